Source: an optimization exercise on an open RTL-to-GDS flow (aim: small area). Production flows keep margins and buffers that such runs may drop. At most, simulation tests tie the RTL to the original design; equivalence was not proved. Order is by start time. A run may have started before the one above it ended, and the first run may already hold edits. Not every run is shown, and edits may drop behaviour that the tests do not exercise. The RTL of run 3 was laid out without a check of its function. Power is estimated from default activity; no workload was simulated.

==> flow/design.v <==
`timescale 1ns / 1ps
module Counter #(parameter WIDTH = 8, parameter LIMIT = 127)(
    input clk,
    input rst,                       
    input en,                        
    output rdy,                      
    output [WIDTH-1:0] out           
    );
reg [WIDTH:0] counter;
assign rdy = counter[WIDTH];
assign out = counter[WIDTH-1:0];
always @ (posedge clk)
begin
	if(rst) counter <= LIMIT;
	else if(en) begin
		if(!counter[WIDTH]) counter <= counter - 1;
		else counter <= LIMIT;
	end
end
endmodule
`timescale 1ns / 1ps
module Random_Counter #(parameter WIDTH = 8, parameter LIMIT = 255)(
    input clk,
    input rst,                       
    input en,                        
    output [WIDTH:0] out
    );
reg [WIDTH:0] counter;
assign out = counter;
always @ (posedge clk)
begin
	if(rst) counter <= 0;
	else if(en) begin
		if(counter < LIMIT) counter <= counter + 1;
		else counter <= 0;
	end
end
endmodule
`timescale 1ns / 1ps
module Register #(parameter WIDTH = 9)(
    input clk,
    input rst,                       
    input enable,                    
    input [WIDTH:0] in,
    output reg [WIDTH:0] out
    );
always @ (posedge clk)
begin
	if(rst) out <= 0;
	else if(enable) out <= in;
end
endmodule
`timescale 1ns / 1ps
module Timer(
    input clk,
    input rst,
    input en,                        
    output tmr_rdy0,                 
    output tmr_rdy1                  
    );
wire [5:0] timer_out;
Counter #(6, 58) timer (
    .clk(clk),
    .rst(rst),
    .en(en),
    .rdy(tmr_rdy0),
    .out(timer_out)
    );
assign tmr_rdy1 = timer_out == 1;
endmodule
`timescale 1ns / 1ps
module Sync_Generator(
    input clk,
    input rst,
    output [9:0] pixel_out,           
    output [9:0] line_out,            
    output visible,                   
    output hsync,
    output vsync,
    output p_rdy,                     
    output l_rdy                      
    );
Counter #(10, 798) pixel_counter (
    .clk(clk),
    .rst(rst),
    .en(1'b1),
    .rdy(p_rdy),
    .out(pixel_out)
    );
Counter #(10, 523) line_counter (
    .clk(clk),
    .rst(rst),
    .en(p_rdy),
    .rdy(l_rdy),
    .out(line_out)
    );
assign visible = pixel_out < 640 & line_out < 480;
assign hsync = pixel_out >= 687 & pixel_out < 783;
assign vsync = line_out >= 512 & line_out < 514;
endmodule
`timescale 1ns / 1ps
module Random_Rectangle_Generator(
    input clk,
    input rst,
    input p_rdy,                      
    input red_load,                   
    input blue_load,                  
    output [9:0] rw0_out, rw1_out,    
    output [8:0] rh0_out, rh1_out,    
    output [9:0] bw0_out, bw1_out,    
    output [8:0] bh0_out, bh1_out     
    );
wire [9:0] w0_in, w1_in;
wire [8:0] h0_in, h1_in;
Random_Counter #(9, 640) random_width0 (.clk(clk), .rst(rst), .en(1'b1), .out(w0_in));
Register #(9) red_width0(.clk(clk), .rst(rst), .enable(red_load), .in(w0_in), .out(rw0_out));
Register #(9) blue_width0(.clk(clk), .rst(rst), .enable(blue_load), .in(w0_in), .out(bw0_out));
Random_Counter #(9, 640) random_width1 (.clk(clk), .rst(rst), .en(p_rdy), .out(w1_in));
Register #(9) red_width1(.clk(clk), .rst(rst), .enable(red_load), .in(w1_in), .out(rw1_out));
Register #(9) blue_width1(.clk(clk), .rst(rst), .enable(blue_load), .in(w1_in), .out(bw1_out));
Random_Counter #(8, 480) random_height0 (.clk(clk), .rst(rst), .en(1'b1), .out(h0_in));
Register #(8) red_height0(.clk(clk), .rst(rst), .enable(red_load), .in(h0_in), .out(rh0_out));
Register #(8) blue_height0(.clk(clk), .rst(rst), .enable(blue_load), .in(h0_in), .out(bh0_out));
Random_Counter #(8, 480) random_height1 (.clk(clk), .rst(rst), .en(p_rdy), .out(h1_in));
Register #(8) red_height1(.clk(clk), .rst(rst), .enable(red_load), .in(h1_in), .out(rh1_out));
Register #(8) blue_height1(.clk(clk), .rst(rst), .enable(blue_load), .in(h1_in), .out(bh1_out));
endmodule
`timescale 1ns / 1ps
module Rectangle_Display(
    input [9:0] pixel_out,
    input [9:0] line_out,
    input [9:0] rw0_out, rw1_out,
    input [8:0] rh0_out, rh1_out,
    input [9:0] bw0_out, bw1_out,
    input [8:0] bh0_out, bh1_out,
    input visible,
    output [1:0] red,
    output [1:0] green,
    output [1:0] blue
    );
wire red_box = ((rw0_out > pixel_out & rw1_out < pixel_out) | (rw1_out > pixel_out & rw0_out < pixel_out)) & ((rh0_out > line_out & rh1_out < line_out) | (rh1_out > line_out & rh0_out < line_out));
wire blue_box = ((bw0_out > pixel_out & bw1_out < pixel_out) | (bw1_out > pixel_out & bw0_out < pixel_out)) & ((bh0_out > line_out & bh1_out < line_out) | (bh1_out > line_out & bh0_out < line_out));
assign green[0] = ~(red_box | blue_box) & visible;
assign green[1] = green[0];
assign blue[0] = (~red_box & visible);
assign blue[1] = blue[0];
assign red[0] = red_box | green[0];
assign red[1] = red[0];
endmodule
`timescale 1ns / 1ps
module Vga_Driver(
    input clk,
    input rst,
    output vsync,
    output hsync,
    output [1:0] red,
    output [1:0] green,
    output [1:0] blue,
    output sec                        
    );
wire [9:0] pixel_out;
wire [9:0] line_cnt;
wire [8:0] line_out = line_cnt[8:0];  
wire visible, p_rdy, l_rdy;
Sync_Generator sync_generator (
    .clk(clk),
    .rst(rst),
    .pixel_out(pixel_out),
    .line_out(line_cnt),
    .visible(visible),
    .hsync(hsync),
    .vsync(vsync),
    .p_rdy(p_rdy),
    .l_rdy(l_rdy)
    );
wire frame_end = p_rdy & l_rdy;
wire tmr_rdy0, tmr_rdy1;
Timer timer (
    .clk(clk),
    .rst(rst),
    .en(frame_end),
    .tmr_rdy0(tmr_rdy0),
    .tmr_rdy1(tmr_rdy1)
    );
wire red_load = frame_end & tmr_rdy0;
wire blue_load = frame_end & tmr_rdy1;
assign sec = red_load;
wire [9:0] rw0_out, rw1_out;
wire [8:0] rh0_out, rh1_out;
wire [9:0] bw0_out, bw1_out;
wire [8:0] bh0_out, bh1_out;
Random_Rectangle_Generator random_rectangle_generator (
    .clk(clk),
    .rst(rst),
    .p_rdy(p_rdy),
    .red_load(red_load),
    .blue_load(blue_load),
    .rw0_out(rw0_out),
    .rw1_out(rw1_out),
    .rh0_out(rh0_out),
    .rh1_out(rh1_out),
    .bw0_out(bw0_out),
    .bw1_out(bw1_out),
    .bh0_out(bh0_out),
    .bh1_out(bh1_out)
    );
Rectangle_Display rectangle_display (
    .pixel_out(pixel_out),
    .line_out({1'b0, line_out}),
    .rw0_out(rw0_out),
    .rw1_out(rw1_out),
    .rh0_out(rh0_out),
    .rh1_out(rh1_out),
    .bw0_out(bw0_out),
    .bw1_out(bw1_out),
    .bh0_out(bh0_out),
    .bh1_out(bh1_out),
    .visible(visible),
    .red(red),
    .green(green),
    .blue(blue)
    );
endmodule
`timescale 1ns / 1ps
module Random_Frequency_Generator(
    input clk,
    input rst,
    input sec,                        
    output [11:0] frequency
    );
wire [11:0] r_out;
Counter #(12, 3000) rnd_freq (
    .clk(clk),
    .rst(r_out < 300 | rst),
    .en(1'b1),
    .rdy(),
    .out(r_out)
    );
Register #(11) frequency_reg (.clk(clk), .rst(rst), .enable(sec), .in(r_out), .out(frequency));
endmodule
`timescale 1ns / 1ps
module Frequency_To_PWM(
    input clk,
    input rst,
    input [11:0] frequency,
    output reg pwm
    );
reg [23:0] accumulator;
always@(posedge clk)
begin
	if(rst) begin
		accumulator <= 0;
		pwm <= 1'b1;
	end
	else if(accumulator > 12500000)
		begin
			accumulator <= 0;
			pwm <= ~pwm;
		end
	else
		accumulator <= accumulator + frequency;
end
endmodule
`timescale 1ns / 1ps
module Sound_Driver(
    input clk,
    input rst,
    input sec,                        
    output pwm
    );
wire [11:0] frequency;
Random_Frequency_Generator random_frequency_generator (
    .clk(clk),
    .rst(rst),
    .sec(sec),
    .frequency(frequency)
    );
Frequency_To_PWM frequency_to_pwm (
    .clk(clk),
    .rst(rst),
    .frequency(frequency),
    .pwm(pwm)
    );
endmodule
`timescale 1ns / 1ps
module WEBDRIVER_TORSO(
    input clk,                        
    input rstbt,                      
    output [12:4] aio                 
    );
wire sec;
Vga_Driver vga_driver (
    .clk(clk),
    .rst(rstbt),
    .vsync(aio[11]),
    .hsync(aio[12]),
    .red(aio[6:5]),
    .green(aio[8:7]),
    .blue(aio[10:9]),
    .sec(sec)
    );
Sound_Driver sound_driver (
    .clk(clk),
    .rst(rstbt),
    .sec(sec),
    .pwm(aio[4])
    );
endmodule
==> flow/run.sh <==
#!/bin/bash
# synth_recipe.tcl (not shown) runs the flow's synth.tcl, then flattens the netlist and writes it again
# the make line also repeats each setting of config.mk as NAME=value (left out here)
make -C /OpenROAD-flow-scripts/flow DESIGN_CONFIG=/design/flow/config.mk WORK_HOME=/design/flow/orfs CLKGATE_MAP_FILE= SYNTH_SCRIPT=/design/flow/synth_recipe.tcl finish
==> flow/config.mk <==
export PLATFORM = sky130hd
export DESIGN_NAME = WEBDRIVER_TORSO
export DESIGN_NICKNAME = WEBDRIVER_TORSO
export VERILOG_FILES = /design/flow/design.v
export SDC_FILE = /design/flow/constraint.sdc
export NUM_CORES = 4
export LEC_CHECK = 0
export CAP_MARGIN = 20
export CORE_MARGIN = 2
export CORE_UTILIZATION = 40
export SLEW_MARGIN = 20
==> flow/constraint.sdc <==
create_clock -name core_clock -period 40.0 [get_ports {clk}]
set_input_delay 8.0000 -clock core_clock [delete_from_list [all_inputs] [get_ports {clk}]]
set_output_delay 8.0000 -clock core_clock [all_outputs]
set_load 0.01 [all_outputs]
==> reports/metrics.cfg, run 1 <==
[routing]
remaining_drc_errors=0
vias_per_cell=5.20
route.final.wire_length_um=21500
dr.pass1.iters=4
detailroute.via_count=7827
initialDrtViolationCount=389
wl_per_cell_um=14.3
route.antenna.remaining_nets=0

[yosys]
synth_largest_type_area_fraction=0.396
synth_seq_area_share=0.396
synth.distinct_cells=62
yosysWarningCount=10
postSynthCellCount=1184
syn_area_per_cell_sq_um=8.25
syn-num-nets=1285
ys_ff_latch=193
netlist_top_cells_area=sky130_fd_sc_hd__dfxtp_1 (40%), sky130_fd_sc_hd__ha_1 (13%), sky130_fd_sc_hd__nand2_1 (9.3%)
netlist.top_cell.by_area=sky130_fd_sc_hd__dfxtp_1
synth_enable_flop_cells=0
asyncSetResetFlopFracSynth=0
post_synth_instance_area_sq_mm=0.00977
synth-main-ff-cell=sky130_fd_sc_hd__dfxtp_1

[critical_path]
setup.worst_path.class=flop to output port
cp_slowest_cell=sky130_fd_sc_hd__a2111oi_0
crit_fanout=7
worst_path_largest_cell_delay_ns=0.66
critPathTopFamily=compound AO/OA/AOI/OAI gates
setup.worst_path.end_class=output port
worst-endpoint-arrival_ns=3.60
crit_path_cell_chain=inv_1 -> ha_1 -> a211oi_1 -> nor2_1 -> a2111oi_0 -> o311ai_0 -> a22oi_1 -> o2bb2ai_1 -> clkdlybuf4s50_1
critical_path.startpoint_type=flop
worstPathBufferInverterCount=2
worst-endpoint-required_ns=32.00

[global_route]
grt_max_degree=68
grt_remaining_overflow=0
wire_length_of_the_first_global_routing_pass_um=35900
grt_antenna_before_repair=0
grt.total_usage=0.172
number_of_global_route_vias_before_repair=7157

[clock_tree]
source_to_sink_clock_delay_at_the_later_pin_of_the_worst_skew_pair_ns=0.44
cts_tree=built
clock_tree.root_cell=sky130_fd_sc_hd__clkbuf_16
cts.sink_count=193
cts.path.max_buffers=2
ctsHoldBuffers=0
postCtsResizedCells=0
post-cts-setup-buffers=0
htreeDepth=4
clk_pin_slew_ns=0.08
cts_inserted_buffers=17

[cells_and_area]
n_fill_cell=2419
final_cell_mix=sky130_fd_sc_hd__nand2_1 (242), sky130_fd_sc_hd__dfxtp_1 (193), sky130_fd_sc_hd__a21oi_1 (143), sky130_fd_sc_hd__ha_1 (98), sky130_fd_sc_hd__nor2_1 (85)
final_net_count=1269
area_used_by_multi_input_combinational_logic_sq_mm=0.00551
ff_latch_area_sq_mm=0.00386
area.growth.synth_to_final_pct=9.36
layout.cell_area.non_filler_sq_mm=0.0107
final_instance_count_without_filler_cells=1505
layout_commonest_cell=sky130_fd_sc_hd__nand2_1
drive_above_1_share=0.0423
antenna-diode-count=0

[power]
vdd_ir_drop_max_mv=0.0243
share_clk_of_total_power=0.451
powerDensity_mw_per_mm2=34.8
p_switching_uw=92.0
p_int_uw=279
power_frac_seq=0.525
share_comb_of_total_power=0.024
switching_share=0.248
p_leak_nw=4.02

[timing]
clock-skew-final_ns=0.00874
layout_min_cycle_time_ns=11.60
min_period_over_period=0.290
finalSetupViolCount=0
fmax_mhz=86.2
relSlewSlack=0.356
final.setup.worst_slack_ns=28.40
grt_setup_unrepaired=false
slew_at_the_pin_closest_to_its_max_slew_limit_ns=0.965
maxSlewViolCount=0
final_hold_viol_count=0
setup-tns-final_ns=0

[placed_design]
gp_congestion=0.830
dpl_cell_area_sq_mm=0.0101
dp.final_hpwl_um=15000
placed_cells_incl_taps=1472
port_buffers=10
preCtsSetupSlack_ns=28.89

[die]
die_y_um=160
standard_cell_rows=57
fp.dieArea_sq_mm=0.0257
initial_utilization=0.404
io_pins=11
floorplan.die.width_um=160
core_sq_mm=0.0242

[run]
timing.max_cap.violations=0

[run_status]
result_of_the_run=finished clean

[hold_path]
hold_path.class=flop to flop

## tightest hold or removal path, cell delays in order, from the launching register on
cell	delay, ns
sky130_fd_sc_hd__dfxtp_1	0.31
sky130_fd_sc_hd__nand2_1	0.05
sky130_fd_sc_hd__a21oi_1	0.05
## cell type report
type | instances | area share
Clock buffer | 17 | 0.0398
Timing Repair Buffer | 14 | 0.0131
Multi-Input combinational cell | 893 | 0.516
Clock inverter | 15 | 0.0141
Sequential cell | 193 | 0.362
Tap cell | 324 | 0.0379
Inverter | 49 | 0.0172
## synth_stat cells, types with 7 or more instances
| master | number |
|---|---|
| sky130_fd_sc_hd__clkbuf_1 | 40 |
| sky130_fd_sc_hd__a211o_1 | 7 |
| sky130_fd_sc_hd__o21ai_0 | 35 |
| sky130_fd_sc_hd__xnor2_1 | 30 |
| sky130_fd_sc_hd__xor2_1 | 23 |
| sky130_fd_sc_hd__or3_1 | 10 |
| sky130_fd_sc_hd__nor2_1 | 85 |
| sky130_fd_sc_hd__nand4_1 | 27 |
| sky130_fd_sc_hd__inv_1 | 49 |
| sky130_fd_sc_hd__nand2_1 | 243 |
| sky130_fd_sc_hd__dfxtp_1 | 193 |
| sky130_fd_sc_hd__nand3_1 | 29 |
| sky130_fd_sc_hd__a211oi_1 | 13 |
| sky130_fd_sc_hd__and3_1 | 14 |
| sky130_fd_sc_hd__ha_1 | 98 |
| sky130_fd_sc_hd__a21oi_1 | 143 |
| sky130_fd_sc_hd__nor3_1 | 19 |
| sky130_fd_sc_hd__a21o_1 | 13 |
## cell families (layout without fill, tap and decap cells)
logic type / after synthesis / count (layout) / share of synthesized area
compound gates: 268 / 268 / 0.168
xor+xnor: 53 / 53 / 0.0475
fa+ha+maj: 99 / 99 / 0.128
buf+inv: 98 / 95 / 0.0407
flops: 193 / 193 / 0.396
mux: 3 / 3 / 0.00320
other cells: 1 / 1 / 0.000384
simple gates: 469 / 469 / 0.217
## power groups by stage
stage	sequential, mW	combinational [mW]	clock (mW)
floorplan	0.199	0.00723	0
global route	0.195	0.0103	0.179
CTS	0.195	0.00909	0.171
global placement	0.199	0.00885	0
finish	0.195	0.00900	0.167
detailed placement	0.199	0.00895	0
## sequential cells by signal (all words and copies together) (netlist names)
name,cells
sound_driver.frequency_to_pwm.accumulator,24
sound_driver.random_frequency_generator.rnd_freq.counter,13
sound_driver.random_frequency_generator.frequency_reg.out,12
vga_driver.sync_generator.line_counter.counter,11
vga_driver.sync_generator.pixel_counter.counter,11
vga_driver.random_rectangle_generator.blue_width0.out,10
vga_driver.random_rectangle_generator.blue_width1.out,10
vga_driver.random_rectangle_generator.random_width0.counter,10
vga_driver.random_rectangle_generator.random_width1.counter,10
vga_driver.random_rectangle_generator.red_width0.out,10
vga_driver.random_rectangle_generator.red_width1.out,10
vga_driver.random_rectangle_generator.blue_height0.out,9
vga_driver.random_rectangle_generator.blue_height1.out,9
vga_driver.random_rectangle_generator.random_height0.counter,9
vga_driver.random_rectangle_generator.random_height1.counter,9
vga_driver.random_rectangle_generator.red_height0.out,9
vga_driver.random_rectangle_generator.red_height1.out,9
vga_driver.timer.timer.counter,7
sound_driver.frequency_to_pwm.pwm,1
## per-stage QoR
step	power [mW]	hold slack, ns	util
finish	0.371	0.457	0.442
global route	0.385	0.484	0.442
CTS	0.375	0.461	0.441
detailed placement	0.208	0.444	0.417
global placement	0.208	0.443	0.417
floorplan	0.206	0.422	-
## final timing paths
kind | cells past startpoint | slack [ns] | from | endpoint
max | 9 | 28.40 | flop | aio[5]
min | 2 | 0.46 | flop | flop
max reg2reg | 6 | 37.54 | sound_driver.frequency_to_pwm.accumulator[7]$_SDFF_PP0_ | sound_driver.frequency_to_pwm.accumulator[23]$_SDFF_PP0_
min reg2reg | 2 | 0.46 | flop | flop
## routing by layer
| layer | vias up | GRT usage | wire length (um) |
|---|---|---|---|
| met3 | 17 | 0.0306 | 452 |
| li1 | 4095 | - | - |
| met2 | 71 | 0.275 | 9690 |
| met4 | 0 | 0.0455 | 278 |
| met5 | - | 0 | 0 |
| met1 | 3644 | 0.238 | 11100 |
==> run 2, diff against run 1 <==
==> flow/design.v (replaced) <==
`timescale 1ns / 1ps
module WEBDRIVER_TORSO(
    input clk,                        
    input rstbt,                      
    output [12:4] aio                 
    );
wire rst = rstbt;
reg [9:0] px;
reg [9:0] ln;
reg [5:0] tm;
wire p_rdy = &px;
wire frame_end = p_rdy & (&ln);
wire red_load = frame_end & (&tm);
wire blue_load = frame_end & (tm == 6'd1);
always @(posedge clk) begin
	if (rst) px <= 10'd798;
	else if (p_rdy) px <= 10'd798;
	else px <= px - 10'd1;
end
always @(posedge clk) begin
	if (rst) ln <= 10'd523;
	else if (p_rdy) begin
		if (&ln) ln <= 10'd523;
		else ln <= ln - 10'd1;
	end
end
always @(posedge clk) begin
	if (rst) tm <= 6'd58;
	else if (frame_end) begin
		if (&tm) tm <= 6'd58;
		else tm <= tm - 6'd1;
	end
end
reg sb, sr;
always @(posedge clk) begin
	if (rst) begin
		sb <= 1'b0;
		sr <= 1'b0;
	end else if (red_load) begin
		sb <= 1'b0;
		sr <= 1'b1;
	end else if (blue_load) sb <= 1'b1;
end
reg [9:0] bw0, bw1;
reg [8:0] bh0, bh1;
wire [9:0] cw0 = blue_load ? 10'd367 : sb ? 10'd564 : 10'd290;
wire [9:0] cw1 = blue_load ? 10'd91  : sb ? 10'd318 : 10'd409;
wire [8:0] ch0 = blue_load ? 9'd410  : sb ? 9'd245  : 9'd174;
wire [8:0] ch1 = blue_load ? 9'd235  : sb ? 9'd334  : 9'd88;
wire [10:0] sw0 = bw0 + cw0;
wire [10:0] sw1 = bw1 + cw1;
wire [9:0] sh0 = bh0 + ch0;
wire [9:0] sh1 = bh1 + ch1;
wire [9:0] rw0 = (sw0 >= 11'd641) ? sw0 - 11'd641 : sw0;
wire [9:0] rw1 = (sw1 >= 11'd641) ? sw1 - 11'd641 : sw1;
wire [8:0] rh0 = (sh0 >= 10'd481) ? sh0 - 10'd481 : sh0;
wire [8:0] rh1 = (sh1 >= 10'd481) ? sh1 - 10'd481 : sh1;
always @(posedge clk) begin
	if (rst) begin
		bw0 <= 10'd350;
		bw1 <= 10'd231;
		bh0 <= 9'd306;
		bh1 <= 9'd392;
	end else if (blue_load) begin
		bw0 <= rw0;
		bw1 <= rw1;
		bh0 <= rh0;
		bh1 <= rh1;
	end
end
wire [9:0] x = px;
wire [8:0] y9 = ln[8:0];
wire visible = (x < 10'd640) & (ln < 10'd480);
wire hsync = (x >= 10'd687) & (x < 10'd783);
wire vsync = (ln >= 10'd512) & (ln < 10'd514);
wire red_box = sr & ((rw0 > x & rw1 < x) | (rw1 > x & rw0 < x))
                  & ((rh0 > y9 & rh1 < y9) | (rh1 > y9 & rh0 < y9));
wire blue_box = (sb | sr) & ((bw0 > x & bw1 < x) | (bw1 > x & bw0 < x))
                  & ((bh0 > y9 & bh1 < y9) | (bh1 > y9 & bh0 < y9));
wire green = ~(red_box | blue_box) & visible;
wire blue = ~red_box & visible;
wire red = red_box | green;
reg [11:0] freq;
reg [23:0] acc;
reg pwm;
always @(posedge clk) begin
	if (rst) freq <= 12'd299;
	else if (red_load) freq <= (freq >= 12'd1447) ? freq - 12'd1148 : freq + 12'd1554;
end
always @(posedge clk) begin
	if (rst | ~sr) begin
		acc <= 24'd0;
		pwm <= 1'b1;
	end else if (acc > 24'd12500000) begin
		acc <= 24'd0;
		pwm <= ~pwm;
	end else acc <= acc + {12'd0, freq};
end
assign aio[12] = hsync;
assign aio[11] = vsync;
assign aio[10:9] = {2{blue}};
assign aio[8:7] = {2{green}};
assign aio[6:5] = {2{red}};
assign aio[4] = pwm;
endmodule
==> run 2 against run 1 <==
Effect of this change:
- core utilization is 0.82 points lower
- fmax is 31% lower
- sequential power is 48% lower
- setup slack worse by 5.2 ns
- area after synthesis is 5.9% lower
- clock power is 46% lower
- non-clock buffer count stayed put
==> reports/metrics.cfg, run 2 <==
[clock_tree]
post-cts-setup-buffers=0  ; unchanged
postCtsResizedCells=0  ; unchanged
cts.path.max_buffers=2  ; unchanged
clock_tree.root_cell=sky130_fd_sc_hd__clkbuf_16  ; unchanged
ctsHoldBuffers=0  ; unchanged
source_to_sink_clock_delay_at_the_later_pin_of_the_worst_skew_pair_ns=0.36  ; was 0.44 ns
cts_tree=built  ; unchanged
cts.sink_count=102  ; was 193
cts_inserted_buffers=9  ; was 17
htreeDepth=3  ; was 4
clk_pin_slew_ns=0.08  ; about the same

[cells_and_area]
n_fill_cell=2293  ; was 2419
top_regs=acc: 24 flops, freq: 11 flops  ; was sound_driver.frequency_to_pwm.accumulator: 24 flops, sound_driver.random_frequency_generator.rnd_freq.counter: 13 flops, sound_driver.random_frequency_generator.frequency_reg.out: 12 flops
final_cell_mix=sky130_fd_sc_hd__ha_1 (130), sky130_fd_sc_hd__nand2_1 (106), sky130_fd_sc_hd__nor2_1 (105), sky130_fd_sc_hd__dfxtp_1 (102), sky130_fd_sc_hd__inv_1 (74)  ; was sky130_fd_sc_hd__nand2_1 (242), sky130_fd_sc_hd__dfxtp_1 (193), sky130_fd_sc_hd__a21oi_1 (143), sky130_fd_sc_hd__ha_1 (98), sky130_fd_sc_hd__nor2_1 (85)
final_net_count=1286  ; was 1269
ff_latch_area_sq_mm=0.00204  ; was 0.00386 sq mm
drive_above_1_share=0.0399  ; was 0.0423
regMostFlops=acc  ; was sound_driver.frequency_to_pwm.accumulator
area_used_by_multi_input_combinational_logic_sq_mm=0.00669  ; was 0.00551 sq mm
layout_commonest_cell=sky130_fd_sc_hd__ha_1  ; was sky130_fd_sc_hd__nand2_1
final_instance_count_without_filler_cells=1439  ; was 1505
antenna-diode-count=0  ; unchanged
area.growth.synth_to_final_pct=6.48  ; was 9.36%
largest_register_ff_count=24  ; unchanged

[yosys]
syn-num-nets=1298  ; was 1285
yosysWarningCount=1  ; was 10
post_synth_instance_area_sq_mm=0.00919  ; was 0.00977 sq mm
asyncSetResetFlopFracSynth=0  ; unchanged
synth_seq_area_share=0.222  ; was 0.396
synth.distinct_cells=76  ; was 62
postSynthCellCount=1161  ; was 1184
synth_largest_type_area_fraction=0.222  ; was 0.396
netlist_top_cells_area=sky130_fd_sc_hd__dfxtp_1 (22%), sky130_fd_sc_hd__ha_1 (18%), sky130_fd_sc_hd__xnor2_1 (6.7%)  ; was sky130_fd_sc_hd__dfxtp_1 (40%), sky130_fd_sc_hd__ha_1 (13%), sky130_fd_sc_hd__nand2_1 (9.3%)
synth-main-ff-cell=sky130_fd_sc_hd__dfxtp_1  ; unchanged
cell_with_the_most_instances_after_synthesis=sky130_fd_sc_hd__ha_1  ; was sky130_fd_sc_hd__nand2_1
synth.cells.most_frequent=sky130_fd_sc_hd__ha_1 (130), sky130_fd_sc_hd__nand2_1 (106), sky130_fd_sc_hd__nor2_1 (105)  ; was sky130_fd_sc_hd__nand2_1 (243), sky130_fd_sc_hd__dfxtp_1 (193), sky130_fd_sc_hd__a21oi_1 (143)
netlist.top_cell.by_area=sky130_fd_sc_hd__dfxtp_1  ; unchanged
ys_ff_latch=102  ; was 193
synth_enable_flop_cells=0  ; unchanged
syn_area_per_cell_sq_um=7.92  ; was 8.25 sq um

[placed_design]
placed_cells_incl_taps=1423  ; was 1472
dp.final_hpwl_um=18100  ; was 15000 um
port_buffers=10  ; unchanged
gp_congestion=0.955  ; was 0.830
preCtsSetupSlack_ns=23.61  ; was 28.89 ns

[timing]
finalSetupViolCount=0  ; unchanged
relSlewSlack=0.406  ; was 0.356
final_hold_viol_count=0  ; unchanged
clock-skew-final_ns=0.0120  ; was 0.00874 ns
fmax_mhz=59.5  ; was 86.2 MHz
slew_at_the_pin_closest_to_its_max_slew_limit_ns=0.888  ; was 0.965 ns
grt_setup_unrepaired=false  ; unchanged
final.setup.worst_slack_ns=23.19  ; was 28.40 ns
holdWs_ns=0.472  ; was 0.457 ns
setup-tns-final_ns=0  ; unchanged
layout_min_cycle_time_ns=16.81  ; was 11.60 ns
min_period_over_period=0.420  ; was 0.290
maxSlewViolCount=0  ; unchanged

[critical_path]
worst_path_largest_cell_delay_ns=0.79  ; was 0.66 ns
critical_path.startpoint_type=flop  ; unchanged
worst-endpoint-arrival_ns=8.81  ; was 3.60 ns
worstPathBufferInverterCount=3  ; was 2
worst-endpoint-required_ns=32.00  ; about the same
crit_fanout=14  ; was 7
setup.worst_path.class=flop to output port  ; unchanged
cp_slowest_cell=sky130_fd_sc_hd__or4_1  ; was sky130_fd_sc_hd__a2111oi_0
setup.worst_path.end_class=output port  ; unchanged
cp_common_cell=sky130_fd_sc_hd__o21ai_0
critPathTopFamily=compound AO/OA/AOI/OAI gates  ; unchanged

[die]
standard_cell_rows=55  ; was 57
initial_utilization=0.407  ; was 0.404
core_sq_mm=0.0226  ; was 0.0242 sq mm
die_y_um=156  ; was 160 um
io_pins=11  ; unchanged
floorplan.die.width_um=156  ; was 160 um
fp.dieArea_sq_mm=0.0242  ; was 0.0257 sq mm

[routing]
detailroute.via_count=8126  ; was 7827
route.antenna.remaining_nets=0  ; unchanged
vias_per_cell=5.65  ; was 5.20
remaining_drc_errors=0  ; unchanged
dr.pass1.iters=8  ; was 4
initialDrtViolationCount=508  ; was 389
wl_per_cell_um=16.6  ; was 14.3 um
route.final.wire_length_um=23900  ; was 21500 um

[power]
p_switching_uw=50.8  ; was 92.0 uW
p_leak_nw=4.10  ; was 4.02 nW
vdd_ir_drop_max_mv=0.0188  ; was 0.0243 mV
switching_share=0.255  ; was 0.248
share_comb_of_total_power=0.035  ; was 0.024
powerDensity_mw_per_mm2=20.3  ; was 34.8 mW/mm^2
p_int_uw=148  ; was 279 uW
share_clk_of_total_power=0.450  ; was 0.451
power_frac_seq=0.514  ; was 0.525

[global_route]
grt_max_degree=42  ; was 68
number_of_global_route_vias_before_repair=7469  ; was 7157
grt.total_usage=0.204  ; was 0.172
grt_remaining_overflow=0  ; unchanged
wire_length_of_the_first_global_routing_pass_um=39500  ; was 35900 um
grt_antenna_before_repair=0  ; unchanged

[hold_path]
hold_path.class=flop to flop  ; unchanged

[run]
timing.max_cap.violations=0  ; unchanged

[run_status]
result_of_the_run=finished clean  ; unchanged

==> run 2: cell count changes in the layout (fill, tap and decap cells not counted), sizes merged, moves of 9 or more <==
cell	previous run	this run
a21oi	143	69
dfxtp	193	102
ha	98	130
inv	56	78
nand2	243	107
nor2	85	105
nor2b	5	21
nor3	19	31
nor3b	2	11
o211ai	6	16
o21a	6	32
o21ai	36	79
xnor2	30	70
==> run 2: cell type report <==
cell class                 instances  area share
multi-input combinational        947       0.683
sequential                       102       0.209
tap                              285      0.0364
inverter                          75      0.0290
clock buffer                       9      0.0230
timing repair buffer              14      0.0128
clock inverter                     7     0.00690
==> run 2: logic make-up (layout without fill, tap and decap cells) <==
| group | count (synthesis) | in the layout | synth area share |
|---|---|---|---|
| xor gates and xnor gates | 100 | 100 | 0.0953 |
| muxes | 8 | 8 | 0.00885 |
| DFF | 102 | 102 | 0.222 |
| and+or+nand+nor | 414 | 414 | 0.226 |
| buffers and inverters | 112 | 105 | 0.0514 |
| adders and majority gates | 137 | 137 | 0.190 |
| AOI/OAI and AO/OA | 288 | 288 | 0.207 |
==> run 2: tightest hold or removal path: cells and delay by family, from the launching register on <==
family	cells	cell delay, ns
and+or+nand+nor	1	0.07
AOI/OAI and AO/OA	1	0.05
DFF	1	0.33
==> run 2: metrics by stage <==
step	cell area, sq um	util	power [mW]
2_1_floorplan	9190	-	0.110
3_3_place_gp	9490	0.421	0.112
3_5_place_dp	9490	0.421	0.112
4_1_cts	9790	0.434	0.202
5_1_grt	9790	0.434	0.206
6_report	9790	0.434	0.199
==> run 2: power by group through the flow <==
stage / combinational, mW / clock, mW / sequential (mW)
floorplan: 0.00505 / 0 / 0.105
global placement: 0.00690 / 0 / 0.105
detailed placement: 0.00692 / 0 / 0.105
CTS: 0.00699 / 0.0921 / 0.102
global route: 0.00801 / 0.0957 / 0.103
finish: 0.00700 / 0.0897 / 0.102
==> run 2: path summary, 6_finish.rpt <==
check / startpoint / endpoint / slack, ns / cells past startpoint
worst max register to register: px[0]$_SDFF_PP0_ / bw0[8]$_SDFFE_PP1P_ / 33.85 / 19
worst min-delay path: acc[23]$_SDFF_PP0_ / acc[23]$_SDFF_PP0_ / 0.47 / 2
worst min register to register: acc[23]$_SDFF_PP0_ / acc[23]$_SDFF_PP0_ / 0.47 / 2
worst max-delay path: px[0]$_SDFF_PP0_ / aio[6] / 23.19 / 30
==> run 2: layer usage <==
metal | vias up | GRT usage | part of all wire
met1 | 3810 | 0.293 | 0.51
met4 | 0 | 0.0463 | 0.016
li1 | 4142 | - | -
met2 | 144 | 0.315 | 0.43
met3 | 30 | 0.0392 | 0.041
met5 | - | 0 | 0
==> run 3, diff against run 2 <==
==> flow/design.v (replaced) <==
`timescale 1ns / 1ps
module WEBDRIVER_TORSO(
    input clk,                        
    input rstbt,                      
    output [12:4] aio                 
    );
wire rst = rstbt;
reg [9:0] px;
reg [9:0] ln;
reg [5:0] tm;
wire p_rdy = &px;
wire frame_end = p_rdy & (&ln);
wire red_load = frame_end & (&tm);
always @(posedge clk) begin
	if (rst) px <= 10'd798;
	else if (p_rdy) px <= 10'd798;
	else px <= px - 10'd1;
end
always @(posedge clk) begin
	if (rst) ln <= 10'd523;
	else if (p_rdy) begin
		if (&ln) ln <= 10'd523;
		else ln <= ln - 10'd1;
	end
end
always @(posedge clk) begin
	if (rst) tm <= 6'd58;
	else if (frame_end) begin
		if (&tm) tm <= 6'd58;
		else tm <= tm - 6'd1;
	end
end
reg sr;
always @(posedge clk) begin
	if (rst) sr <= 1'b0;
	else if (red_load) sr <= 1'b1;
end
wire [9:0] x = px;
wire [8:0] y9 = ln[8:0];
wire step_line = (ln[9:5] == 5'b01111);
wire step = step_line & (tm == 6'd0);
wire [9:0] hv = step_line ? x : {1'b0, y9};
wire bw0_lt, bw0_eq, rw0_lt, rw0_eq, f0;
wire bw1_lt, bw1_eq, rw1_lt, rw1_eq, f1;
wire bh0_lt, bh0_eq, rh0_lt, rh0_eq, f2;
wire bh1_lt, bh1_eq, rh1_lt, rh1_eq, f3;
Torso_Side #(.N(641), .INIT(350), .DR(290), .DB(77),  .DF(367)) side_w0 (
    .clk(clk), .rst(rst), .v(x), .step(step), .clr(red_load),
    .b_lt(bw0_lt), .b_eq(bw0_eq), .r_lt(rw0_lt), .r_eq(rw0_eq), .stepped(f0));
Torso_Side #(.N(641), .INIT(231), .DR(409), .DB(323), .DF(91)) side_w1 (
    .clk(clk), .rst(rst), .v(x), .step(step), .clr(red_load),
    .b_lt(bw1_lt), .b_eq(bw1_eq), .r_lt(rw1_lt), .r_eq(rw1_eq), .stepped(f1));
Torso_Side #(.N(481), .INIT(306), .DR(174), .DB(236), .DF(410)) side_h0 (
    .clk(clk), .rst(rst), .v(hv), .step(step), .clr(red_load),
    .b_lt(bh0_lt), .b_eq(bh0_eq), .r_lt(rh0_lt), .r_eq(rh0_eq), .stepped(f2));
Torso_Side #(.N(481), .INIT(392), .DR(88),  .DB(147), .DF(235)) side_h1 (
    .clk(clk), .rst(rst), .v(hv), .step(step), .clr(red_load),
    .b_lt(bh1_lt), .b_eq(bh1_eq), .r_lt(rh1_lt), .r_eq(rh1_eq), .stepped(f3));
wire red_box = sr & ~step_line
             & (rw0_lt ^ rw1_lt) & ~rw0_eq & ~rw1_eq
             & (rh0_lt ^ rh1_lt) & ~rh0_eq & ~rh1_eq;
wire blue_box = (sr | f0)
             & (bw0_lt ^ bw1_lt) & ~bw0_eq & ~bw1_eq
             & (bh0_lt ^ bh1_lt) & ~bh0_eq & ~bh1_eq;
wire visible = (x < 10'd640) & (ln < 10'd480);
wire hsync = (x >= 10'd687) & (x < 10'd783);
wire vsync = (ln >= 10'd512) & (ln < 10'd514);
wire green = ~(red_box | blue_box) & visible;
wire blue = ~red_box & visible;
wire red = red_box | green;
reg [11:0] freq;
reg [23:0] acc;
reg pwm;
always @(posedge clk) begin
	if (rst) freq <= 12'd299;
	else if (red_load) freq <= (freq >= 12'd1447) ? freq - 12'd1148 : freq + 12'd1554;
end
always @(posedge clk) begin
	if (rst | ~sr) begin
		acc <= 24'd0;
		pwm <= 1'b1;
	end else if (acc > 24'd12500000) begin
		acc <= 24'd0;
		pwm <= ~pwm;
	end else acc <= acc + {12'd0, freq};
end
assign aio[12] = hsync;
assign aio[11] = vsync;
assign aio[10:9] = {2{blue}};
assign aio[8:7] = {2{green}};
assign aio[6:5] = {2{red}};
assign aio[4] = pwm;
endmodule
module Torso_Side #(parameter N = 641, parameter INIT = 0, parameter DR = 0,
                    parameter DB = 0, parameter DF = 0)(
    input clk,
    input rst,
    input [9:0] v,                   
    input step,                      
    input clr,                       
    output b_lt,                     
    output b_eq,                     
    output r_lt,                     
    output r_eq,                     
    output reg stepped               
    );
reg [9:0] b;
wire signed [11:0] d = $signed({2'b00, v}) - $signed({2'b00, b});
localparam signed [11:0] KA = DR;
localparam signed [11:0] KAW = DR - N;
localparam signed [11:0] KB = N - DB;
localparam signed [11:0] KBW = -DB;
localparam signed [11:0] KF = DF;
localparam signed [11:0] KFW = DF - N;
wire wrap = stepped ? (b >= DB) : (b >= N - DR);
wire signed [11:0] k = stepped ? (wrap ? KBW : KB) : (wrap ? KAW : KA);
assign b_lt = d < 0;
assign b_eq = d == 0;
assign r_lt = d < k;
assign r_eq = d == k;
wire take = step & ~stepped & ((d == KF & v < N) | d == KFW);
always @(posedge clk) begin
	if (rst) begin
		b <= INIT;
		stepped <= 1'b0;
	end else if (take) begin
		b <= v;
		stepped <= 1'b1;
	end else if (clr) stepped <= 1'b0;
end
endmodule
==> flow/flow/run.sh (new file) <==
#!/bin/bash
# Own layout flow: the standard synthesis, then the combinational logic
# is mapped again with an area-oriented ABC script (flip-flops, their names
# and cell types are kept as they are), then the standard layout.
set -euo pipefail
R=orfs/results/${FLOW_PLATFORM}/WEBDRIVER_TORSO/base
LIB=${FLOW_HOME}/platforms/${FLOW_PLATFORM}/lib/sky130_fd_sc_hd__tt_025C_1v80.lib

bash standard.sh synth > flow_synth.log 2>&1
cp $R/1_2_yosys.v std_synth.v

sed -e "s#@LIB@#${LIB}#g" -e "s#@ABC@#${PWD}/flow/area.abc#g" \
    -e "s#@IN@#${PWD}/std_synth.v#g" -e "s#@OUT@#${PWD}/remap.v#g" \
    flow/remap.ys > remap_run.ys
yosys -s remap_run.ys > flow_remap.log 2>&1

cp remap.v $R/1_2_yosys.v
rm -f $R/1_synth.odb $R/1_synth.sdc
touch $R/1_2_yosys.v
bash standard.sh > flow_layout.log 2>&1
==> flow/flow/area.abc (new file) <==
strash
dc2
dc2
strash
&get -n
&dch -f
&nf -R 1000
&put
==> flow/flow/remap.ys (new file) <==
# Map the standard synthesis's combinational cells again for area.
read_liberty -ignore_miss_func @LIB@
setattr -mod -set blackbox 1 sky130_fd_sc_hd__df* sky130_fd_sc_hd__edf* sky130_fd_sc_hd__sdf* sky130_fd_sc_hd__sedf* sky130_fd_sc_hd__dl* sky130_fd_sc_hd__conb_1
read_verilog @IN@
hierarchy -top WEBDRIVER_TORSO
flatten
opt_clean -purge
opt
abc -script @ABC@ -liberty @LIB@ -dont_use sky130_fd_sc_hd__lpflow_* -dont_use sky130_fd_sc_hd__fa* -dont_use sky130_fd_sc_hd__ha_* -dont_use sky130_fd_sc_hd__probe_p_8 -dont_use sky130_fd_sc_hd__probec_p_8
read_liberty -lib -ignore_miss_func @LIB@
opt_clean -purge
hilomap -singleton -hicell sky130_fd_sc_hd__conb_1 HI -locell sky130_fd_sc_hd__conb_1 LO
insbuf -buf sky130_fd_sc_hd__buf_4 A X
splitnets
opt_clean -purge
stat -liberty @LIB@
check -assert -mapped
write_verilog -noattr -nohex -nodec @OUT@
==> flow/standard.sh (new file) <==
#!/bin/bash
# synth_recipe.tcl (not shown) runs the flow's synth.tcl, then flattens the netlist and writes it again
# the make line also repeats each setting of config.mk as NAME=value (left out here)
make -C /OpenROAD-flow-scripts/flow DESIGN_CONFIG=/design/flow/config.mk WORK_HOME=/design/flow/orfs CLKGATE_MAP_FILE= SYNTH_SCRIPT=/design/flow/synth_recipe.tcl "${@:-finish}"
removed: flow/run.sh
==> run 3 against run 2 <==
Effect of this change:
- area after synthesis is 25% lower
- via count is 19% lower
- combinational power is 41% higher
- die area is 24% lower
- critical endpoint unchanged
- critical path type unchanged
- flip-flop and latch count is 5 higher
- still clean on timing, DRC and antenna
- cell count is 18% lower
- synthesized cell count is 20% lower
==> reports/metrics.cfg, run 3 <==
[run_status]
result_of_the_run=finished clean  ; unchanged

[routing]
detailroute.via_count=6622  ; was 8126
wl_per_cell_um=15.1  ; was 16.6 um
dr.pass1.iters=5  ; was 8
route.final.wire_length_um=17800  ; was 23900 um
vias_per_cell=5.59  ; was 5.65
route.antenna.remaining_nets=0  ; unchanged
remaining_drc_errors=0  ; unchanged
initialDrtViolationCount=414  ; was 508

[power]
vdd_ir_drop_max_mv=0.0223  ; was 0.0188 mV
p_leak_nw=2.61  ; was 4.10 nW
total_power_uw=212  ; was 199 uW
powerDensity_mw_per_mm2=27.8  ; was 20.3 mW/mm^2

[timing]
layout_min_cycle_time_ns=14.64  ; was 16.81 ns
final_hold_viol_count=0  ; unchanged
clock-skew-final_ns=0.0123  ; was 0.0120 ns
grt_setup_unrepaired=false  ; unchanged
fmax_mhz=68.3  ; was 59.5 MHz
finalSetupViolCount=0  ; unchanged
setup-tns-final_ns=0  ; unchanged
final.setup.worst_slack_ns=25.36  ; was 23.19 ns
min_period_over_period=0.366  ; was 0.420
relSlewSlack=0.443  ; was 0.406
slew_at_the_pin_closest_to_its_max_slew_limit_ns=0.813  ; was 0.888 ns
maxSlewViolCount=0  ; unchanged

[hold_path]
worst_hold_path.endpoint=acc[23]$_SDFF_PP0_  ; unchanged
hold_path.class=flop to flop  ; unchanged
timing.hold.worst.start=acc[23]$_SDFF_PP0_  ; unchanged
timing.hold.worst_path_depth=2  ; unchanged

[critical_path]
setup.worst_path.class=flop to output port  ; unchanged
worst-endpoint-required_ns=32.00  ; about the same
critical_path.startpoint_type=flop  ; unchanged
rr_startpoint=ln[6]$_SDFFE_PP0P_  ; was px[0]$_SDFF_PP0_
setup.worst_path.end_class=output port  ; unchanged
worst-endpoint-arrival_ns=6.64  ; was 8.81 ns
register_to_register_setup_slack_ns=33.98  ; was 33.85 ns
r2r-end=side_h0.b[4]$_SDFFE_PP1P_  ; was bw0[8]$_SDFFE_PP1P_
crit_fanout=9  ; was 14
r2r_cells=26  ; was 19

[placed_design]
preCtsSetupSlack_ns=25.81  ; was 23.61 ns
dp.final_hpwl_um=13300  ; was 18100 um
gp_congestion=0.926  ; was 0.955
port_buffers=10  ; unchanged
placed_cells_incl_taps=1169  ; was 1423
dpl_cell_area_sq_mm=0.00731  ; was 0.00949 sq mm

[clock_tree]
cts_tree=built  ; unchanged
cts_inserted_buffers=9  ; unchanged
postCtsResizedCells=0  ; unchanged
source_to_sink_clock_delay_at_the_later_pin_of_the_worst_skew_pair_ns=0.36  ; about the same
ctsHoldBuffers=0  ; unchanged
clock_tree.root_cell=sky130_fd_sc_hd__clkbuf_16  ; unchanged
post-cts-setup-buffers=0  ; unchanged
cts.sink_count=107  ; was 102
cts.path.max_buffers=2  ; unchanged
htreeDepth=3  ; unchanged
clk_pin_slew_ns=0.07  ; was 0.08 ns

[die]
floorplan.die.width_um=136  ; was 156 um
io_pins=11  ; unchanged
core_sq_mm=0.0171  ; was 0.0226 sq mm
die_y_um=136  ; was 156 um
fp.dieArea_sq_mm=0.0184  ; was 0.0242 sq mm
standard_cell_rows=48  ; was 55
initial_utilization=0.405  ; was 0.407

[global_route]
grt_antenna_before_repair=0  ; unchanged
grt_max_degree=61  ; was 42
grt.total_usage=0.201  ; was 0.204
grt_remaining_overflow=0  ; unchanged
number_of_global_route_vias_before_repair=5829  ; was 7469
wire_length_of_the_first_global_routing_pass_um=29700  ; was 39500 um

[cells_and_area]
antenna-diode-count=0  ; unchanged
layout_commonest_cell=sky130_fd_sc_hd__nor2_1  ; was sky130_fd_sc_hd__ha_1
largest_register_ff_count=24  ; unchanged
top_regs=acc: 24 flops, freq: 11 flops  ; unchanged
final_cell_mix=sky130_fd_sc_hd__nor2_1 (137), sky130_fd_sc_hd__dfxtp_1 (107), sky130_fd_sc_hd__a21oi_1 (90), sky130_fd_sc_hd__nand2_1 (79), sky130_fd_sc_hd__o21ai_0 (73)  ; was sky130_fd_sc_hd__ha_1 (130), sky130_fd_sc_hd__nand2_1 (106), sky130_fd_sc_hd__nor2_1 (105), sky130_fd_sc_hd__dfxtp_1 (102), sky130_fd_sc_hd__inv_1 (74)
final_net_count=957  ; was 1286
drive_above_1_share=0.0292  ; was 0.0399
n_fill_cell=1702  ; was 2293
final_instance_count_without_filler_cells=1185  ; was 1439
regMostFlops=acc  ; unchanged
layout.cell_area.non_filler_sq_mm=0.00764  ; was 0.00979 sq mm
area.growth.synth_to_final_pct=10.2  ; was 6.48%

[run]
timing.max_cap.violations=0  ; unchanged

[yosys]
post_synth_instance_area_sq_mm=0.00693  ; was 0.00919 sq mm
syn-num-nets=936  ; was 1298
yosysWarningCount=5  ; was 1
postSynthCellCount=934  ; was 1161
syn_area_per_cell_sq_um=7.42  ; was 7.92 sq um

## run 3: critical path, cell delays in order, from the launching register on
cell and delay, ns:
sky130_fd_sc_hd__dfxtp_1 0.42, sky130_fd_sc_hd__nand3_1 0.19, sky130_fd_sc_hd__nor2_1 0.54, sky130_fd_sc_hd__clkinv_1 0.31, sky130_fd_sc_hd__nor2_1 0.14, sky130_fd_sc_hd__a21oi_1 0.14
sky130_fd_sc_hd__nand2_1 0.13, sky130_fd_sc_hd__a21oi_1 0.09, sky130_fd_sc_hd__maj3_1 0.40, sky130_fd_sc_hd__maj3_1 0.40, sky130_fd_sc_hd__maj3_1 0.40, sky130_fd_sc_hd__o21a_1 0.12
sky130_fd_sc_hd__a21oi_1 0.18, sky130_fd_sc_hd__nor2_1 0.06, sky130_fd_sc_hd__a21oi_1 0.19, sky130_fd_sc_hd__nor2_1 0.06, sky130_fd_sc_hd__a21oi_1 0.22, sky130_fd_sc_hd__o21ai_0 0.15
sky130_fd_sc_hd__xnor2_1 0.36, sky130_fd_sc_hd__o22ai_1 0.15, sky130_fd_sc_hd__a211oi_1 0.31, sky130_fd_sc_hd__o211ai_1 0.14, sky130_fd_sc_hd__nand3_1 0.10, sky130_fd_sc_hd__xor2_1 0.08
sky130_fd_sc_hd__nor3_1 0.29, sky130_fd_sc_hd__nand2b_1 0.17, sky130_fd_sc_hd__clkdlybuf4s50_1 0.54
## run 3: through the flow
step,hold WS (ns),utilization
2_1_floorplan,0.410,-
3_3_place_gp,0.448,0.427
3_5_place_dp,0.464,0.427
4_1_cts,0.482,0.446
5_1_grt,0.510,0.446
6_report,0.472,0.446
## run 3: worst max-delay path by stage
stage                        from      to  cells past startpoint
3_5_place_dp   ln[8]$_SDFFE_PP0P_  aio[6]                     26
6_report       ln[6]$_SDFFE_PP0P_  aio[6]                     26
4_1_cts        ln[8]$_SDFFE_PP0P_  aio[6]                     26
3_3_place_gp   ln[7]$_SDFFE_PP0P_  aio[6]                     26
2_1_floorplan  ln[7]$_SDFFE_PP0P_  aio[5]                     26
5_1_grt        ln[8]$_SDFFE_PP0P_  aio[5]                     26
## run 3: per-layer routing
layer / vias up / global-route usage / wire length (um)
met5: - / 0 / 0
met4: 0 / 0.0567 / 286
met3: 19 / 0.0415 / 827
met2: 146 / 0.313 / 7900
met1: 3030 / 0.282 / 8830
li1: 3427 / - / -
## run 3: area by class of cell
class | count | area [sq um] | share of cell area
Clock inverter | 5 | 66.3 | 0.00868
Clock buffer | 11 | 253 | 0.0331
Timing Repair Buffer | 19 | 163 | 0.0213
Sequential cell | 107 | 2140 | 0.280
Tap cell | 225 | 282 | 0.0369
Inverter | 29 | 109 | 0.0143
Multi-Input combinational cell | 789 | 4620 | 0.605
## run 3: power by group
group	internal [mW]	total [mW]	switching, mW
combinational	0.00345	0.00987	0.00642
clock	0.0528	0.0948	0.0421
sequential	0.107	0.107	0.000588
total	0.163	0.212	0.0491
==> run 4, diff against run 3 <==
==> flow/design.v (replaced) <==
`timescale 1ns / 1ps
module WEBDRIVER_TORSO(
    input clk,                        
    input rstbt,                      
    output [12:4] aio                 
    );
wire rst = rstbt;
reg [9:0] px;
reg [9:0] ln;
reg [5:0] tm;
wire p_rdy = &px;
wire l_end = &ln;
wire frame_end = p_rdy & l_end;
wire t_end = &tm;
wire t_one = (tm == 6'd1);
wire red_load = frame_end & t_end;
wire blue_load = frame_end & t_one;
wire [9:0] ln_dec = ln - 10'd1;
wire [9:0] ln_next = l_end ? 10'd523 : ln_dec;
always @(posedge clk) begin
	if (rst) px <= 10'd798;
	else if (p_rdy) px <= 10'd798;
	else px <= px - 10'd1;
end
always @(posedge clk) begin
	if (rst) ln <= 10'd523;
	else if (p_rdy) ln <= ln_next;
end
always @(posedge clk) begin
	if (rst) tm <= 6'd58;
	else if (frame_end) begin
		if (t_end) tm <= 6'd58;
		else tm <= tm - 6'd1;
	end
end
reg sb, sr;
wire sb_next = red_load ? 1'b0 : (blue_load | sb);
always @(posedge clk) begin
	if (rst) begin
		sb <= 1'b0;
		sr <= 1'b0;
	end else begin
		sb <= sb_next;
		sr <= sr | red_load;
	end
end
wire [9:0] x = px;
wire upd_line = l_end & t_one;
wire upd_w = upd_line & (x == 10'd798);
wire upd_h = upd_line & (x == 10'd797);
wire upd = upd_w | upd_h;
wire ysel = p_rdy | upd_h;
wire [9:0] v = ysel ? {1'b0, ln_next[8:0]} : x;
reg [9:0] bw0, bw1;
reg [8:0] bh0, bh1;
wire [9:0] bs0 = ysel ? {1'b0, bh0} : bw0;
wire [9:0] bs1 = ysel ? {1'b0, bh1} : bw1;
wire [9:0] c0 = ysel ? (upd ? 10'd410 : sb_next ? 10'd245 : 10'd174)
                     : (upd ? 10'd367 : sb_next ? 10'd564 : 10'd290);
wire [9:0] c1 = ysel ? (upd ? 10'd235 : sb_next ? 10'd334 : 10'd88)
                     : (upd ? 10'd91  : sb_next ? 10'd318 : 10'd409);
wire [10:0] nm = ysel ? 11'd481 : 11'd641;
wire [10:0] s0 = bs0 + c0;
wire [10:0] s1 = bs1 + c1;
wire [9:0] r0 = (s0 >= nm) ? s0 - nm : s0;
wire [9:0] r1 = (s1 >= nm) ? s1 - nm : s1;
always @(posedge clk) begin
	if (rst) begin
		bw0 <= 10'd350;
		bw1 <= 10'd231;
		bh0 <= 9'd306;
		bh1 <= 9'd392;
	end else begin
		if (upd_w) begin
			bw0 <= r0;
			bw1 <= r1;
		end
		if (upd_h) begin
			bh0 <= r0[8:0];
			bh1 <= r1[8:0];
		end
	end
end
wire red_in = (r0 > v & r1 < v) | (r1 > v & r0 < v);
wire blue_in = (bs0 > v & bs1 < v) | (bs1 > v & bs0 < v);
reg ry, by;
always @(posedge clk) begin
	if (rst) begin
		ry <= 1'b0;
		by <= 1'b0;
	end else if (p_rdy) begin
		ry <= red_in;
		by <= blue_in;
	end
end
wire xv = x < 10'd640;
wire visible = xv & (ln < 10'd480);
wire hsync = (x >= 10'd687) & (x < 10'd783);
wire vsync = (ln[9:1] == 9'd256);
wire red_box = sr & xv & ry & red_in;
wire blue_box = (sb | sr) & by & blue_in;
wire green = ~(red_box | blue_box) & visible;
wire blue = ~red_box & visible;
wire red = red_box | green;
reg [10:0] fq;
wire [11:0] freq = {fq, 1'b1};
reg [23:0] acc;
reg pwm;
always @(posedge clk) begin
	if (rst) fq <= 11'd149;
	else if (red_load) fq <= (fq >= 11'd723) ? fq - 11'd574 : fq + 11'd777;
end
always @(posedge clk) begin
	if (rst | ~sr) begin
		acc <= 24'd0;
		pwm <= 1'b1;
	end else if (acc > 24'd12500000) begin
		acc <= 24'd0;
		pwm <= ~pwm;
	end else acc <= acc + {12'd0, freq};
end
assign aio[12] = hsync;
assign aio[11] = vsync;
assign aio[10:9] = {2{blue}};
assign aio[8:7] = {2{green}};
assign aio[6:5] = {2{red}};
assign aio[4] = pwm;
endmodule
==> run 4 against run 3 <==
Effect of this change:
- still clean
- die area shrank 6.7%
- synthesized cell count decreased by 7.3%
- combinational power fell by 41%
- sequential share of layout area is 1.1 points higher
- flip-flop and latch count decreased by 3
- wire length decreased by 0.97%
- via count shrank 6.9%
- critical path type unchanged
- largest power group unchanged
==> reports/metrics.cfg, run 4 <==
[timing]
fmax_mhz=57.1  ; was 68.3 MHz
layout_min_cycle_time_ns=17.52  ; was 14.64 ns
grt_setup_unrepaired=false  ; unchanged
clock-skew-final_ns=0.0128  ; was 0.0123 ns
min_period_over_period=0.438  ; was 0.366
slew_at_the_pin_closest_to_its_max_slew_limit_ns=1.06  ; was 0.813 ns
final_hold_viol_count=0  ; unchanged
finalSetupViolCount=0  ; unchanged
setup-tns-final_ns=0  ; unchanged
maxSlewViolCount=0  ; unchanged
relSlewSlack=0.289  ; was 0.443

[routing]
wl_per_cell_um=16.0  ; was 15.1 um
initialDrtViolationCount=478  ; was 414
detailroute.via_count=6164  ; was 6622
vias_per_cell=5.57  ; was 5.59
route.final.wire_length_um=17700  ; was 17800 um
dr.pass1.iters=8  ; was 5
route.antenna.remaining_nets=0  ; unchanged
remaining_drc_errors=0  ; unchanged

[die]
core_sq_mm=0.0158  ; was 0.0171 sq mm
die_y_um=131  ; was 136 um
initial_utilization=0.408  ; was 0.405
fp.dieArea_sq_mm=0.0172  ; was 0.0184 sq mm
floorplan.die.width_um=131  ; was 136 um
io_pins=11  ; unchanged
standard_cell_rows=46  ; was 48

[global_route]
grt_antenna_before_repair=0  ; unchanged
grt.total_usage=0.214  ; was 0.201
grt_max_degree=39  ; was 61
number_of_global_route_vias_before_repair=5505  ; was 5829
wire_length_of_the_first_global_routing_pass_um=28500  ; was 29700 um
grt_remaining_overflow=0  ; unchanged

[critical_path]
crit_fanout=30  ; was 9
worst-endpoint-required_ns=32.00  ; about the same
setup.worst_path.end_class=output port  ; unchanged
cp_slowest_cell=sky130_fd_sc_hd__nor4_1  ; was sky130_fd_sc_hd__nor2_1
worst_path_largest_cell_delay_ns=0.63  ; was 0.54 ns
critical_path.startpoint_type=flop  ; unchanged
worst-endpoint-arrival_ns=9.52  ; was 6.64 ns
cp_common_cell=sky130_fd_sc_hd__o21ai_0  ; was sky130_fd_sc_hd__a21oi_1
setup.worst_path.class=flop to output port  ; unchanged
r2r_cells=32  ; was 26

[hold_path]
timing.hold.worst_path_depth=2  ; unchanged
hold_path.class=flop to flop  ; unchanged

[yosys]
syn-num-nets=868  ; was 936
postSynthCellCount=866  ; was 934
yosysWarningCount=1  ; was 5
syn_area_per_cell_sq_um=7.45  ; was 7.42 sq um
post_synth_instance_area_sq_mm=0.00645  ; was 0.00693 sq mm

[clock_tree]
cts_inserted_buffers=9  ; unchanged
clk_pin_slew_ns=0.08  ; was 0.07 ns
post-cts-setup-buffers=0  ; unchanged
cts.sink_count=104  ; was 107
clock_tree.root_cell=sky130_fd_sc_hd__clkbuf_16  ; unchanged
cts_tree=built  ; unchanged
htreeDepth=3  ; unchanged
postCtsResizedCells=0  ; unchanged
source_to_sink_clock_delay_at_the_later_pin_of_the_worst_skew_pair_ns=0.36  ; about the same
cts.path.max_buffers=2  ; unchanged
ctsHoldBuffers=0  ; unchanged

[run_status]
result_of_the_run=finished clean  ; unchanged

[placed_design]
dpl_cell_area_sq_mm=0.00682  ; was 0.00731 sq mm
port_buffers=10  ; unchanged
dp.final_hpwl_um=13000  ; was 13300 um
gp_congestion=0.952  ; was 0.926

[cells_and_area]
largest_register_ff_count=24  ; unchanged
antenna-diode-count=0  ; unchanged
layout_commonest_cell=sky130_fd_sc_hd__nor2_1  ; unchanged
top_regs=acc: 24 flops, fq: 11 flops  ; was acc: 24 flops, freq: 11 flops
final_net_count=887  ; was 957
regMostFlops=acc  ; unchanged
area.growth.synth_to_final_pct=10.6  ; was 10.2%
layout.cell_area.non_filler_sq_mm=0.00714  ; was 0.00764 sq mm
drive_above_1_share=0.0281  ; was 0.0292
final_cell_mix=sky130_fd_sc_hd__nor2_1 (133), sky130_fd_sc_hd__nand2_1 (104), sky130_fd_sc_hd__dfxtp_1 (104), sky130_fd_sc_hd__a21oi_1 (84), sky130_fd_sc_hd__o21ai_0 (59)  ; was sky130_fd_sc_hd__nor2_1 (137), sky130_fd_sc_hd__dfxtp_1 (107), sky130_fd_sc_hd__a21oi_1 (90), sky130_fd_sc_hd__nand2_1 (79), sky130_fd_sc_hd__o21ai_0 (73)

[power]
vdd_ir_drop_max_mv=0.0223  ; about the same
p_leak_nw=2.72  ; was 2.61 nW
powerDensity_mw_per_mm2=28.4  ; was 27.8 mW/mm^2

[run]
timing.max_cap.violations=0  ; unchanged

-- run 4: path summary, 6_finish.rpt --
kind | startpoint | endpoint | slack (ns)
min | bw1[8]$_SDFFE_PP0P_ | bw1[8]$_SDFFE_PP0P_ | 0.46
max reg2reg | ln[6]$_SDFFE_PP0P_ | ry$_SDFFE_PP0P_ | 31.62
min reg2reg | bw1[8]$_SDFFE_PP0P_ | bw1[8]$_SDFFE_PP0P_ | 0.46
max | ln[6]$_SDFFE_PP0P_ | aio[5] | 22.48
-- run 4: final cells by class --
type / count / area (sq um)
Fill cell: 1654 / 8690
Multi-Input combinational cell: 741 / 4270
Sequential cell: 104 / 2080
Tap cell: 216 / 270
Clock buffer: 9 / 225
Timing Repair Buffer: 17 / 153
Clock inverter: 7 / 91.3
Inverter: 12 / 45.0
-- run 4: per-layer routing --
metal / vias to the layer above / track usage / wire length [um]
li1: 3125 / - / -
met1: 2815 / 0.287 / 8280
met2: 190 / 0.333 / 7690
met3: 34 / 0.0517 / 1130
met4: 0 / 0.0801 / 569
met5: - / 0 / 0
-- run 4: power breakdown --
group / internal (mW) / total (mW) / switching [mW] / leakage [nW]
Sequential: 0.104 / 0.104 / 0.000595 / 0.840
Combinational: 0.00174 / 0.00586 / 0.00412 / 1.72
Clock: 0.0454 / 0.0922 / 0.0468 / 0.152
-- run 4: through the flow --
stage / setup WS (ns) / cells / hold WS (ns) / util / total power, mW
global route: 21.56 / 1106 / 0.500 / 0.451 / 0.211
finish: 22.48 / 1106 / 0.459 / 0.451 / 0.203
detailed placement: 23.01 / 1090 / 0.443 / 0.431 / 0.113
floorplan: 24.02 / 866 / 0.424 / - / 0.110
global placement: 23.29 / 1090 / 0.435 / 0.431 / 0.113
CTS: 22.61 / 1106 / 0.462 / 0.451 / 0.206
-- run 4: worst max-delay path: cells and delay by family, from the launching register on --
| kind | cells | cell delay (ns) |
|---|---|---|
| fa+ha+maj | 1 | 0.42 |
| compound gates | 15 | 3.53 |
| flops | 1 | 0.41 |
| buf+inv | 3 | 1.03 |
| mux | 2 | 0.71 |
| xor+xnor | 1 | 0.29 |
| simple gates | 13 | 2.74 |
==> run 5, diff against run 4 <==
==> flow/flow/area.abc (replaced) <==
strash
&get -n
&deepsyn -J 100
&put
dc2
strash
&get -n
&dch -f
&nf -R 1000
&put
--- a/flow/config.mk
+++ b/flow/config.mk
@@ -9,3 +9,5 @@
 export CORE_MARGIN = 2
 export CORE_UTILIZATION = 40
+export CTS_BUF_LIST = sky130_fd_sc_hd__clkbuf_8
+export CTS_CLUSTER_SIZE = 30
 export SLEW_MARGIN = 20
==> run 5 against run 4 <==
Effect of this change:
- critical endpoint unchanged
- largest power group unchanged
- sequential power is essentially flat
- critical path depth grew 3
- fmax shrank 6.4%
- highest routed layer unchanged
- flip-flop and latch count is the same
==> reports/metrics.cfg, run 5 <==
[critical_path]
register_to_register_setup_slack_ns=31.01  ; was 31.62 ns
r2r_cells=34  ; was 32
rr_startpoint=px[0]$_SDFF_PP0_  ; was ln[6]$_SDFFE_PP0P_
r2r-end=ry$_SDFFE_PP0P_  ; unchanged
setup.worst_path.class=flop to output port  ; unchanged
critical_path.startpoint_type=flop  ; unchanged
setup.worst_path.end_class=output port  ; unchanged
critPathTopFamily=simple AND/OR/NAND/NOR gates  ; was compound AO/OA/AOI/OAI gates
worst-endpoint-required_ns=32.00  ; about the same
crit_fanout=14  ; was 30
worst_path_largest_cell_delay_ns=1.07  ; was 0.63 ns
worstPathBufferInverterCount=2  ; was 3
cp_slowest_cell=sky130_fd_sc_hd__nor4_1  ; unchanged
worst-endpoint-arrival_ns=10.71  ; was 9.52 ns

[hold_path]
timing.hold.worst_path_depth=2  ; unchanged
hold_path.class=flop to flop  ; unchanged
worst_hold_path.endpoint=bh1[0]$_SDFFE_PP0P_  ; was bw1[8]$_SDFFE_PP0P_
timing.hold.worst.start=bh1[0]$_SDFFE_PP0P_  ; was bw1[8]$_SDFFE_PP0P_

[die]
core_sq_mm=0.0145  ; was 0.0158 sq mm
initial_utilization=0.410  ; was 0.408
standard_cell_rows=44  ; was 46
fp.dieArea_sq_mm=0.0159  ; was 0.0172 sq mm
floorplan.die.width_um=126  ; was 131 um
die_y_um=126  ; was 131 um
io_pins=11  ; unchanged

[routing]
route.final.wire_length_um=16600  ; was 17700 um
vias_per_cell=5.86  ; was 5.57
initialDrtViolationCount=510  ; was 478
dr.pass1.iters=6  ; was 8
detailroute.via_count=5769  ; was 6164
route.antenna.remaining_nets=0  ; unchanged
wl_per_cell_um=16.9  ; was 16.0 um
remaining_drc_errors=0  ; unchanged

[clock_tree]
source_to_sink_clock_delay_at_the_later_pin_of_the_worst_skew_pair_ns=0.39  ; was 0.36 ns
cts_tree=built  ; unchanged
cts.sink_count=104  ; unchanged
cts.path.max_buffers=2  ; unchanged
cts_inserted_buffers=9  ; unchanged
postCtsResizedCells=0  ; unchanged
ctsHoldBuffers=0  ; unchanged
post-cts-setup-buffers=0  ; unchanged
htreeDepth=3  ; unchanged
clock_tree.root_cell=sky130_fd_sc_hd__clkbuf_8  ; was sky130_fd_sc_hd__clkbuf_16
clk_pin_slew_ns=0.10  ; was 0.08 ns

[timing]
maxSlewViolCount=0  ; unchanged
relSlewSlack=0.172  ; was 0.289
grt_setup_unrepaired=false  ; unchanged
final_hold_viol_count=0  ; unchanged
min_period_over_period=0.468  ; was 0.438
layout_min_cycle_time_ns=18.71  ; was 17.52 ns
fmax_mhz=53.4  ; was 57.1 MHz
setup-tns-final_ns=0  ; unchanged
clock-skew-final_ns=0.0133  ; was 0.0128 ns
finalSetupViolCount=0  ; unchanged
slew_at_the_pin_closest_to_its_max_slew_limit_ns=1.23  ; was 1.06 ns

[cells_and_area]
largest_register_ff_count=24  ; unchanged
layout_commonest_cell=sky130_fd_sc_hd__nor2_1  ; unchanged
n_fill_cell=1479  ; was 1654
layout.cell_area.non_filler_sq_mm=0.00645  ; was 0.00714 sq mm
final_net_count=798  ; was 887
ff_latch_area_sq_mm=0.00208  ; unchanged
antenna-diode-count=0  ; unchanged
drive_above_1_share=0.0263  ; was 0.0281
top_regs=acc: 24 flops, fq: 11 flops  ; unchanged
regMostFlops=acc  ; unchanged
final_cell_mix=sky130_fd_sc_hd__nor2_1 (117), sky130_fd_sc_hd__dfxtp_1 (104), sky130_fd_sc_hd__nand2_1 (93), sky130_fd_sc_hd__a21oi_1 (71), sky130_fd_sc_hd__o21ai_0 (62)  ; was sky130_fd_sc_hd__nor2_1 (133), sky130_fd_sc_hd__nand2_1 (104), sky130_fd_sc_hd__dfxtp_1 (104), sky130_fd_sc_hd__a21oi_1 (84), sky130_fd_sc_hd__o21ai_0 (59)
area_used_by_multi_input_combinational_logic_sq_mm=0.00380  ; was 0.00427 sq mm
area.growth.synth_to_final_pct=8.19  ; was 10.6%

[yosys]
postSynthCellCount=779  ; was 866
syn-num-nets=781  ; was 868
syn_area_per_cell_sq_um=7.65  ; was 7.45 sq um
post_synth_instance_area_sq_mm=0.00596  ; was 0.00645 sq mm
yosysWarningCount=1  ; unchanged

[power]
powerDensity_mw_per_mm2=26.7  ; was 28.4 mW/mm^2
power_frac_seq=0.607  ; was 0.516
vdd_ir_drop_max_mv=0.0169  ; was 0.0223 mV
share_clk_of_total_power=0.359  ; was 0.456
p_int_uw=129  ; was 151 uW
switching_share=0.248  ; was 0.255
p_leak_nw=2.40  ; was 2.72 nW
share_comb_of_total_power=0.034  ; was 0.029
p_switching_uw=42.8  ; was 51.5 uW

[global_route]
grt_antenna_before_repair=0  ; unchanged
grt_max_degree=37  ; was 39
grt_remaining_overflow=0  ; unchanged
number_of_global_route_vias_before_repair=5369  ; was 5505
grt.total_usage=0.210  ; was 0.214
wire_length_of_the_first_global_routing_pass_um=27000  ; was 28500 um

[run_status]
result_of_the_run=finished clean  ; unchanged

[run]
timing.max_cap.violations=0  ; unchanged

[placed_design]
gp_congestion=1.01  ; was 0.952
dpl_cell_area_sq_mm=0.00628  ; was 0.00682 sq mm
dp.final_hpwl_um=12300  ; was 13000 um
port_buffers=10  ; unchanged

## run 5: worst register-to-register path, delay by kind of cell, from the launching register on
kind                   cells  cell delay (ns)
AND/OR/NAND/NOR           12             3.96
AO/OA/AOI/OAI             17             3.06
XOR/XNOR                   4             1.10
flip-flops                 1             0.68
buffers and inverters      1             0.10
## run 5: metrics by stage
| step | util | cells | hold WS (ns) | total power [mW] | setup WS, ns |
|---|---|---|---|---|---|
| 3_3_place_gp | 0.432 | 969 | 0.438 | 0.113 | 22.41 |
| 6_report | 0.444 | 984 | 0.467 | 0.172 | 21.29 |
| 4_1_cts | 0.444 | 984 | 0.470 | 0.174 | 21.51 |
| 2_1_floorplan | - | 779 | 0.424 | 0.110 | 24.00 |
| 3_5_place_dp | 0.432 | 969 | 0.447 | 0.113 | 22.05 |
| 5_1_grt | 0.444 | 984 | 0.492 | 0.178 | 20.50 |
## run 5: how the worst max path moves through the flow
stage	slack [ns]	cells after the start	from	to
finish	21.29	38	px[0]$_SDFF_PP0_	aio[5]
global route	20.50	38	px[0]$_SDFF_PP0_	aio[5]
CTS	21.51	38	px[0]$_SDFF_PP0_	aio[5]
detailed placement	22.05	38	px[0]$_SDFF_PP0_	aio[5]
global placement	22.41	38	px[0]$_SDFF_PP0_	aio[5]
floorplan	24.00	33	px[5]$_SDFF_PP0_	aio[5]
## run 5: routing by layer
layer | part of all wire | track usage | up-vias
met1 | 0.46 | 0.272 | 2740
met2 | 0.46 | 0.336 | 161
met4 | 0.027 | 0.0821 | 0
met3 | 0.052 | 0.0548 | 37
met5 | 0 | 0 | -
li1 | - | - | 2831
## run 5: power by group through the flow
stage	logic, mW	registers (mW)	clock network [mW]
after global routing	0.00623	0.105	0.0668
after CTS	0.00566	0.105	0.0638
final	0.00580	0.105	0.0618
after floorplan	0.00338	0.107	0
after global placement	0.00558	0.107	0
after detailed placement	0.00564	0.107	0
## run 5: final cells by class
type                       instances  area share
sequential                       104       0.323
multi-input combinational        658       0.589
timing repair buffer              15      0.0213
clock inverter                     5     0.00505
clock buffer                      10      0.0213
inverter                           8     0.00466
tap                              184      0.0357
==> run 6, diff against run 5 <==
--- a/flow/design.v
+++ b/flow/design.v
@@ -86,8 +86,5 @@
 reg ry, by;
 always @(posedge clk) begin
-	if (rst) begin
-		ry <= 1'b0;
-		by <= 1'b0;
-	end else if (p_rdy) begin
+	if (p_rdy) begin
 		ry <= red_in;
 		by <= blue_in;
==> flow/flow/run.sh (replaced) <==
#!/bin/bash
# Own layout flow: the standard synthesis, then the combinational logic
# is mapped again for area with ABC (flip-flops, their names and cell types
# are kept as they are), then the standard layout with smaller port
# buffers and no CTS dummy loads.
set -euo pipefail
R=orfs/results/${FLOW_PLATFORM}/WEBDRIVER_TORSO/base
LIB=${FLOW_HOME}/platforms/${FLOW_PLATFORM}/lib/sky130_fd_sc_hd__tt_025C_1v80.lib

bash standard.sh synth > flow_synth.log 2>&1
cp $R/1_2_yosys.v std_synth.v

# a few deterministic ABC runs (deepsyn seeds); keep the smallest netlist
for s in 0 1 2 3; do
  sed -e "s#@SEED@#$s#" flow/area.abc > area_$s.abc
  sed -e "s#@LIB@#${LIB}#g" -e "s#@ABC@#${PWD}/area_$s.abc#g" \
      -e "s#@IN@#${PWD}/std_synth.v#g" -e "s#@OUT@#${PWD}/remap_$s.v#g" \
      flow/remap.ys > remap_$s.ys
  ( yosys -s remap_$s.ys > flow_remap_$s.log 2>&1 || true ) &
done
wait
best=""; besta=""
for s in 0 1 2 3; do
  if [[ -f remap_$s.v ]] && grep -q "Found and reported 0 problems" flow_remap_$s.log; then
    a=$(grep "Chip area" flow_remap_$s.log | tail -1 | awk '{print $NF}')
    echo "seed $s area $a" >> flow_remap_pick.log
    if [[ -z "$besta" ]] || awk "BEGIN{exit !($a < $besta)}"; then best=$s; besta=$a; fi
  fi
done
echo "picked seed $best area $besta" >> flow_remap_pick.log
[[ -n "$best" ]]

cp remap_$best.v $R/1_2_yosys.v
rm -f $R/1_synth.odb $R/1_synth.sdc
touch $R/1_2_yosys.v
export BUFFER_PORTS_ARGS="-buffer_cell sky130_fd_sc_hd__buf_1"
export CTS_ARGS="$(cat flow/cts_args.txt)"
bash standard.sh > flow_layout.log 2>&1
==> flow/flow/area.abc (replaced) <==
strash
&get -n
&deepsyn -J 100 -S @SEED@
&put
dc2
strash
&get -n
&dch -f
&nf -R 1000
&put
==> flow/flow/cts_args.txt (new file) <==
-sink_clustering_enable -repair_clock_nets -dont_use_dummy_load -buf_list sky130_fd_sc_hd__clkbuf_8 -sink_clustering_size 30 -sink_clustering_max_diameter 200
--- a/flow/config.mk
+++ b/flow/config.mk
@@ -9,5 +9,3 @@
 export CORE_MARGIN = 2
 export CORE_UTILIZATION = 40
-export CTS_BUF_LIST = sky130_fd_sc_hd__clkbuf_8
-export CTS_CLUSTER_SIZE = 30
 export SLEW_MARGIN = 20
==> run 6 against run 5 <==
Effect of this change:
- hold slack lost 0.010 ns
- synthesized cell count grew 0.77%
- register-to-register slack lost 0.10 ns
- fmax grew 4.5%
- via count shrank 0.64%
- setup slack gained 0.80 ns
- critical path depth shrank 2
- power shrank 3.5%
- sequential power is essentially flat
- core utilization shrank 0.66 points
- clock-buffer cell count shrank 1
==> reports/metrics.cfg, run 6 <==
[run_status]
result_of_the_run=finished clean  ; unchanged

[critical_path]
worst-endpoint-arrival_ns=9.91  ; was 10.71 ns
r2r-end=ry$_DFFE_PP_  ; was ry$_SDFFE_PP0P_
critPathTopFamily=compound AO/OA/AOI/OAI gates  ; was simple AND/OR/NAND/NOR gates
worst_path_largest_cell_delay_ns=0.65  ; was 1.07 ns
rr_startpoint=ln[5]$_SDFFE_PP0P_  ; was px[0]$_SDFF_PP0_
setup.worst_path.class=flop to output port  ; unchanged
worstPathBufferInverterCount=2  ; unchanged
register_to_register_setup_slack_ns=30.91  ; was 31.01 ns
critical_path.startpoint_type=flop  ; unchanged
r2r_cells=33  ; was 34
setup.worst_path.end_class=output port  ; unchanged
worstSetupPathDepth=36  ; was 38
worst-endpoint-required_ns=32.00  ; about the same
cp_slowest_cell=sky130_fd_sc_hd__o31ai_2  ; was sky130_fd_sc_hd__nor4_1
crit_fanout=14  ; unchanged

[cells_and_area]
area_used_by_multi_input_combinational_logic_sq_mm=0.00378  ; was 0.00380 sq mm
area.growth.synth_to_final_pct=6.61  ; was 8.19%
n_fill_cell=1428  ; was 1479
largest_register_ff_count=24  ; unchanged
final_net_count=807  ; was 798
top_regs=acc: 24 flops, fq: 11 flops  ; unchanged
layout_commonest_cell=sky130_fd_sc_hd__nor2_1  ; unchanged
antenna-diode-count=0  ; unchanged
ff_latch_area_sq_mm=0.00210  ; was 0.00208 sq mm
drive_above_1_share=0.0237  ; was 0.0263
regMostFlops=acc  ; unchanged
final_cell_mix=sky130_fd_sc_hd__nor2_1 (113), sky130_fd_sc_hd__dfxtp_1 (102), sky130_fd_sc_hd__nand2_1 (92), sky130_fd_sc_hd__a21oi_1 (74), sky130_fd_sc_hd__o21ai_0 (60)  ; was sky130_fd_sc_hd__nor2_1 (117), sky130_fd_sc_hd__dfxtp_1 (104), sky130_fd_sc_hd__nand2_1 (93), sky130_fd_sc_hd__a21oi_1 (71), sky130_fd_sc_hd__o21ai_0 (62)

[die]
standard_cell_rows=44  ; unchanged
fp.dieArea_sq_mm=0.0159  ; about the same
io_pins=11  ; unchanged
floorplan.die.width_um=126  ; about the same
die_y_um=126  ; about the same
core_sq_mm=0.0146  ; was 0.0145 sq mm
initial_utilization=0.410  ; about the same

[global_route]
wire_length_of_the_first_global_routing_pass_um=26500  ; was 27000 um
grt_util_met3=0.0289  ; was 0.0548
grt_antenna_before_repair=0  ; unchanged
grt_most_used_layer=met2  ; unchanged
grt_max_degree=37  ; unchanged
grt.total_usage=0.206  ; was 0.210
number_of_global_route_vias_before_repair=5250  ; was 5369
grtUsageMet1=0.288  ; was 0.272
grt_remaining_overflow=0  ; unchanged
globalRouteMet2Util=0.324  ; was 0.336

[placed_design]
port_buffers=10  ; unchanged
preCtsSetupSlack_ns=22.38  ; was 22.05 ns
dp.final_hpwl_um=11800  ; was 12300 um
gp_congestion=0.936  ; was 1.01

[timing]
setup-tns-final_ns=0  ; unchanged
slew_at_the_pin_closest_to_its_max_slew_limit_ns=0.934  ; was 1.23 ns
layout_min_cycle_time_ns=17.91  ; was 18.71 ns
holdWs_ns=0.457  ; was 0.467 ns
relSlewSlack=0.375  ; was 0.172
fmax_mhz=55.8  ; was 53.4 MHz
final.setup.worst_slack_ns=22.09  ; was 21.29 ns
maxSlewViolCount=0  ; unchanged
clock-skew-final_ns=0.0296  ; was 0.0133 ns
min_period_over_period=0.448  ; was 0.468
grt_setup_unrepaired=false  ; unchanged
final_hold_viol_count=0  ; unchanged
finalSetupViolCount=0  ; unchanged

[power]
p_int_uw=127  ; was 129 uW
powerDensity_mw_per_mm2=26.1  ; was 26.7 mW/mm^2
p_switching_uw=39.6  ; was 42.8 uW
power_frac_seq=0.634  ; was 0.607
share_clk_of_total_power=0.328  ; was 0.359
switching_share=0.238  ; was 0.248
p_leak_nw=2.37  ; was 2.40 nW
vdd_ir_drop_max_mv=0.0128  ; was 0.0169 mV
share_comb_of_total_power=0.038  ; was 0.034

[yosys]
postSynthCellCount=785  ; was 779
yosysWarningCount=1  ; unchanged
syn_area_per_cell_sq_um=7.62  ; was 7.65 sq um
post_synth_instance_area_sq_mm=0.00598  ; was 0.00596 sq mm
syn-num-nets=787  ; was 781

[clock_tree]
post-cts-setup-buffers=0  ; unchanged
htreeDepth=3  ; unchanged
clk_pin_slew_ns=0.11  ; was 0.10 ns
ctsHoldBuffers=0  ; unchanged
cts.sink_count=104  ; unchanged
cts_inserted_buffers=9  ; unchanged
cts_tree=built  ; unchanged
postCtsResizedCells=0  ; unchanged
clock_tree.root_cell=sky130_fd_sc_hd__clkbuf_8  ; unchanged
cts.path.max_buffers=2  ; unchanged
source_to_sink_clock_delay_at_the_later_pin_of_the_worst_skew_pair_ns=0.40  ; was 0.39 ns

[run]
timing.max_cap.violations=0  ; unchanged

[hold_path]
timing.hold.worst.start=acc[0]$_SDFF_PP0_  ; was bh1[0]$_SDFFE_PP0P_
hold_path.class=flop to flop  ; unchanged
timing.hold.worst_path_depth=1  ; was 2
worst_hold_path.endpoint=acc[0]$_SDFF_PP0_  ; was bh1[0]$_SDFFE_PP0P_

[routing]
initialDrtViolationCount=479  ; was 510
wl_per_cell_um=16.5  ; was 16.9 um
vias_per_cell=5.81  ; was 5.86
detailroute.via_count=5732  ; was 5769
route.final.wire_length_um=16300  ; was 16600 um
remaining_drc_errors=0  ; unchanged
dr.pass1.iters=6  ; unchanged
route.antenna.remaining_nets=0  ; unchanged

-- run 6: worst register-to-register path, delay by kind of cell (launching register included) --
kind                       cells  cell delay, ns
AOI/OAI and AO/OA             14            3.58
and+or+nand+nor               11            2.46
muxes                          3            1.03
xor gates and xnor gates       3            0.64
DFF                            1            0.43
adders and majority gates      1            0.35
buffers and inverters          1            0.34
-- run 6: worst max-delay path by stage --
stage,from,slack (ns),end
finish,ln[5]$_SDFFE_PP0P_,22.09,aio[5]
global route,ln[5]$_SDFFE_PP0P_,21.22,aio[6]
CTS,ln[5]$_SDFFE_PP0P_,21.89,aio[5]
detailed placement,ln[5]$_SDFFE_PP0P_,22.38,aio[5]
global placement,ln[7]$_SDFFE_PP0P_,22.50,aio[5]
floorplan,ln[4]$_SDFFE_PP0P_,23.72,aio[10]
-- run 6: final cells by class --
| class | instances | area share |
|---|---|---|
| multi-input combinational | 662 | 0.594 |
| sequential | 104 | 0.330 |
| tap | 184 | 0.0361 |
| clock buffer | 9 | 0.0194 |
| timing repair buffer | 18 | 0.0153 |
| inverter | 10 | 0.00589 |
-- run 6: metrics by stage --
stage / total power, mW / utilization / std cells / instance area, sq um
floorplan: 0.111 / - / 785 / 5980
global placement: 0.114 / 0.428 / 978 / 6250
detailed placement: 0.114 / 0.428 / 978 / 6250
CTS: 0.167 / 0.437 / 987 / 6370
global route: 0.172 / 0.437 / 987 / 6380
finish: 0.166 / 0.437 / 987 / 6380
-- run 6: metal layers --
metal | wire [um] | vias to the layer above
li1 | - | 2847
met3 | 929 | 39
met1 | 7790 | 2665
met2 | 7150 | 181
met4 | 406 | 0
met5 | 0 | -
-- run 6: power groups by stage --
stage	sequential (mW)	clock (mW)	combinational (mW)
after CTS	0.105	0.0559	0.00608
after global placement	0.108	0	0.00602
after floorplan	0.107	0	0.00375
after global routing	0.105	0.0595	0.00678
final	0.105	0.0546	0.00625
after detailed placement	0.108	0	0.00604
==> run 7, diff against run 6 <==
--- a/flow/flow/run.sh
+++ b/flow/flow/run.sh
@@ -35,4 +35,4 @@
 touch $R/1_2_yosys.v
 export BUFFER_PORTS_ARGS="-buffer_cell sky130_fd_sc_hd__buf_1"
-export CTS_ARGS="$(cat flow/cts_args.txt)"
+export CTS_ARGS="-sink_clustering_enable -repair_clock_nets -dont_use_dummy_load -buf_list sky130_fd_sc_hd__clkbuf_8"
 bash standard.sh > flow_layout.log 2>&1
removed: flow/flow/cts_args.txt
==> run 7 against run 6 <==
Effect of this change:
- critical endpoint unchanged
- flip-flop and latch count is the same
- area after synthesis is the same
- clock-buffer cell count is the same
- power is the same
- combinational power is essentially flat
- setup slack is the same
- fmax is the same
- hold slack is the same
- sequential share of layout area is the same
==> reports/metrics.cfg, run 7 <==
[global_route]
number_of_global_route_vias_before_repair=5250  ; unchanged
grt.total_usage=0.206  ; unchanged
grt_max_degree=37  ; unchanged
wire_length_of_the_first_global_routing_pass_um=26500  ; unchanged
grt_antenna_before_repair=0  ; unchanged
grt_remaining_overflow=0  ; unchanged

[clock_tree]
cts_inserted_buffers=9  ; unchanged
clock_tree.root_cell=sky130_fd_sc_hd__clkbuf_8  ; unchanged
cts.path.max_buffers=2  ; unchanged
source_to_sink_clock_delay_at_the_later_pin_of_the_worst_skew_pair_ns=0.40  ; about the same
clk_pin_slew_ns=0.11  ; about the same
post-cts-setup-buffers=0  ; unchanged
cts_tree=built  ; unchanged
postCtsResizedCells=0  ; unchanged
htreeDepth=3  ; unchanged
cts.sink_count=104  ; unchanged
ctsHoldBuffers=0  ; unchanged

[hold_path]
worst_hold_path.endpoint=acc[0]$_SDFF_PP0_  ; unchanged
timing.hold.worst.start=acc[0]$_SDFF_PP0_  ; unchanged
hold_path.class=flop to flop  ; unchanged
timing.hold.worst_path_depth=1  ; unchanged

[power]
share_comb_of_total_power=0.038  ; about the same
powerDensity_mw_per_mm2=26.1  ; unchanged
p_switching_uw=39.6  ; unchanged
p_leak_nw=2.37  ; unchanged
vdd_ir_drop_max_mv=0.0128  ; unchanged
share_clk_of_total_power=0.328  ; about the same
switching_share=0.238  ; unchanged
p_int_uw=127  ; unchanged
total_power_uw=166  ; unchanged
power_frac_seq=0.634  ; about the same

[cells_and_area]
area.growth.synth_to_final_pct=6.61  ; unchanged
top_regs=acc: 24 flops, fq: 11 flops  ; unchanged
layout_commonest_cell=sky130_fd_sc_hd__nor2_1  ; unchanged
largest_register_ff_count=24  ; unchanged
final_net_count=807  ; unchanged
final_cell_mix=sky130_fd_sc_hd__nor2_1 (113), sky130_fd_sc_hd__dfxtp_1 (102), sky130_fd_sc_hd__nand2_1 (92), sky130_fd_sc_hd__a21oi_1 (74), sky130_fd_sc_hd__o21ai_0 (60)  ; unchanged
regMostFlops=acc  ; unchanged
drive_above_1_share=0.0237  ; unchanged
antenna-diode-count=0  ; unchanged

[die]
standard_cell_rows=44  ; unchanged
initial_utilization=0.410  ; unchanged
fp.dieArea_sq_mm=0.0159  ; unchanged
io_pins=11  ; unchanged
core_sq_mm=0.0146  ; unchanged
die_y_um=126  ; unchanged
floorplan.die.width_um=126  ; unchanged

[routing]
initialDrtViolationCount=479  ; unchanged
remaining_drc_errors=0  ; unchanged
detailroute.via_count=5732  ; unchanged
route.final.wire_length_um=16300  ; unchanged
wl_per_cell_um=16.5  ; unchanged
vias_per_cell=5.81  ; unchanged
dr.pass1.iters=6  ; unchanged
route.antenna.remaining_nets=0  ; unchanged

[critical_path]
crit_fanout=14  ; unchanged
r2r-end=ry$_DFFE_PP_  ; unchanged
rr_startpoint=ln[5]$_SDFFE_PP0P_  ; unchanged
critPathTopFamily=compound AO/OA/AOI/OAI gates  ; unchanged
worst-endpoint-arrival_ns=9.91  ; about the same
setup.worst_path.end_class=output port  ; unchanged
r2r_cells=33  ; unchanged
register_to_register_setup_slack_ns=30.91  ; about the same
worstPathBufferInverterCount=2  ; unchanged
worst-endpoint-required_ns=32.00  ; about the same
critical_path.startpoint_type=flop  ; unchanged
setup.worst_path.class=flop to output port  ; unchanged
cp_slowest_cell=sky130_fd_sc_hd__o31ai_2  ; unchanged
worst_path_largest_cell_delay_ns=0.65  ; about the same

[timing]
min_period_over_period=0.448  ; unchanged
clock-skew-final_ns=0.0296  ; unchanged
relSlewSlack=0.375  ; unchanged
holdWs_ns=0.457  ; unchanged
layout_min_cycle_time_ns=17.91  ; unchanged
grt_setup_unrepaired=false  ; unchanged
fmax_mhz=55.8  ; unchanged
slew_at_the_pin_closest_to_its_max_slew_limit_ns=0.934  ; unchanged
final_hold_viol_count=0  ; unchanged
maxSlewViolCount=0  ; unchanged
setup-tns-final_ns=0  ; unchanged
finalSetupViolCount=0  ; unchanged

[run]
timing.max_cap.violations=0  ; unchanged

[yosys]
postSynthCellCount=785  ; unchanged
syn_area_per_cell_sq_um=7.62  ; unchanged
yosysWarningCount=1  ; unchanged
post_synth_instance_area_sq_mm=0.00598  ; unchanged
syn-num-nets=787  ; unchanged

[placed_design]
port_buffers=10  ; unchanged
gp_congestion=0.936  ; unchanged
dp.final_hpwl_um=11800  ; unchanged

[run_status]
result_of_the_run=finished clean  ; unchanged

## run 7: worst max-delay path by stage
stage | cells after the start | to | startpoint | slack, ns
finish | 36 | aio[5] | ln[5]$_SDFFE_PP0P_ | 22.09
global route | 37 | aio[6] | ln[5]$_SDFFE_PP0P_ | 21.22
CTS | 36 | aio[5] | ln[5]$_SDFFE_PP0P_ | 21.89
detailed placement | 36 | aio[5] | ln[5]$_SDFFE_PP0P_ | 22.38
global placement | 36 | aio[5] | ln[7]$_SDFFE_PP0P_ | 22.50
floorplan | 35 | aio[10] | ln[4]$_SDFFE_PP0P_ | 23.72
## run 7: worst reg2reg max path, delay by kind of cell, from the launching register on
family | cells | cell delay (ns)
AOI/OAI and AO/OA | 14 | 3.58
and+or+nand+nor | 11 | 2.46
buffers and inverters | 1 | 0.34
DFF | 1 | 0.43
muxes | 3 | 1.03
xor gates and xnor gates | 3 | 0.64
adders and majority gates | 1 | 0.35
## run 7: power by group through the flow
stage	clock (mW)	sequential, mW	combinational [mW]
detailed placement	0	0.108	0.00604
finish	0.0546	0.105	0.00625
floorplan	0	0.107	0.00375
global placement	0	0.108	0.00602
CTS	0.0559	0.105	0.00608
global route	0.0595	0.105	0.00678
## run 7: area by class of cell
class	count	area, sq um
Tap cell	184	230
Clock buffer	9	124
Sequential cell	104	2100
Fill cell	1428	8210
Multi-Input combinational cell	662	3780
Timing Repair Buffer	18	97.6
Inverter	10	37.5
## run 7: metal layers
| layer | track usage | vias to the layer above | share of wire |
|---|---|---|---|
| met1 | 0.288 | 2665 | 0.48 |
| met4 | 0.0776 | 0 | 0.025 |
| li1 | - | 2847 | - |
| met2 | 0.324 | 181 | 0.44 |
| met5 | 0 | - | 0 |
| met3 | 0.0289 | 39 | 0.057 |
## run 7: metrics by stage
stage / util / cells / instance area, sq um / setup slack, ns
after floorplan: - / 785 / 5980 / 23.72
after global placement: 0.428 / 978 / 6250 / 22.50
after detailed placement: 0.428 / 978 / 6250 / 22.38
after CTS: 0.437 / 987 / 6370 / 21.89
after global routing: 0.437 / 987 / 6380 / 21.22
final: 0.437 / 987 / 6380 / 22.09
==> run 8, diff against run 7 <==
--- a/flow/design.v
+++ b/flow/design.v
@@ -60,9 +60,11 @@
 wire [9:0] c1 = ysel ? (upd ? 10'd235 : sb_next ? 10'd334 : 10'd88)
                      : (upd ? 10'd91  : sb_next ? 10'd318 : 10'd409);
-wire [10:0] nm = ysel ? 11'd481 : 11'd641;
-wire [10:0] s0 = bs0 + c0;
-wire [10:0] s1 = bs1 + c1;
-wire [9:0] r0 = (s0 >= nm) ? s0 - nm : s0;
-wire [9:0] r1 = (s1 >= nm) ? s1 - nm : s1;
+wire [9:0] l0 = ysel ? (upd ? 10'd71 : sb_next ? 10'd236 : 10'd307)
+                     : (upd ? 10'd274 : sb_next ? 10'd77 : 10'd351);
+wire [9:0] l1 = ysel ? (upd ? 10'd246 : sb_next ? 10'd147 : 10'd393)
+                     : (upd ? 10'd550  : sb_next ? 10'd323 : 10'd232);
+wire [9:0] nm = ysel ? 10'd481 : 10'd641;
+wire [9:0] r0 = bs0 + ((bs0 >= l0) ? c0 - nm : c0);
+wire [9:0] r1 = bs1 + ((bs1 >= l1) ? c1 - nm : c1);
 always @(posedge clk) begin
 	if (rst) begin
@@ -102,5 +104,5 @@
 reg [10:0] fq;
 wire [11:0] freq = {fq, 1'b1};
-reg [23:0] acc;
+reg [24:0] dn;
 reg pwm;
 always @(posedge clk) begin
@@ -110,10 +112,10 @@
 always @(posedge clk) begin
 	if (rst | ~sr) begin
-		acc <= 24'd0;
+		dn <= 25'd12500000;
 		pwm <= 1'b1;
-	end else if (acc > 24'd12500000) begin
-		acc <= 24'd0;
+	end else if (dn[24]) begin
+		dn <= 25'd12500000;
 		pwm <= ~pwm;
-	end else acc <= acc + {12'd0, freq};
+	end else dn <= dn - {13'd0, freq};
 end
 assign aio[12] = hsync;
==> flow/flow/run.sh (replaced) <==
#!/bin/bash
# Own layout flow: the standard synthesis, then the combinational logic
# is mapped again for area with ABC (flip-flops, their names and cell types
# are kept as they are), then the standard layout with smaller port
# buffers and no CTS dummy loads.
set -euo pipefail
R=orfs/results/${FLOW_PLATFORM}/WEBDRIVER_TORSO/base
LIB=${FLOW_HOME}/platforms/${FLOW_PLATFORM}/lib/sky130_fd_sc_hd__tt_025C_1v80.lib

bash standard.sh synth > flow_synth.log 2>&1
cp $R/1_2_yosys.v std_synth.v

# a few deterministic ABC runs (deepsyn seeds, two mappers); keep the
# smallest netlist that passes yosys's check
runs=""
for s in 0 1 2 3; do
  for m in nf amap; do
    k=${m}_$s
    runs="$runs $k"
    sed -e "s#@SEED@#$s#" flow/area_$m.abc > area_$k.abc
    sed -e "s#@LIB@#${LIB}#g" -e "s#@ABC@#${PWD}/area_$k.abc#g" \
        -e "s#@IN@#${PWD}/std_synth.v#g" -e "s#@OUT@#${PWD}/remap_$k.v#g" \
        flow/remap.ys > remap_$k.ys
  done
done
printf '%s\n' $runs | xargs -P 4 -I{} sh -c 'yosys -s remap_{}.ys > flow_remap_{}.log 2>&1 || true'
best=""; besta=""
for k in $runs; do
  if [[ -f remap_$k.v ]] && grep -q "Found and reported 0 problems" flow_remap_$k.log; then
    a=$(grep "Chip area" flow_remap_$k.log | tail -1 | awk '{print $NF}')
    echo "run $k area $a" >> flow_remap_pick.log
    if [[ -z "$besta" ]] || awk "BEGIN{exit !($a < $besta)}"; then best=$k; besta=$a; fi
  fi
done
echo "picked $best area $besta" >> flow_remap_pick.log
[[ -n "$best" ]]

cp remap_$best.v $R/1_2_yosys.v
rm -f $R/1_synth.odb $R/1_synth.sdc
touch $R/1_2_yosys.v
export BUFFER_PORTS_ARGS="-buffer_cell sky130_fd_sc_hd__buf_1"
export CTS_ARGS="$(cat flow/cts_args.txt)"
bash standard.sh > flow_layout.log 2>&1
==> flow/flow/area_amap.abc (new file) <==
strash
&get -n
&deepsyn -J 100 -S @SEED@
&put
dc2
strash
dch -f
amap
==> flow/flow/area_nf.abc (new file) <==
strash
&get -n
&deepsyn -J 100 -S @SEED@
&put
dc2
strash
&get -n
&dch -f
&nf -R 1000
&put
strash
&get -n
&dch -f
&nf -R 1000
&put
==> flow/flow/cts_args.txt (new file) <==
-sink_clustering_enable -repair_clock_nets -dont_use_dummy_load -buf_list sky130_fd_sc_hd__clkbuf_8
removed: flow/flow/area.abc
==> run 8 against run 7 <==
Effect of this change:
- first-iteration DRC count is 4.4% higher
- global-route usage is 2.3 points higher
- fmax shrank 8.1%
- largest power group unchanged
- critical endpoint is now aio[6]
- core utilization increased by 0.19 points
- power shrank 1.2%
- cell count up 4.4%
- flip-flop and latch count increased by 1
- critical path depth rose by 13
- area after synthesis shrank 3.8%
- die area fell by 3.7%
- wire length rose by 2.3%
==> reports/metrics.cfg, run 8 <==
[global_route]
wire_length_of_the_first_global_routing_pass_um=26900  ; was 26500 um
grt_antenna_before_repair=0  ; unchanged
grt_remaining_overflow=0  ; unchanged
grt_max_degree=29  ; was 37
grt.total_usage=0.229  ; was 0.206
number_of_global_route_vias_before_repair=5207  ; was 5250

[timing]
grt_setup_unrepaired=false  ; unchanged
maxSlewViolCount=0  ; unchanged
setup-tns-final_ns=0  ; unchanged
final_hold_viol_count=0  ; unchanged
min_period_over_period=0.487  ; was 0.448
final.setup.worst_slack_ns=20.50  ; was 22.09 ns
slew_at_the_pin_closest_to_its_max_slew_limit_ns=0.936  ; was 0.934 ns
relSlewSlack=0.376  ; was 0.375
layout_min_cycle_time_ns=19.50  ; was 17.91 ns
clock-skew-final_ns=0.0226  ; was 0.0296 ns
fmax_mhz=51.3  ; was 55.8 MHz
finalSetupViolCount=0  ; unchanged

[clock_tree]
cts.sink_count=105  ; was 104
post-cts-setup-buffers=0  ; unchanged
htreeDepth=3  ; unchanged
cts_tree=built  ; unchanged
clock_tree.root_cell=sky130_fd_sc_hd__clkbuf_8  ; unchanged
postCtsResizedCells=0  ; unchanged
clk_pin_slew_ns=0.08  ; was 0.11 ns
cts.path.max_buffers=2  ; unchanged
source_to_sink_clock_delay_at_the_later_pin_of_the_worst_skew_pair_ns=0.39  ; was 0.40 ns
ctsHoldBuffers=0  ; unchanged
cts_inserted_buffers=9  ; unchanged

[routing]
dr.pass1.iters=5  ; was 6
route.final.wire_length_um=16700  ; was 16300 um
met3_wirelength_um=1270  ; was 929 um
vias_per_cell=5.73  ; was 5.81
detailroute.via_count=5905  ; was 5732
initialDrtViolationCount=500  ; was 479
route.antenna.remaining_nets=0  ; unchanged
met1_length_um=7660  ; was 7790 um
highest_signal_layer_in_the_routed_design=met4  ; unchanged
route.met2.wl_um=7260  ; was 7150 um
remaining_drc_errors=0  ; unchanged
wl_per_cell_um=16.2  ; was 16.5 um

[run_status]
result_of_the_run=finished clean  ; unchanged

[cells_and_area]
final_net_count=854  ; was 807
final_cell_mix=sky130_fd_sc_hd__nor2_1 (162), sky130_fd_sc_hd__clkinv_1 (122), sky130_fd_sc_hd__dfxtp_1 (103), sky130_fd_sc_hd__o21ai_0 (84), sky130_fd_sc_hd__nand2_1 (80)  ; was sky130_fd_sc_hd__nor2_1 (113), sky130_fd_sc_hd__dfxtp_1 (102), sky130_fd_sc_hd__nand2_1 (92), sky130_fd_sc_hd__a21oi_1 (74), sky130_fd_sc_hd__o21ai_0 (60)
layout_commonest_cell=sky130_fd_sc_hd__nor2_1  ; unchanged
final_core_util=0.439  ; was 0.437
layout.cell_area.non_filler_sq_mm=0.00614  ; was 0.00638 sq mm
regMostFlops=dn  ; was acc
top_regs=dn: 25 flops, fq: 11 flops  ; was acc: 24 flops, fq: 11 flops
n_fill_cell=1457  ; was 1428
area.growth.synth_to_final_pct=6.72  ; was 6.61%
largest_register_ff_count=25  ; was 24
drive_above_1_share=0.0212  ; was 0.0237
antenna-diode-count=0  ; unchanged

[power]
total_power_uw=164  ; was 166 uW
p_leak_nw=2.11  ; was 2.37 nW
powerDensity_mw_per_mm2=26.7  ; was 26.1 mW/mm^2
vdd_ir_drop_max_mv=0.0170  ; was 0.0128 mV

[critical_path]
crit_fanout=18  ; was 14
cp_slowest_cell=sky130_fd_sc_hd__a221oi_1  ; was sky130_fd_sc_hd__o31ai_2
cp_common_cell=sky130_fd_sc_hd__o21ai_0
worst-endpoint-arrival_ns=11.50  ; was 9.91 ns
worst-endpoint-required_ns=32.00  ; about the same
rr_startpoint=px[9]$_SDFF_PP1_  ; was ln[5]$_SDFFE_PP0P_
setup.worst_path.end_class=output port  ; unchanged
worstPathBufferInverterCount=7  ; was 2
worst_path_largest_cell_delay_ns=0.82  ; was 0.65 ns
critical_path.startpoint_type=flop  ; unchanged
critPathTopFamily=simple AND/OR/NAND/NOR gates  ; was compound AO/OA/AOI/OAI gates
timing.critical_path.from=px[9]$_SDFF_PP1_  ; was ln[5]$_SDFFE_PP0P_
setup.worst_path.class=flop to output port  ; unchanged

[die]
fp.dieArea_sq_mm=0.0154  ; was 0.0159 sq mm
die_y_um=124  ; was 126 um
standard_cell_rows=43  ; was 44
floorplan.die.width_um=124  ; was 126 um
core_sq_mm=0.0140  ; was 0.0146 sq mm
initial_utilization=0.411  ; was 0.410
io_pins=11  ; unchanged

[run]
timing.max_cap.violations=0  ; unchanged

[hold_path]
timing.hold.worst.start=px[0]$_SDFF_PP0_  ; was acc[0]$_SDFF_PP0_
hold_path.class=flop to flop  ; unchanged

[yosys]
postSynthCellCount=831  ; was 785
post_synth_instance_area_sq_mm=0.00575  ; was 0.00598 sq mm
yosysWarningCount=1  ; unchanged
syn_area_per_cell_sq_um=6.92  ; was 7.62 sq um
syn-num-nets=833  ; was 787

[placed_design]
preCtsSetupSlack_ns=21.17  ; was 22.38 ns
gp_congestion=0.989  ; was 0.936
port_buffers=10  ; unchanged
dpl_cell_area_sq_mm=0.00602  ; was 0.00625 sq mm
dp.final_hpwl_um=12500  ; was 11800 um

## run 8: path summary, 6_finish.rpt
kind                                         end  slack (ns)  depth (start not counted)
worst max-delay path                      aio[6]       20.50                         49
worst min-delay path            px[0]$_SDFF_PP0_        0.41                          1
worst max register to register      ry$_DFFE_PP_       29.81                         44
worst min register to register  px[0]$_SDFF_PP0_        0.41                          1
## run 8: routing by layer
metal  track usage  up-vias
li1              -     3004
met1         0.301     2625
met2         0.361      228
met3        0.0568       48
met4        0.0899        0
met5             0        -
## run 8: power by group
part / switching, mW / internal [mW]
sequential: 0.000222 / 0.105
combinational: 0.00426 / 0.00126
clock: 0.0331 / 0.0203
## run 8: layout make-up
cell class / count / area (sq um) / share of cell area
flip-flops and latches: 105 / 2120 / 0.346
clock buffers: 9 / 124 / 0.0202
well taps: 180 / 225 / 0.0367
inverters: 122 / 458 / 0.0746
multi-input cells: 595 / 3110 / 0.506
repair buffers: 19 / 105 / 0.0171
## run 8: per-stage QoR
step / std cells / hold WS (ns)
finish: 1030 / 0.412
floorplan: 831 / 0.389
CTS: 1030 / 0.416
global placement: 1021 / 0.402
global route: 1030 / 0.456
detailed placement: 1021 / 0.404
==> run 9, diff against run 8 <==
==> flow/flow/cts_args.txt (replaced) <==
-sink_clustering_enable -repair_clock_nets -dont_use_dummy_load -buf_list sky130_fd_sc_hd__clkbuf_2 -root_buf sky130_fd_sc_hd__clkbuf_8 -sink_buffer_max_cap_derate 0.5
==> run 9 against run 8 <==
Effect of this change:
- critical path depth stayed put
- clock skew stayed put
- clock power hardly changed
- power stayed put
- largest cell class unchanged
- critical path type unchanged
- design area stayed put
- via count stayed put
- wire length stayed put
- fmax stayed put
- first-iteration DRC count stayed put
- hold slack stayed put
==> reports/metrics.cfg, run 9 <==
[clock_tree]
post-cts-setup-buffers=0  ; unchanged
cts.path.max_buffers=2  ; unchanged
cts_inserted_buffers=9  ; unchanged
htreeDepth=3  ; unchanged
cts.sink_count=105  ; unchanged
clock_tree.root_cell=sky130_fd_sc_hd__clkbuf_8  ; unchanged
postCtsResizedCells=0  ; unchanged
cts_tree=built  ; unchanged
source_to_sink_clock_delay_at_the_later_pin_of_the_worst_skew_pair_ns=0.39  ; about the same
ctsHoldBuffers=0  ; unchanged
clk_pin_slew_ns=0.08  ; about the same

[die]
initial_utilization=0.411  ; unchanged
floorplan.die.width_um=124  ; unchanged
core_sq_mm=0.0140  ; unchanged
die_y_um=124  ; unchanged
io_pins=11  ; unchanged
standard_cell_rows=43  ; unchanged
fp.dieArea_sq_mm=0.0154  ; unchanged

[critical_path]
cp_common_cell=sky130_fd_sc_hd__o21ai_0  ; unchanged
critPathTopFamily=simple AND/OR/NAND/NOR gates  ; unchanged
crit_fanout=18  ; unchanged
worstPathBufferInverterCount=7  ; unchanged
worst_path_largest_cell_delay_ns=0.82  ; about the same
worst-endpoint-arrival_ns=11.50  ; about the same
cp_slowest_cell=sky130_fd_sc_hd__a221oi_1  ; unchanged
setup.worst_path.class=flop to output port  ; unchanged
critical_path.startpoint_type=flop  ; unchanged
worst-endpoint-required_ns=32.00  ; about the same
setup.worst_path.end_class=output port  ; unchanged
register_to_register_setup_slack_ns=29.81  ; about the same

[cells_and_area]
layout_commonest_cell=sky130_fd_sc_hd__nor2_1  ; unchanged
final_net_count=854  ; unchanged
regMostFlops=dn  ; unchanged
area.growth.synth_to_final_pct=6.72  ; unchanged
antenna-diode-count=0  ; unchanged
drive_above_1_share=0.0212  ; unchanged
final_cell_mix=sky130_fd_sc_hd__nor2_1 (162), sky130_fd_sc_hd__clkinv_1 (122), sky130_fd_sc_hd__dfxtp_1 (103), sky130_fd_sc_hd__o21ai_0 (84), sky130_fd_sc_hd__nand2_1 (80)  ; unchanged
top_regs=dn: 25 flops, fq: 11 flops  ; unchanged
largest_register_ff_count=25  ; unchanged

[timing]
grt_setup_unrepaired=false  ; unchanged
setup-tns-final_ns=0  ; unchanged
final_hold_viol_count=0  ; unchanged
min_period_over_period=0.487  ; unchanged
relSlewSlack=0.376  ; unchanged
final.setup.worst_slack_ns=20.50  ; unchanged
layout_min_cycle_time_ns=19.50  ; unchanged
maxSlewViolCount=0  ; unchanged
finalSetupViolCount=0  ; unchanged
clock-skew-final_ns=0.0226  ; unchanged
fmax_mhz=51.3  ; unchanged
slew_at_the_pin_closest_to_its_max_slew_limit_ns=0.936  ; unchanged

[routing]
dr.pass1.iters=5  ; unchanged
initialDrtViolationCount=500  ; unchanged
detailroute.via_count=5905  ; unchanged
wl_per_cell_um=16.2  ; unchanged
route.antenna.remaining_nets=0  ; unchanged
remaining_drc_errors=0  ; unchanged
route.final.wire_length_um=16700  ; unchanged
vias_per_cell=5.73  ; unchanged

[yosys]
syn-num-nets=833  ; unchanged
yosysWarningCount=1  ; unchanged
postSynthCellCount=831  ; unchanged
syn_area_per_cell_sq_um=6.92  ; unchanged
post_synth_instance_area_sq_mm=0.00575  ; unchanged

[global_route]
grt_remaining_overflow=0  ; unchanged
grt.total_usage=0.229  ; unchanged
wire_length_of_the_first_global_routing_pass_um=26900  ; unchanged
grt_max_degree=29  ; unchanged
grt_antenna_before_repair=0  ; unchanged
number_of_global_route_vias_before_repair=5207  ; unchanged

[placed_design]
port_buffers=10  ; unchanged
gp_congestion=0.989  ; unchanged
dp.final_hpwl_um=12500  ; unchanged
preCtsSetupSlack_ns=21.17  ; unchanged

[run]
timing.max_cap.violations=0  ; unchanged

[run_status]
result_of_the_run=finished clean  ; unchanged

[power]
powerDensity_mw_per_mm2=26.7  ; unchanged
p_leak_nw=2.11  ; unchanged
vdd_ir_drop_max_mv=0.0170  ; unchanged

[hold_path]
hold_path.class=flop to flop  ; unchanged

==> run 9: cell counts in the layout (fill, tap and decap cells not counted) <==
Identical to the previous run, type by type.
==> run 9: path summary, 6_finish.rpt <==
check / startpoint / endpoint / cells after the start
worst min register to register: px[0]$_SDFF_PP0_ / px[0]$_SDFF_PP0_ / 1
worst min-delay path: px[0]$_SDFF_PP0_ / px[0]$_SDFF_PP0_ / 1
worst max register to register: px[9]$_SDFF_PP1_ / ry$_DFFE_PP_ / 44
worst max-delay path: px[9]$_SDFF_PP1_ / aio[6] / 49
==> run 9: worst reg2reg max path, delay by kind of cell, from the launching register on <==
family,cells,cell delay (ns)
compound gates,19,4.16
buf+inv,6,1.37
flops,1,0.47
simple gates,19,3.91
==> run 9: per-stage QoR <==
| stage | cells | hold slack (ns) | power, mW | cell area (sq um) | utilization |
|---|---|---|---|---|---|
| after floorplan | 831 | 0.389 | 0.111 | 5750 | - |
| after global placement | 1021 | 0.402 | 0.113 | 6020 | 0.430 |
| after detailed placement | 1021 | 0.404 | 0.113 | 6020 | 0.430 |
| after CTS | 1030 | 0.416 | 0.166 | 6140 | 0.439 |
| after global routing | 1030 | 0.456 | 0.171 | 6140 | 0.439 |
| final | 1030 | 0.412 | 0.164 | 6140 | 0.439 |
==> run 9: cell type report <==
cell class | instances | area, sq um
Inverter | 122 | 458
Sequential cell | 105 | 2120
Timing Repair Buffer | 19 | 105
Tap cell | 180 | 225
Multi-Input combinational cell | 595 | 3110
Fill cell | 1457 | 7850
Clock buffer | 9 | 124
==> run 9: where the power goes <==
| part | switching (mW) | internal (mW) |
|---|---|---|
| clock network | 0.0331 | 0.0203 |
| logic | 0.00426 | 0.00126 |
| registers | 0.000222 | 0.105 |
| total | 0.0376 | 0.127 |
==> run 9: metal layers <==
metal	vias up	global-route usage	part of all wire	wire (um)
met3	48	0.0568	0.076	1270
li1	3004	-	-	-
met1	2625	0.301	0.46	7660
met4	0	0.0899	0.028	471
met5	-	0	0	0
met2	228	0.361	0.44	7260
==> run 10, diff against run 9 <==
--- a/flow/design.v
+++ b/flow/design.v
@@ -6,6 +6,8 @@
     );
 wire rst = rstbt;
-reg [9:0] px;
-reg [9:0] ln;
+reg [9:0] pxn;                   
+wire [9:0] px = ~pxn;
+reg [9:0] lnn;                   
+wire [9:0] ln = ~lnn;
 reg [5:0] tm;
 wire p_rdy = &px;
@@ -19,11 +21,11 @@
 wire [9:0] ln_next = l_end ? 10'd523 : ln_dec;
 always @(posedge clk) begin
-	if (rst) px <= 10'd798;
-	else if (p_rdy) px <= 10'd798;
-	else px <= px - 10'd1;
+	if (rst) pxn <= ~10'd798;
+	else if (p_rdy) pxn <= ~10'd798;
+	else pxn <= ~(px - 10'd1);
 end
 always @(posedge clk) begin
-	if (rst) ln <= 10'd523;
-	else if (p_rdy) ln <= ln_next;
+	if (rst) lnn <= ~10'd523;
+	else if (p_rdy) lnn <= ~ln_next;
 end
 always @(posedge clk) begin
@@ -102,11 +104,12 @@
 wire blue = ~red_box & visible;
 wire red = red_box | green;
-reg [10:0] fq;
+reg [10:0] fqn;                  
+wire [10:0] fq = ~fqn;
 wire [11:0] freq = {fq, 1'b1};
 reg [24:0] dn;
 reg pwm;
 always @(posedge clk) begin
-	if (rst) fq <= 11'd149;
-	else if (red_load) fq <= (fq >= 11'd723) ? fq - 11'd574 : fq + 11'd777;
+	if (rst) fqn <= ~11'd149;
+	else if (red_load) fqn <= ~((fq >= 11'd723) ? fq - 11'd574 : fq + 11'd777);
 end
 always @(posedge clk) begin
==> flow/flow/cts_args.txt (replaced) <==
-sink_clustering_enable -repair_clock_nets -dont_use_dummy_load -buf_list sky130_fd_sc_hd__clkbuf_8
==> run 10 against run 9 <==
Effect of this change:
- still clean on timing, DRC and antenna
- sequential power about the same
- combinational power up about 20%
- non-clock buffer count grew 1
- clock-buffer cell count is the same
- design area fell by 0.71%
- cell count shrank 1.3%
- flip-flop and latch count unchanged
- first-iteration DRC count grew 12%
- via count is 1.6% lower
- critical path depth stayed put
- register-to-register slack better by 0.03 ns
- critical endpoint unchanged
==> reports/metrics.cfg, run 10 <==
[run_status]
result_of_the_run=finished clean  ; unchanged

[cells_and_area]
antenna-diode-count=0  ; unchanged
top_regs=dn: 25 flops, fqn: 11 flops  ; was dn: 25 flops, fq: 11 flops
area_used_by_multi_input_combinational_logic_sq_mm=0.00309  ; was 0.00311 sq mm
largest_register_ff_count=25  ; unchanged
n_fill_cell=1447  ; was 1457
final_instance_count_without_filler_cells=1017  ; was 1030
final_cell_mix=sky130_fd_sc_hd__nor2_1 (160), sky130_fd_sc_hd__clkinv_1 (114), sky130_fd_sc_hd__dfxtp_1 (103), sky130_fd_sc_hd__a21oi_1 (79), sky130_fd_sc_hd__o21ai_0 (74)  ; was sky130_fd_sc_hd__nor2_1 (162), sky130_fd_sc_hd__clkinv_1 (122), sky130_fd_sc_hd__dfxtp_1 (103), sky130_fd_sc_hd__o21ai_0 (84), sky130_fd_sc_hd__nand2_1 (80)
area.growth.synth_to_final_pct=7.08  ; was 6.72%
layout.cell_area.non_filler_sq_mm=0.00610  ; was 0.00614 sq mm
layout_commonest_cell=sky130_fd_sc_hd__nor2_1  ; unchanged
final_net_count=841  ; was 854
drive_above_1_share=0.0251  ; was 0.0212
regMostFlops=dn  ; unchanged
ff_latch_area_sq_mm=0.00212  ; unchanged

[placed_design]
dpl_cell_area_sq_mm=0.00597  ; was 0.00602 sq mm
gp_congestion=1.01  ; was 0.989
port_buffers=10  ; unchanged
placed_cells_incl_taps=1007  ; was 1021
dp.final_hpwl_um=12300  ; was 12500 um

[timing]
min_period_over_period=0.481  ; was 0.487
slew_at_the_pin_closest_to_its_max_slew_limit_ns=1.03  ; was 0.936 ns
relSlewSlack=0.307  ; was 0.376
fmax_mhz=52.0  ; was 51.3 MHz
final_hold_viol_count=0  ; unchanged
grt_setup_unrepaired=false  ; unchanged
clock-skew-final_ns=0.0419  ; was 0.0226 ns
maxSlewViolCount=0  ; unchanged
setup-tns-final_ns=0  ; unchanged
layout_min_cycle_time_ns=19.23  ; was 19.50 ns
finalSetupViolCount=0  ; unchanged
holdWs_ns=0.429  ; was 0.412 ns

[clock_tree]
postCtsResizedCells=0  ; unchanged
htreeDepth=3  ; unchanged
clock_tree.root_cell=sky130_fd_sc_hd__clkbuf_8  ; unchanged
source_to_sink_clock_delay_at_the_later_pin_of_the_worst_skew_pair_ns=0.41  ; was 0.39 ns
cts.sink_count=105  ; unchanged
cts.path.max_buffers=2  ; unchanged
cts_inserted_buffers=9  ; unchanged
clk_pin_slew_ns=0.11  ; was 0.08 ns
ctsHoldBuffers=0  ; unchanged
cts_tree=built  ; unchanged
post-cts-setup-buffers=0  ; unchanged

[power]
p_leak_nw=2.11  ; about the same
powerDensity_mw_per_mm2=27.3  ; was 26.7 mW/mm^2
total_power_uw=166  ; was 164 uW
vdd_ir_drop_max_mv=0.0162  ; was 0.0170 mV

[routing]
vias_per_cell=5.71  ; was 5.73
detailroute.via_count=5810  ; was 5905
wl_per_cell_um=16.5  ; was 16.2 um
dr.pass1.iters=6  ; was 5
route.final.wire_length_um=16800  ; was 16700 um
initialDrtViolationCount=559  ; was 500
remaining_drc_errors=0  ; unchanged
route.antenna.remaining_nets=0  ; unchanged

[yosys]
syn-num-nets=819  ; was 833
postSynthCellCount=817  ; was 831
yosysWarningCount=1  ; unchanged
post_synth_instance_area_sq_mm=0.00569  ; was 0.00575 sq mm
syn_area_per_cell_sq_um=6.97  ; was 6.92 sq um

[critical_path]
crit_fanout=10  ; was 18
critical_path.startpoint_type=flop  ; unchanged
worst-endpoint-required_ns=32.00  ; about the same
worst-endpoint-arrival_ns=11.23  ; was 11.50 ns
setup.worst_path.class=flop to output port  ; unchanged
worst_path_largest_cell_delay_ns=0.61  ; was 0.82 ns
cp_slowest_cell=sky130_fd_sc_hd__o21ai_0  ; was sky130_fd_sc_hd__a221oi_1
setup.worst_path.end_class=output port  ; unchanged

[global_route]
grt.total_usage=0.227  ; was 0.229
wire_length_of_the_first_global_routing_pass_um=26500  ; was 26900 um
grt_remaining_overflow=0  ; unchanged
grt_max_degree=30  ; was 29
grt_antenna_before_repair=0  ; unchanged
number_of_global_route_vias_before_repair=5110  ; was 5207

[die]
fp.dieArea_sq_mm=0.0152  ; was 0.0154 sq mm
initial_utilization=0.410  ; was 0.411
die_y_um=123  ; was 124 um
core_sq_mm=0.0139  ; was 0.0140 sq mm
standard_cell_rows=43  ; unchanged
io_pins=11  ; unchanged
floorplan.die.width_um=123  ; was 124 um

[run]
timing.max_cap.violations=0  ; unchanged

[hold_path]
hold_path.class=flop to flop  ; unchanged

[run 10: cell count changes in the layout (fill, tap and decap cells not counted), moves of 5 or more]
cell                        delta
sky130_fd_sc_hd__o21ai_0      -10
sky130_fd_sc_hd__nand2_1      -11
sky130_fd_sc_hd__a2111oi_0     +5
sky130_fd_sc_hd__or3_1         +6
sky130_fd_sc_hd__o211ai_1      +6
sky130_fd_sc_hd__clkinv_1      -8
sky130_fd_sc_hd__nor3b_1       -8
sky130_fd_sc_hd__a21oi_1      +26
[run 10: path summary, 6_finish.rpt]
check               startpoint                 to  slack (ns)  depth (start not counted)
min          dn[23]$_SDFF_PP1_  dn[24]$_SDFF_PP0_        0.43                          1
max          pxn[3]$_SDFF_PP0_             aio[6]       20.77                         49
max reg2reg  pxn[3]$_SDFF_PP0_       ry$_DFFE_PP_       29.84                         39
min reg2reg  dn[23]$_SDFF_PP1_  dn[24]$_SDFF_PP0_        0.43                          1
[run 10: cell type report]
cell class	count	area share
Sequential cell	105	0.348
Multi-Input combinational cell	589	0.506
Tap cell	180	0.0369
Clock buffer	9	0.0203
Inverter	114	0.0702
Timing Repair Buffer	20	0.0185
[run 10: metal layers]
| layer | share of wire | wire length [um] | vias to the layer above | track usage |
|---|---|---|---|---|
| li1 | - | - | 2960 | - |
| met1 | 0.48 | 8030 | 2601 | 0.319 |
| met2 | 0.42 | 7140 | 223 | 0.348 |
| met3 | 0.081 | 1360 | 26 | 0.0558 |
| met4 | 0.017 | 290 | 0 | 0.0568 |
| met5 | 0 | 0 | - | 0 |
[run 10: stage by stage]
step | util | setup slack [ns]
finish | 0.439 | 20.77
global route | 0.439 | 19.58
CTS | 0.439 | 20.94
detailed placement | 0.430 | 21.42
global placement | 0.430 | 21.33
floorplan | - | 22.72
[run 10: where the power goes]
group / switching [mW] / total (mW) / internal (mW) / leakage [nW]
sequential: 0.000229 / 0.105 / 0.105 / 0.852
clock: 0.0341 / 0.0544 / 0.0203 / 0.0647
combinational: 0.00507 / 0.00665 / 0.00158 / 1.19
total: 0.0394 / 0.166 / 0.127 / 2.11
[run 10: worst max-delay path: cells and delay by family, from the launching register on]
family          cells  cell delay [ns]
simple gates       20             3.70
compound gates     23             5.44
flops               1             0.35
buf+inv             6             1.36
==> run 11, diff against run 10 <==
--- a/flow/design.v
+++ b/flow/design.v
@@ -10,5 +10,6 @@
 reg [9:0] lnn;                   
 wire [9:0] ln = ~lnn;
-reg [5:0] tm;
+reg [5:0] tmn;                   
+wire [5:0] tm = ~tmn;
 wire p_rdy = &px;
 wire l_end = &ln;
@@ -30,8 +31,8 @@
 end
 always @(posedge clk) begin
-	if (rst) tm <= 6'd58;
+	if (rst) tmn <= ~6'd58;
 	else if (frame_end) begin
-		if (t_end) tm <= 6'd58;
-		else tm <= tm - 6'd1;
+		if (t_end) tmn <= ~6'd58;
+		else tmn <= ~(tm - 6'd1);
 	end
 end
--- a/flow/flow/run.sh
+++ b/flow/flow/run.sh
@@ -14,5 +14,5 @@
 # smallest netlist that passes yosys's check
 runs=""
-for s in 0 1 2 3; do
+for s in 0 1 2 3 4 5; do
   for m in nf amap; do
     k=${m}_$s
==> run 11 against run 10 <==
Effect of this change:
- fmax is 0.81% lower
- non-clock buffer count is 2 lower
- synthesized cell count decreased by 3.4%
- design area shrank 1.6%
- clock-buffer cell count unchanged
- sequential power about the same
- die area shrank 1.3%
- clock power fell by 0.7%
- first-iteration DRC count rose by 2.0%
- area after synthesis down 1.3%
==> reports/metrics.cfg, run 11 <==
[yosys]
post_synth_instance_area_sq_mm=0.00562  ; was 0.00569 sq mm
yosysWarningCount=1  ; unchanged
syn_area_per_cell_sq_um=7.12  ; was 6.97 sq um
syn-num-nets=791  ; was 819
postSynthCellCount=789  ; was 817

[clock_tree]
postCtsResizedCells=0  ; unchanged
post-cts-setup-buffers=0  ; unchanged
cts_tree=built  ; unchanged
htreeDepth=3  ; unchanged
clock_tree.root_cell=sky130_fd_sc_hd__clkbuf_8  ; unchanged
cts.sink_count=105  ; unchanged
cts.path.max_buffers=2  ; unchanged
cts_inserted_buffers=9  ; unchanged
source_to_sink_clock_delay_at_the_later_pin_of_the_worst_skew_pair_ns=0.40  ; was 0.41 ns
clk_pin_slew_ns=0.12  ; was 0.11 ns
ctsHoldBuffers=0  ; unchanged

[power]
vdd_ir_drop_max_mv=0.0158  ; was 0.0162 mV
p_switching_uw=38.3  ; was 39.4 uW
p_int_uw=127  ; about the same
switching_share=0.232  ; was 0.237
p_leak_nw=2.04  ; was 2.11 nW
power_frac_seq=0.638  ; was 0.633
powerDensity_mw_per_mm2=27.5  ; was 27.3 mW/mm^2
share_clk_of_total_power=0.327  ; about the same
share_comb_of_total_power=0.035  ; was 0.040
total_power_uw=165  ; was 166 uW

[routing]
route.antenna.remaining_nets=0  ; unchanged
remaining_drc_errors=0  ; unchanged
dr.pass1.iters=5  ; was 6
detailroute.via_count=5748  ; was 5810
vias_per_cell=5.82  ; was 5.71
route.final.wire_length_um=17200  ; was 16800 um
wl_per_cell_um=17.4  ; was 16.5 um
initialDrtViolationCount=570  ; was 559

[critical_path]
worst-endpoint-arrival_ns=11.38  ; was 11.23 ns
setup.worst_path.class=flop to output port  ; unchanged
cp_common_cell=sky130_fd_sc_hd__nor2_1
crit_fanout=16  ; was 10
setup.worst_path.end_class=output port  ; unchanged
r2r_cells=52  ; was 39
rr_startpoint=pxn[3]$_SDFF_PP0_  ; unchanged
r2r-end=ry$_DFFE_PP_  ; unchanged
register_to_register_setup_slack_ns=29.85  ; was 29.84 ns
cp_slowest_cell=sky130_fd_sc_hd__nand4_1  ; was sky130_fd_sc_hd__o21ai_0
timing.critical_path.from=pxn[3]$_SDFF_PP0_  ; unchanged
worst-endpoint-required_ns=32.00  ; about the same
worst_path_largest_cell_delay_ns=0.66  ; was 0.61 ns
worst_setup_path_endpoint=aio[6]  ; unchanged
worstPathBufferInverterCount=5  ; was 6
critical_path.startpoint_type=flop  ; unchanged
critPathTopFamily=simple AND/OR/NAND/NOR gates  ; was compound AO/OA/AOI/OAI gates
worstSetupPathDepth=57  ; was 49

[die]
fp.dieArea_sq_mm=0.0150  ; was 0.0152 sq mm
initial_utilization=0.406  ; was 0.410
core_sq_mm=0.0138  ; was 0.0139 sq mm
floorplan.die.width_um=123  ; about the same
io_pins=11  ; unchanged
standard_cell_rows=43  ; unchanged
die_y_um=123  ; about the same

[global_route]
grt_max_degree=30  ; unchanged
grt_remaining_overflow=0  ; unchanged
wire_length_of_the_first_global_routing_pass_um=27700  ; was 26500 um
grtUsageMet1=0.323  ; was 0.319
grt_most_used_layer=met2  ; unchanged
grt.total_usage=0.241  ; was 0.227
grt_antenna_before_repair=0  ; unchanged
grt_util_met3=0.0534  ; was 0.0558
globalRouteMet2Util=0.382  ; was 0.348
number_of_global_route_vias_before_repair=5217  ; was 5110

[cells_and_area]
n_fill_cell=1414  ; was 1447
final_net_count=811  ; was 841
drive_above_1_share=0.0211  ; was 0.0251
final_cell_mix=sky130_fd_sc_hd__nor2_1 (137), sky130_fd_sc_hd__clkinv_1 (115), sky130_fd_sc_hd__dfxtp_1 (103), sky130_fd_sc_hd__o21ai_0 (73), sky130_fd_sc_hd__nand2_1 (71)  ; was sky130_fd_sc_hd__nor2_1 (160), sky130_fd_sc_hd__clkinv_1 (114), sky130_fd_sc_hd__dfxtp_1 (103), sky130_fd_sc_hd__a21oi_1 (79), sky130_fd_sc_hd__o21ai_0 (74)
area.growth.synth_to_final_pct=6.75  ; was 7.08%
regMostFlops=dn  ; unchanged
top_regs=dn: 25 flops, fqn: 11 flops  ; unchanged
final_instance_count_without_filler_cells=987  ; was 1017
layout_commonest_cell=sky130_fd_sc_hd__nor2_1  ; unchanged
antenna-diode-count=0  ; unchanged
largest_register_ff_count=25  ; unchanged

[timing]
slew_at_the_pin_closest_to_its_max_slew_limit_ns=1.05  ; was 1.03 ns
maxSlewViolCount=0  ; unchanged
layout_min_cycle_time_ns=19.38  ; was 19.23 ns
finalSetupViolCount=0  ; unchanged
relSlewSlack=0.294  ; was 0.307
clock-skew-final_ns=0.0425  ; was 0.0419 ns
grt_setup_unrepaired=false  ; unchanged
fmax_mhz=51.6  ; was 52.0 MHz
setup-tns-final_ns=0  ; unchanged
min_period_over_period=0.485  ; was 0.481
final.setup.worst_slack_ns=20.62  ; was 20.77 ns
final_hold_viol_count=0  ; unchanged

[run_status]
result_of_the_run=finished clean  ; unchanged

[placed_design]
dp.final_hpwl_um=13000  ; was 12300 um
placed_cells_incl_taps=978  ; was 1007
port_buffers=10  ; unchanged
gp_congestion=1.05  ; was 1.01
preCtsSetupSlack_ns=21.34  ; was 21.42 ns

[hold_path]
hold_path.class=flop to flop  ; unchanged

[run]
timing.max_cap.violations=0  ; unchanged

run 11: layer usage:
metal / part of all wire / wire length (um)
met5: 0 / 0
met4: 0.024 / 411
met3: 0.062 / 1070
met2: 0.44 / 7620
met1: 0.47 / 8090
run 11: layout make-up:
type                       instances  area, sq um  share of cell area
clock buffer                       9          124              0.0207
inverter                         115          432              0.0720
multi-input combinational        560         3000               0.500
sequential                       105         2120               0.354
tap                              180          225              0.0375
timing repair buffer              18         97.6              0.0163
run 11: worst reg2reg max path, delay by kind of cell (launching register included):
kind,cells,cell delay (ns)
and+or+nand+nor,28,5.20
DFF,1,0.34
AOI/OAI and AO/OA,20,3.70
buffers and inverters,4,0.70
run 11: power by group through the flow:
| stage | Combinational (mW) | Clock (mW) | Sequential, mW |
|---|---|---|---|
| 6_report | 0.00583 | 0.0540 | 0.105 |
| 5_1_grt | 0.00645 | 0.0603 | 0.105 |
| 4_1_cts | 0.00584 | 0.0560 | 0.105 |
| 3_5_place_dp | 0.00583 | 0 | 0.108 |
| 3_3_place_gp | 0.00581 | 0 | 0.108 |
| 2_1_floorplan | 0.00312 | 0 | 0.108 |
run 11: worst min path at each step:
| stage | depth (start not counted) | to | start |
|---|---|---|---|
| 4_1_cts | 2 | dn[21]$_SDFF_PP1_ | dn[21]$_SDFF_PP1_ |
| 6_report | 2 | dn[21]$_SDFF_PP1_ | dn[21]$_SDFF_PP1_ |
| 2_1_floorplan | 1 | dn[24]$_SDFF_PP0_ | dn[23]$_SDFF_PP1_ |
| 3_5_place_dp | 2 | dn[21]$_SDFF_PP1_ | dn[21]$_SDFF_PP1_ |
| 5_1_grt | 2 | bh0[7]$_SDFFE_PP0P_ | bh0[7]$_SDFFE_PP0P_ |
| 3_3_place_gp | 1 | dn[24]$_SDFF_PP0_ | dn[23]$_SDFF_PP1_ |
run 11: metrics by stage:
| step | util | hold WS, ns | area, sq um |
|---|---|---|---|
| floorplan | - | 0.402 | 5620 |
| global placement | 0.425 | 0.415 | 5870 |
| detailed placement | 0.425 | 0.429 | 5870 |
| CTS | 0.434 | 0.446 | 6000 |
| global route | 0.434 | 0.478 | 6000 |
| finish | 0.434 | 0.446 | 6000 |

-- port drivers added, routing unchanged --
The results above use ideal ports. As a check the final layouts listed here were re-extracted and re-timed, cells and wires unchanged. Step 1 sets driving cells, clkbuf_16 on the clock port and buf_2 on the other inputs (assumed; they add their load-dependent delay and slew). Step 2 also shifts input and output timing later by t, the mid clock arrival at the registers, as if the neighbouring blocks saw the same clock. Slacks: no drivers / after step 1 / after step 2; pairs: no drivers / after step 1.
| run | t (ns) | slack for setup (ns) | worst hold slack (ns) |
|---|---|---|---|
| run 1 | 0.486 | 28.403 / 28.351 / 28.837 | 0.457 / 0.457 / 0.457 |
| run 2 | 0.406 | 23.188 / 23.140 / 23.546 | 0.472 / 0.472 / 0.472 |
| run 3 | 0.399 | 25.359 / 25.319 / 25.717 | 0.472 / 0.472 / 0.472 |
| run 4 | 0.397 | 22.481 / 22.439 / 22.836 | 0.459 / 0.459 / 0.459 |
| run 5 | 0.422 | 21.290 / 21.252 / 21.674 | 0.467 / 0.467 / 0.467 |
| run 6 | 0.425 | 22.091 / 22.053 / 22.479 | 0.457 / 0.457 / 0.457 |
| run 7 | 0.425 | 22.091 / 22.053 / 22.479 | 0.457 / 0.457 / 0.457 |
| run 8 | 0.418 | 20.503 / 20.463 / 20.881 | 0.412 / 0.412 / 0.412 |
| run 9 | 0.418 | 20.503 / 20.463 / 20.881 | 0.412 / 0.412 / 0.412 |
| run 10 | 0.428 | 20.773 / 20.732 / 21.160 | 0.429 / 0.429 / 0.429 |
| run 11 | 0.420 | 20.615 / 20.577 / 20.997 | 0.446 / 0.446 / 0.446 |
After both steps setup and hold are still met in every run listed.
